Context: an optimization exercise on an open-source flow, tuned for small area. The choices shown serve that exercise and are no tape-out recipe.
Where RTL was checked, it was by simulation tests only, not by an equivalence proof against the original.
Order is by start time. A run may have started before the one above it ended, and the first run may already hold edits.
Some runs may be left out. An edit can pass the tests and still lose a function that they never use.
Only the layout flow was run in runs 1 and 2; the RTL was not checked for function there.
Power is estimated from default activity; no workload was simulated.

### design/flow/design.v
module MUX2X32(A0, A1, S, Y);
	input [31:0] A0;
	input [31:0] A1;
	input S;
	output [31:0] Y;
	assign Y = S? A1 : A0; 
endmodule
module MUX2X5(A0, A1, S, Y);
	input [4:0] A0;
	input [4:0] A1;
	input S;
	output [4:0] Y;
	assign Y = S? A1 : A0; 
endmodule
module MUX4X32(A0 , A1, A2, A3, S, Y);
    input [31:0] A0, A1, A2, A3;
    input [1:0] S;
    output [31:0] Y;
    assign Y = (S == 2'b00)? A0 : (S == 2'b01)? A1 :
	             (S == 2'b10)? A2 : A3; 
endmodule
module addsub32(A, B, sub, Result);
	input [31:0] A, B;
	input sub;
	output[31:0] Result;
	cla32 as32(A , B^{32{sub}} , sub , Result); 
endmodule
module cla32(a, b, c, s);
	input [31:0] a, b;
	input c;
	output[31:0] s;
	assign s = a + b + c; 
endmodule
module SHIFTER_32(X,Sa,Arith,Right,Sh);
    input[31:0]X;
    input[4:0]Sa;
    input Arith,Right;
    output [31:0]Sh;
    wire [31:0]T4,S4,T3,S3,T2,S2,T1,S1,T0;
    wire a = X[31] & Arith;
    wire [15:0]e={16{a}};
    parameter z=16'b0;
    wire [31:0]L1u,L1d,L2u,L2d,L3u,L3d,L4u,L4d,L5u,L5d;
    assign L1u={X[15:0],z};
    assign L1d={e,X[31:16]};
    MUX2X32 M1l(L1u,L1d,Right,T4);
    MUX2X32 M1r(X,T4,Sa[4],S4);
    assign L2u={S4[23:0],z[7:0]};
    assign L2d={e[7:0],S4[31:8]};
    MUX2X32 M2l(L2u,L2d,Right,T3);
    MUX2X32 M2r(S4,T3,Sa[3],S3);
    assign L3u={S3[27:0],z[3:0]};
    assign L3d={e[3:0],S3[31:4]};
    MUX2X32 M3l(L3u,L3d,Right,T2);
    MUX2X32 M3r(S3,T2,Sa[2],S2);
    assign L4u={S2[29:0],z[1:0]};
    assign L4d={e[1:0],S2[31:2]};
    MUX2X32 M4l(L4u,L4d,Right,T1);
    MUX2X32 M4r(S2,T1,Sa[1],S1);
    assign L5u={S1[30:0],z[0]};
    assign L5d={e[0],S1[31:1]};
    MUX2X32 M5l(L5u,L5d,Right,T0);
    MUX2X32 M5r(S1,T0,Sa[0],Sh);
endmodule
module ALU(X, Y, Aluc, R, Z, V);
	input [31:0] X, Y;
	input [3:0] Aluc;
	output wire [31:0] R;
	output wire  Z, V;
	wire [31:0] d_and = X & Y;
	wire [31:0] d_or  = X | Y;
	wire [31:0] d_xor = X ^ Y;
	wire [31:0] d_lui = {Y[15:0],16'h0};
	wire [31:0] d_and_or = Aluc[2]? d_or:d_and;
	wire [31:0] d_xor_lui = Aluc[2]? d_lui:d_xor;
	wire [31:0] d_as, d_sh;
	addsub32 as32 (X, Y, Aluc[2], d_as);
	SHIFTER_32 shift_1 (Y, X[4:0], Aluc[2], Aluc[3], d_sh);
	MUX4X32 sel(d_as, d_and_or, d_xor_lui, d_sh, Aluc[1:0], R);
	assign Z = ~|R;
	assign V = ~Aluc[2] & ~X[31] & ~Y[31] &  R[31] & ~Aluc[1] & ~Aluc[0] |
	           ~Aluc[2] &  X[31] &  Y[31] & ~R[31] & ~Aluc[1] & ~Aluc[0] |
	           Aluc[2] & ~X[31] &  Y[31] &  R[31] & ~Aluc[1] & ~Aluc[0] |
	           Aluc[2] &  X[31] & ~Y[31] & ~R[31] & ~Aluc[1] & ~Aluc[0];
endmodule
module RegFile(Ra, Rb, D, Wr, We, Clk, Clrn, Qa, Qb);
	input [4:0] Ra, Rb, Wr;
	input [31:0] D;
	input Clk, Clrn, We;
	output [31:0] Qa, Qb;
    reg [31:0] Register[1:31];
	 assign Qa = (Ra == 0)? 0 : Register[Ra];
	 assign Qb = (Rb == 0)? 0 : Register[Rb];
	 integer i;
	 always @ (posedge Clk or negedge Clrn) begin
		if (Clrn == 0) begin				
			for (i=1 ; i <=31 ; i = i+1) Register[i] <= 0;
		end else  if (( We ) && ( Wr != 0)) 	
			Register[Wr] <= D;
	end
endmodule
module dffe32(D, Clock, Reset,We, Q);	 
	input Clock, Reset,We;
	input [31:0] D;
	output reg [31:0] Q;
	always @(posedge Clock or negedge Reset) 
		if (Reset == 0) begin
			Q <= 0;
		end else begin
			if (We) Q <= D;
		end
endmodule
module dff32(D, Clock, Reset, Q);	 
	input Clock, Reset;
	input [31:0] D;
	output reg [31:0] Q;
	always @(posedge Clock or negedge Reset) begin
		if(Reset == 0) Q <= 0;
		else     Q <= D;
	end
endmodule
module ControlUnit(Op, Func, Z,Op1,rd, Wmem, Wreg, Regrt, Reg2reg, Aluc, Shift, Aluqb, Pcsrc, jal, Se,
intr,inta,ov,sta,cause,exc,wsta,wcau,wepc,mtc0,mfc0,selpc);
	input [5:0] Op, Func;
	input [4:0] Op1, rd;
	input Z;
	output [3:0] Aluc;
	output [1:0] Pcsrc;
	output Wmem, Wreg, Regrt, Se, Shift, Aluqb, Reg2reg, jal;
	input intr, ov;
	input [31:0]sta;
	output inta, exc,wsta, wcau, wepc, mtc0;
	output [1:0]mfc0,selpc;
	output [31:0] cause;
        wire i_add = (Op == 6'b000000 & Func == 6'b100000)?1:0;
        wire i_sub = (Op == 6'b000000 & Func == 6'b100010)?1:0;
        wire i_and = (Op == 6'b000000 & Func == 6'b100100)?1:0;
        wire i_or  = (Op == 6'b000000 & Func == 6'b100101)?1:0;
        wire i_xor = (Op == 6'b000000 & Func == 6'b100110)?1:0;
        wire i_sll = (Op == 6'b000000 & Func == 6'b000000)?1:0;
        wire i_srl = (Op == 6'b000000 & Func == 6'b000010)?1:0;
        wire i_sra = (Op == 6'b000000 & Func == 6'b000011)?1:0;
        wire i_jr  = (Op == 6'b000000 & Func == 6'b001000)?1:0;
        wire i_addi = (Op == 6'b001000)?1:0;
        wire i_andi = (Op == 6'b001100)?1:0; 
        wire i_ori  = (Op == 6'b001101)?1:0;
        wire i_xori = (Op == 6'b001110)?1:0;
        wire i_lw   = (Op == 6'b100011)?1:0;
        wire i_sw   = (Op == 6'b101011)?1:0;
        wire i_beq  = (Op == 6'b000100)?1:0;
        wire i_bne  = (Op == 6'b000101)?1:0;
        wire i_lui  = (Op == 6'b001111)?1:0;
        wire i_j    = (Op == 6'b000010)?1:0;
        wire i_jal  = (Op == 6'b000011)?1:0; 
    wire r_type = ~|Op;
	wire i_syscall = (r_type &(Func == 6'b001100))?1:0;
	wire overflow = ov & (i_add | i_sub | i_addi);
	wire unimplemented_inst = ~(i_mfc0 | i_mtc0 | i_eret | i_syscall | i_add | i_sub | i_and | i_or| 
	i_xor| i_sll | i_srl | i_sra | i_jr | i_addi | i_andi | i_ori | i_xori | i_lw | i_sw | i_beq | i_bne |
	i_lui | i_j | i_jal);
	wire int_int = sta[0] & intr;
	assign inta = int_int;
	wire exc_sys = sta[1] & i_syscall;
	wire exc_uni = sta[2] & unimplemented_inst;
	wire exc_ovr = sta[3] & overflow;
	assign exc = int_int | exc_sys | exc_uni | exc_ovr;
	wire ExcCode0 = i_syscall | overflow;
	wire ExcCode1 = unimplemented_inst | overflow;
	assign cause = {28'h0,ExcCode1, ExcCode0,2'b00};
	wire c0_type = (Op == 6'b010000)?1:0;
	wire i_mfc0 = (c0_type &(Op1 == 5'b00000))?1:0;
	wire i_mtc0 = (c0_type &(Op1 == 5'b00100))?1:0; 
	wire i_eret = (c0_type &(Op1 == 5'b10000) & (Func == 6'b011000))?1:0;
	wire rd_is_status = (rd == 5'd12);
	wire rd_is_cause = (rd == 5'd13);
	wire rd_is_epc = (rd == 5'd14);
    assign mtc0 = i_mtc0;
    assign wsta = exc | mtc0 & rd_is_status | i_eret;
    assign wcau = exc | mtc0 & rd_is_cause;
    assign wepc = exc | mtc0 & rd_is_epc;
    assign mfc0[0] = i_mfc0 & rd_is_status | i_mfc0 & rd_is_epc;
    assign mfc0[1] = i_mfc0 & rd_is_cause | i_mfc0 & rd_is_epc;
    assign selpc[0] = i_eret;
    assign selpc[1] = exc;	
	assign Wreg  = i_add  | i_sub  | i_and | i_or | i_xor  | 
	i_sll | i_srl |i_sra |	i_addi | i_andi | 
	i_ori | i_or | i_xori | i_lw  | i_lui |i_jal | i_mfc0;
	assign Regrt  = i_addi | i_andi | i_ori | i_xori |i_lw |i_lui | i_mfc0; 
	assign jal = i_jal;
	assign Reg2reg  = i_lw;
	assign Shift  = i_sll | i_srl |i_sra;
	assign Aluqb = i_addi | i_andi | i_ori | i_xori | i_lw | i_lui |i_sw;
	assign Se = i_addi | i_lw | i_sw | i_beq | i_bne;
	assign Aluc[3] = i_sra;
	assign Aluc[2] = i_sub |i_or | i_srl | i_sra | i_ori |i_lui;
	assign Aluc[1] = i_xor | i_sll | i_srl | i_sra | i_xori |
	 i_beq | i_bne | i_lui;
	assign Aluc[0] = i_and | i_or | i_sll | i_srl |i_sra |
	 i_andi  | i_ori;
	assign Wmem  = i_sw;
	assign Pcsrc[1] = i_jr | i_j | i_jal;
	assign Pcsrc[0] = i_beq & Z | i_bne&~Z | i_j | i_jal;
endmodule
module CPU(Clk, Clrn, Inst, Dread, Iaddr, Wmem, DAddr, DWrite, intr, inta);
	input Clk, Clrn, intr;
	input [31:0] Inst, Dread;
	output [31:0] Iaddr, DWrite, DAddr;
	output Wmem, inta;
    parameter EXC_BASE = 32'h00000040;
    wire [31:0] p4, adr, npc, res, ra, alu_mem, alua, alub;
    wire [4:0] reg_dest, wn;
    wire [3:0] aluc;
    wire [1:0] Pcsrc;
    wire zero, wreg, regrt, reg2reg, shift, aluqb, jal, se, overflow;
	wire [31:0] sa = {27'b0 , Inst[10:6]};  
	wire e = se & Inst[15];
	wire [15:0] sign = {16{e}};
	wire [31:0] offset = {sign[13:0], Inst[15:0], 2'b00}; 
    wire [31:0] immdiate = {sign , Inst[15:0]}; 
    wire exc, wsta, wcau, wepc, mtc0;
    wire [31:0] sta, cau, epc, sta_in, cau_in, epc_in, sta_l1_a0, epc_l1_a0, cause, alu_mem_c0,next_pc;
    wire [1:0] mfc0, selpc;
    wire [31:0] jpc = {p4[31:28] , Inst[25:0],2'b00}; 
    dffe32 c0_Status (sta_in, Clk, Clrn, wsta, sta);
	dffe32 c0_Cause (cau_in, Clk, Clrn, wcau, cau);
	dffe32 c0_EPC (epc_in,Clk,Clrn, wepc, epc);
    ControlUnit CU (Inst[31:26], Inst[5:0], zero,Inst[25:21],Inst[15:11],  Wmem, wreg, regrt, reg2reg, aluc,shift, aluqb, Pcsrc, jal, se,
        intr,inta,overflow,sta,cause,exc,wsta,wcau,wepc,mtc0,mfc0,selpc);
	dff32 ip (next_pc , Clk , Clrn , Iaddr); 
	cla32 pcplus4(Iaddr , 32'h4 , 1'b0 , p4);
	cla32 br_adr(p4, offset, 1'b0, adr);
	assign wn = reg_dest | {5{jal}}; 
	RegFile rf (Inst[25:21], Inst[20:16], res, wn,
	                wreg, Clk, Clrn, ra, DWrite);               
	MUX2X32 alu_a (ra , sa , shift , alua);
	MUX2X32 alu_b (DWrite, immdiate, aluqb, alub);
	ALU alu(alua, alub, aluc, DAddr, zero, overflow);
	MUX2X5 reg_wn (Inst[15:11], Inst[20:16], regrt, reg_dest);
	MUX2X32 res_mem(DAddr, Dread, reg2reg , alu_mem);
	MUX4X32 nextpc( p4 , adr , ra , jpc , Pcsrc , npc);		
	MUX2X32 sta_l1 (sta_l1_a0, DWrite,mtc0,sta_in);
	MUX2X32 sta_l2 ({4'h0,sta[31:4]}, {sta[27:0],4'h0}, exc, sta_l1_a0);
	MUX2X32 cau_l1 (cause, DWrite, mtc0,cau_in);
	MUX2X32 epc_l1 (epc_l1_a0, DWrite, mtc0, epc_in);
	MUX2X32 epc_l2 (Iaddr, npc, inta, epc_l1_a0);
	MUX4X32 irq_pc (npc, epc,EXC_BASE, 32'h0, selpc, next_pc);
	MUX4X32 fromc0 (alu_mem, sta, cau, epc, mfc0,alu_mem_c0);
    MUX2X32 link(alu_mem_c0,  p4 , jal , res);
endmodule
### design/flow/run.sh
#!/bin/bash
# synth_recipe.tcl (not shown) runs the flow's synth.tcl, then flattens the netlist and writes it again
# the make line also repeats each setting of config.mk as NAME=value (left out here)
make -C /OpenROAD-flow-scripts/flow DESIGN_CONFIG=/design/flow/config.mk WORK_HOME=/design/flow/orfs CLKGATE_MAP_FILE= SYNTH_SCRIPT=/design/flow/synth_recipe.tcl finish
### design/flow/config.mk
export PLATFORM = sky130hd
export DESIGN_NAME = CPU
export DESIGN_NICKNAME = CPU
export VERILOG_FILES = /design/flow/design.v
export SDC_FILE = /design/flow/constraint.sdc
export NUM_CORES = 4
export LEC_CHECK = 0
export CAP_MARGIN = 20
export CORE_MARGIN = 2
export CORE_UTILIZATION = 30
export PLACE_DENSITY = 0.45
export SLEW_MARGIN = 20
### design/flow/constraint.sdc
create_clock -name core_clock -period 13.0 [get_ports {Clk}]
set_input_delay 2.6000 -clock core_clock [delete_from_list [all_inputs] [get_ports {Clk}]]
set_output_delay 2.6000 -clock core_clock [all_outputs]
set_load 0.01 [all_outputs]
==> results.toml, run 1 <==
[timing]
fmax_mhz = 77.8
rsz0062_at_grt = "no"
worstMarginPinSlew_ns = 1.35
tns_ns = 0
slew_violations = 0
setup_viol = 0
skew_ns = 0.0655
max-slew-margin-rel_pct = 9.58
setup_slack_ns = 0.153
timing.final.crit_period_ns = 12.85
min_period_over_period_pct = 98.8
hold-worst-slack_ns = 0.477
final_hold_viol_count = 0

[placed_design]
dpl.hpwl_um = 365000
gp_congestion = 1.03
dpl_worst_slack_ns = 0.146
numPortBuffers = 164
place_area_um2 = 79100

[detailed_routing]
avgRoutedWirePerCell_um = 43.7
drtIter0Drc = 12334
dr_total_vias = 78469
routed_wl_um = 517000
drtAntennaViolNets = 0
drcViolationCount = 0
dr.pass1.iters = 13
routed_via_density = 6.63

[setup_path]
path_common_cell = "buf_4"
critPathMaxFanout = 29
path_buf_inv = 7
worst_path_max_delay_cell = "o21ai_1"
crit_type = "in -> out"
required_ns = 10.40
cp_top_family = "compound AO/OA/AOI/OAI gates"
slowest_delay_ns = 0.74
critPathCaptureType = "output port"
crit_arrival_ns = 10.25
rrSetupSlack_ns = 3.51
cp-start-kind = "input port"

[yosys]
synthTopCellsByCount = "nand2_1, dfrtp_1, o21ai_0"
async_flop_share_pct = 100
synth_top_area_share_pct = 40.3
synth.cell_area_um2 = 69600
ys_types = 106
synth_edf_count = 0
synth-main-ff-cell = "dfrtp_1"
synth_seq_area_share_pct = 40.3
ys_ff_latch = 1120
synth_top_cell_by_area = "dfrtp_1"
synth.most_common_cell = "nand2_1"
syn_avg_cell_area_um2 = 8.25
syn_inst = 8429
ys_top_cells_by_area = "dfrtp_1, nand2_1, o21ai_0, a22oi_1, and3_1"
yosys_warnings = 4

[grt]
grt_pass1_wl_um = 688000
grt_pass1_vias = 73679
antenna_found_initial = 46
gr-total-overflow = 0
gr-usage-all-layers_pct = 42.6
grt_max_degree = 173

[floorplanning]
start_util_pct = 30.2
io_pins = 165
die_w_um = 486
dieHeight_um = 486
design.die.area_um2 = 236000
rows = 176
core_area_um2 = 230000

[clock_tree]
clock_sinks = 1120
cts_root_buf = "clkbuf_16"
cts_buffers = 136
clkSlewWorstSetupHoldPaths_ns = 0.06
cts_tree = "built"
htreeDepth = 4
cts_buffer_depth = 3
clk-insertion-delay-late_ns = 0.83
cts_setup_buffers = 0
cts_hold_buf = 0

[hold_path]
hold_class = "reg -> reg"

[pwr]
powerDensity_nw_per_um2 = 127
ir_drop_v = 0.000123
p_leak_nw = 37.9
power.total_mw = 10.7

[finish]
nNetsFinal = 8868
final_area_um2 = 84000
drive_gt1_share_pct = 15.3
final.fill_count = 23936
area_delta_synth_final_pct = 20.8

[status]
status = "timing/DRC/antenna clean"

[job]
cap_violations = 0
[state kept, by name, summed over array words and instances (netlist names)]
signal and cells:
c0_Cause.Q 32, ip.Q 32, rf.Register 992, c0_EPC.Q 32, c0_Status.Q 32
[metrics by stage]
stage               std cells  utilization, %
floorplan                8429               -
global placement        11559            34.3
detailed placement      11560            34.3
CTS                     11796            36.4
global route            11805            36.4
finish                  11840            36.5
[final timing paths]
check                                endpoint          startpoint  cells after the start
min in group asynchronous  rf.Register[6][18]                Clrn                      1
hold / removal                  c0_Cause.Q[2]       c0_Cause.Q[2]                      1
hold reg to reg                 c0_Cause.Q[2]       c0_Cause.Q[2]                      1
setup reg to reg                      ip.Q[8]  rf.Register[18][0]                     31
max in group asynchronous       c0_Cause.Q[7]                Clrn                      3
setup / recovery                    DAddr[30]            Inst[17]                     29
[where the power goes]
group	switching [mW]	internal [mW]
sequential	0.322	3.73
combinational	1.74	0.769
clock	1.74	2.38
total	3.80	6.88
[layout make-up]
cell class	instances	area [um^2]	share of cell area, %
inverter	123	462	0.550
tap	3026	3790	4.51
multi-input combinational	6412	39000	46.5
clock buffer	187	3950	4.70
timing repair buffer	881	7860	9.35
antenna	42	105	0.125
clock inverter	49	793	0.944
sequential	1120	28000	33.4
[per-layer routing]
metal / vias up / track usage [%] / part of all wire (%)
met2: 5888 / 62.6 / 42
met1: 39224 / 52.1 / 38
met5: - / 0 / 0.024
met4: 14 / 34.3 / 9.9
met3: 1848 / 12.0 / 11
li1: 31495 / - / -
[what timing repair did]
| item | in CTS | in global routing |
|---|---|---|
| hold endpoints to repair | 0 | 0 |
| gates resized for setup | 0 | 3 |
| setup endpoints to repair | 0 | 3 |
[cells by family after synthesis]
kind of cell	synth area share (%)
muxes	3.66
and+or+nand+nor	21.5
DFF	40.3
xor gates and xnor gates	1.28
buffers and inverters	5.10
AOI/OAI and AO/OA	25.8
adders and majority gates	2.31
[placed cells by master (no fill, tap or decap), types with 73 or more instances in the layout]
master | netlist | routed
xnor2_1 | 73 | 73
a211oi_1 | 100 | 99
nand3_1 | 237 | 234
a221oi_1 | 83 | 83
mux2i_1 | 106 | 105
nand2_1 | 1482 | 1461
nor2_1 | 371 | 316
a2111oi_0 | 120 | 120
clkdlybuf4s50_1 | 0 | 156
and3_1 | 461 | 460
mux2_2 | 118 | 118
o21ai_0 | 1103 | 1084
ha_1 | 125 | 125
inv_1 | 115 | 115
nand4_1 | 115 | 115
nor3_1 | 136 | 123
a22oi_1 | 462 | 462
buf_4 | 13 | 652
dfrtp_1 | 1120 | 1120
a21oi_1 | 355 | 330
clkbuf_16 | 0 | 138
==> inputs of run 2 (changes only) <==
==> design/flow/design.v (replaced) <==
module RegFile(Ra, Rb, D, Wr, We, Clk, Clrn, Qa, Qb);
	input [4:0] Ra, Rb, Wr;
	input [31:0] D;
	input Clk, Clrn, We;
	output [31:0] Qa, Qb;
	reg [31:1] valid;
	wire [31:1] wsel, wseln, sela, selb;
	wire [31:1] col [0:31];	 
	genvar i, b;
	generate
		for (i = 1; i < 32; i = i + 1) begin : r
			reg [31:0] q;
			wire [31:0] nx;
			assign wsel[i] = We & (Wr == i);
			assign wseln[i] = ~wsel[i];
			assign sela[i] = valid[i] & (Ra == i);
			assign selb[i] = valid[i] & (Rb == i);
			for (b = 0; b < 32; b = b + 1) begin : w
				rf_wmux m (wsel[i], wseln[i], D[b], q[b], nx[b]);
				assign col[b][i] = q[b];
			end
			always @(posedge Clk)
				q <= nx;
		end
		for (b = 0; b < 32; b = b + 1) begin : rd
			rf_read pa (sela, col[b], Qa[b]);
			rf_read pb (selb, col[b], Qb[b]);
		end
	endgenerate
	always @(posedge Clk or negedge Clrn)
		if (!Clrn) valid <= 31'b0;
		else valid <= valid | wsel;
endmodule
module rf_wmux(w, wn, d, q, y);
	input w, wn, d, q;
	output y;
	assign y = (w & d) | (wn & q);
endmodule
module rf_read(s, d, y);
	input [31:1] s, d;
	output y;
	wire [9:0] l;
	genvar k;
	generate
		for (k = 0; k < 10; k = k + 1) begin : g
			rf_aoi222 a (s[3*k+1], d[3*k+1], s[3*k+2], d[3*k+2], s[3*k+3], d[3*k+3], l[k]);
		end
	endgenerate
	assign y = ~(&l) | (s[31] & d[31]);
endmodule
module rf_aoi222(a1, a2, b1, b2, c1, c2, y);
	input a1, a2, b1, b2, c1, c2;
	output y;
	assign y = ~((a1 & a2) | (b1 & b2) | (c1 & c2));
endmodule
module CPU(Clk, Clrn, Inst, Dread, Iaddr, Wmem, DAddr, DWrite, intr, inta);
	input Clk, Clrn, intr;
	input [31:0] Inst, Dread;
	output [31:0] Iaddr, DWrite, DAddr;
	output Wmem, inta;
	wire [5:0] op = Inst[31:26];
	wire [5:0] fn = Inst[5:0];
	wire [4:0] rs = Inst[25:21];
	wire [4:0] rt = Inst[20:16];
	wire [4:0] rd = Inst[15:11];
	wire rtype  = op == 6'b000000;
	wire i_add  = rtype & (fn == 6'b100000);
	wire i_sub  = rtype & (fn == 6'b100010);
	wire i_and  = rtype & (fn == 6'b100100);
	wire i_or   = rtype & (fn == 6'b100101);
	wire i_xor  = rtype & (fn == 6'b100110);
	wire i_sll  = rtype & (fn == 6'b000000);
	wire i_srl  = rtype & (fn == 6'b000010);
	wire i_sra  = rtype & (fn == 6'b000011);
	wire i_jr   = rtype & (fn == 6'b001000);
	wire i_sys  = rtype & (fn == 6'b001100);
	wire i_addi = op == 6'b001000;
	wire i_andi = op == 6'b001100;
	wire i_ori  = op == 6'b001101;
	wire i_xori = op == 6'b001110;
	wire i_lw   = op == 6'b100011;
	wire i_sw   = op == 6'b101011;
	wire i_beq  = op == 6'b000100;
	wire i_bne  = op == 6'b000101;
	wire i_lui  = op == 6'b001111;
	wire i_j    = op == 6'b000010;
	wire i_jal  = op == 6'b000011;
	wire c0     = op == 6'b010000;
	wire i_mfc0 = c0 & (rs == 5'b00000);
	wire i_mtc0 = c0 & (rs == 5'b00100);
	wire i_eret = c0 & (rs == 5'b10000) & (fn == 6'b011000);
	wire unimpl = ~(i_add | i_sub | i_and | i_or | i_xor | i_sll | i_srl | i_sra | i_jr | i_sys |
		i_addi | i_andi | i_ori | i_xori | i_lw | i_sw | i_beq | i_bne | i_lui | i_j | i_jal |
		i_mfc0 | i_mtc0 | i_eret);
	wire rd12 = rd == 5'd12;
	wire rd13 = rd == 5'd13;
	wire rd14 = rd == 5'd14;
	reg [31:0] pc, sta, cau, epc;
	assign Iaddr = pc;
	wire [31:0] ra, rb;
	wire [31:0] res;
	wire wreg = i_add | i_sub | i_and | i_or | i_xor | i_sll | i_srl | i_sra | i_addi | i_andi |
		i_ori | i_xori | i_lw | i_lui | i_jal | i_mfc0;
	wire regrt = i_addi | i_andi | i_ori | i_xori | i_lw | i_lui | i_mfc0;
	wire [4:0] wn = i_jal ? 5'd31 : (regrt ? rt : rd);
	RegFile rf (rs, rt, res, wn, wreg, Clk, Clrn, ra, rb);
	assign DWrite = rb;
	assign Wmem = i_sw;
	wire se = i_addi | i_lw | i_sw;
	wire aluqb = i_addi | i_andi | i_ori | i_xori | i_lw | i_sw;
	wire [31:0] imm = {{16{se & Inst[15]}}, Inst[15:0]};
	wire [31:0] b = aluqb ? imm : rb;
	wire [31:0] bx = b ^ {32{i_sub}};
	wire [31:0] sum = ra + bx + {31'b0, i_sub};
	wire [31:0] x_and = ra & b;
	wire [31:0] x_or  = ra | b;
	wire [31:0] x_xor = ra ^ b;
	wire [4:0] sh = Inst[10:6];
	wire [31:0] x_shl = rb << sh;
	wire [31:0] x_sra = $signed(rb) >>> sh;
	wire [31:0] x_lui = {Inst[15:0], 16'b0};
	wire s_and = i_and | i_andi;
	wire s_or  = i_or | i_ori;
	wire s_xor = i_xor | i_xori;
	wire s_shl = i_sll | i_srl;
	wire s_sra = i_sra;
	wire s_lui = i_lui;
	wire s_add = ~(s_and | s_or | s_xor | s_shl | s_sra | s_lui);
	wire [31:0] alu = ({32{s_add}} & sum) | ({32{s_and}} & x_and) | ({32{s_or}} & x_or) |
		({32{s_xor}} & x_xor) | ({32{s_shl}} & x_shl) | ({32{s_sra}} & x_sra) | ({32{s_lui}} & x_lui);
	assign DAddr = alu;
	wire zero = ~|x_xor;
	wire ov = (ra[31] == bx[31]) & (sum[31] != ra[31]);
	wire overflow = ov & (i_add | i_sub | i_addi);
	wire [31:0] p4 = {pc[31:2] + 30'd1, pc[1:0]};
	wire [31:0] adr = {pc[31:2] + {{14{Inst[15]}}, Inst[15:0]} + 30'd1, pc[1:0]};
	wire [31:0] jpc = {p4[31:28], Inst[25:0], 2'b00};
	wire taken = i_beq & zero | i_bne & ~zero;
	wire [31:0] npc = i_jr ? ra : (i_j | i_jal) ? jpc : taken ? adr : p4;
	assign inta = sta[0] & intr;
	wire exc = inta | sta[1] & i_sys | sta[2] & unimpl | sta[3] & overflow;
	wire [31:0] cause = {28'b0, unimpl | overflow, i_sys | overflow, 2'b00};
	wire wsta = exc | i_mtc0 & rd12 | i_eret;
	wire wcau = exc | i_mtc0 & rd13;
	wire wepc = exc | i_mtc0 & rd14;
	wire [31:0] sta_in = i_mtc0 ? rb : exc ? {sta[27:0], 4'b0} : {4'b0, sta[31:4]};
	wire [31:0] cau_in = i_mtc0 ? rb : cause;
	wire [31:0] epc_in = i_mtc0 ? rb : inta ? npc : pc;
	wire [31:0] next_pc = exc ? (i_eret ? 32'h0 : 32'h40) : i_eret ? epc : npc;
	always @(posedge Clk or negedge Clrn)
		if (!Clrn) begin
			pc <= 32'b0; sta <= 32'b0; cau <= 32'b0; epc <= 32'b0;
		end else begin
			pc <= next_pc;
			if (wsta) sta <= sta_in;
			if (wcau) cau <= cau_in;
			if (wepc) epc <= epc_in;
		end
	wire [31:0] c0r = ({32{rd12}} & sta) | ({32{rd13}} & cau) | ({32{rd14}} & epc);
	wire mf = i_mfc0 & (rd12 | rd13 | rd14);
	assign res = i_jal ? p4 : mf ? c0r : i_lw ? Dread : alu;
endmodule
--- a/design/flow/config.mk
+++ b/design/flow/config.mk
@@ -7,6 +7,7 @@
 export LEC_CHECK = 0
 export CAP_MARGIN = 20
 export CORE_MARGIN = 2
-export CORE_UTILIZATION = 30
-export PLACE_DENSITY = 0.45
+export CORE_UTILIZATION = 55
+export PLACE_DENSITY = 0.65
 export SLEW_MARGIN = 20
+export SYNTH_HIERARCHICAL = 1
==> results.toml, run 2 <==
[status]
status = "timing/DRC/antenna clean"

[setup_path]
crit_type = "in -> out"
critPathMaxFanout = 20
critPathCaptureType = "output port"
crit_arrival_ns = 10.09
required_ns = 10.40
rrSetupSlack_ns = 5.23
r2r_cells = 19
r2r_end = "sta[15]"
cp-start-kind = "input port"
reg2reg_from = "rf.valid[13]"

[clock_tree]
clock_sinks = 1151
clk-insertion-delay-late_ns = 0.74
cts_tree = "built"
cts_setup_buffers = 0
cts_hold_buf = 0
cts.repair.resized = 0
clkSlewWorstSetupHoldPaths_ns = 0.06
cts_buffer_depth = 3
cts_root_buf = "clkbuf_16"
htreeDepth = 3
cts_buffers = 112

[finish]
final_cell_mix = "a22o_1, dfxtp_1, a222oi_1"
largest_reg_flops = 992
drive_gt1_share_pct = 10.7
area_delta_synth_final_pct = 15.4
final_area_um2 = 66500
nNetsFinal = 6121
top_register = "rf.r.q"
final_common_cell = "a22o_1"

[timing]
setup_viol = 0
timing.final.crit_period_ns = 12.69
tns_ns = 0
final_hold_viol_count = 0
skew_ns = 0.0631
rsz0062_at_grt = "no"
max-slew-margin-rel_pct = 12.5
fmax_mhz = 78.8
hold-worst-slack_ns = 0.475
min_period_over_period_pct = 97.6
slew_violations = 0
worstMarginPinSlew_ns = 1.31

[floorplanning]
die_w_um = 328
dieHeight_um = 328
io_pins = 165
start_util_pct = 55.5
rows = 118
core_area_um2 = 104000
design.die.area_um2 = 107000

[yosys]
synth_top_area_share_pct = 34.5
async_flop_share_pct = 13.8
synth_edf_count = 0
ys_ff_latch = 1151
synth.most_common_cell = "a22o_1"
synthTopCellsByCount = "a22o_1, dfxtp_1, a222oi_1"
synth.cell_area_um2 = 57600
ys_top_cells_by_area = "dfxtp_1, a22o_1, a222oi_1, dfrtp_1, ha_1"
syn_inst = 5648
syn_avg_cell_area_um2 = 10.2
synth_seq_area_share_pct = 41.4
synth_top_cell_by_area = "dfxtp_1"
synth-main-ff-cell = "dfxtp_1"
ys_types = 90
yosys_warnings = 8

[placed_design]
gp_congestion = 1.10
place_area_um2 = 62400
dpl.hpwl_um = 195000
numPortBuffers = 164

[detailed_routing]
dr.pass1.iters = 20
drtIter0Drc = 15575
drcViolationCount = 0
avgRoutedWirePerCell_um = 40.2
drtAntennaViolNets = 0
dr_total_vias = 61884
routed_wl_um = 298000
routed_via_density = 8.34

[hold_path]
hold_path_depth = 1
hold_end = "rf.valid[7]"
hold_path.startpoint = "rf.valid[7]"
hold_class = "reg -> reg"

[grt]
antenna_found_initial = 24
grt_pass1_wl_um = 417000
grt_max_degree = 73
gr-usage-all-layers_pct = 53.1
grt_pass1_vias = 56657
gr-total-overflow = 0

[job]
cap_violations = 0

[pwr]
powerDensity_nw_per_um2 = 128
ir_drop_v = 0.000144
p_leak_nw = 26.3
-- run 2: cell count changes after synthesis, sizes merged, moves of 112 or more --
| cell | delta |
|---|---|
| nand2 | -1145 |
| dfxtp | +992 |
| a22o | +973 |
| dfrtp | -961 |
| o21ai | -925 |
| a222oi | +609 |
| clkbuf | -469 |
| a22oi | -444 |
| and3 | -378 |
| nand3 | -176 |
| a21oi | -163 |
| a2111oi | -114 |
| mux2 | -112 |
-- run 2: per-layer routing --
metal / global-route usage (%) / wire [um] / vias up
li1: - / - / 24554
met1: 63.8 / 99600 / 29540
met4: 43.5 / 31500 / 16
met2: 74.0 / 117000 / 6222
met5: 0.399 / 131 / -
met3: 21.7 / 49600 / 1552
-- run 2: cell families after synthesis --
logic type / count (synthesis) / synth area share (%)
XOR/XNOR: 94 / 1.43
AND/OR/NAND/NOR: 1209 / 10.1
AO/OA/AOI/OAI: 2521 / 36.9
multiplexers: 219 / 5.15
flip-flops: 1151 / 41.4
buffers and inverters: 328 / 2.25
adder cells (fa/ha/maj): 126 / 2.76
-- run 2: metrics by stage --
stage                     utilization, %  power, mW  worst slack [ns]  cells
after global placement              60.1       5.02             0.950   7186
after detailed placement            60.2       5.04             0.830   7189
final                               64.1       8.50             0.314   7418
after global routing                64.1       8.70             0.342   7408
after floorplan                        -       4.62              2.21   5648
after CTS                           64.0       8.41             0.819   7398
-- run 2: worst max-delay path by stage --
stage	startpoint	to	cells after the start
2_1_floorplan	Inst[22]	DAddr[27]	16
3_3_place_gp	Inst[19]	DAddr[27]	21
3_5_place_dp	Inst[20]	DAddr[27]	21
4_1_cts	Inst[20]	DAddr[27]	21
5_1_grt	Inst[20]	DAddr[27]	21
6_report	Inst[19]	DAddr[27]	21
-- run 2: modules after synthesis (local to each module, per instance) --
module     flops+latches  cell area [um^2]  cells inside
CPU                  128             18700          2503
rf_aoi222              0              10.0             1
rf_read                0              27.5             4
RegFile             1023             22000          1257
rf_wmux                0              8.76             1
-- run 2: report_power, final --
| part | internal [mW] | switching, mW | leakage [nW] | total, mW |
|---|---|---|---|---|
| clock | 1.97 | 1.50 | 1.93 | 3.47 |
| combinational | 0.396 | 0.715 | 14.3 | 1.11 |
| sequential | 3.71 | 0.206 | 10.0 | 3.92 |
| total | 6.08 | 2.42 | 26.3 | 8.50 |
-- run 2: layout make-up --
type / count / area (um^2)
Sequential cell: 1151 / 23800
Antenna cell: 15 / 37.5
Clock inverter: 46 / 533
Multi-Input combinational cell: 4169 / 33000
Fill cell: 8598 / 37200
Tap cell: 1380 / 1730
Clock buffer: 163 / 3350
Timing Repair Buffer: 394 / 3550
Inverter: 100 / 375
-- run 2: worst max-delay path: stages --
cell and delay [ns]:
clkdlybuf4s50_1 0.85, and3b_1 0.27, and3_1 0.58, buf_4 0.39, a222oi_1 0.40, nand4_1 0.56, a2111o_1 0.67, a21oi_1 0.33
xor2_1 0.13, ha_1 0.24, a21oi_1 0.23, o21bai_1 0.10, a21oi_1 0.29, o21ai_0 0.15, a21oi_1 0.33, nand2_1 0.20
a21oi_1 0.36, o21ai_0 0.26, mux2_2 0.33, or2_2 0.28, clkdlybuf4s50_1 0.49
==> inputs of run 3 (changes only) <==
==> design/flow/design.v (replaced) <==
module RegFile(Ra, Rb, D, Wr, We, Clk, Clrn, Qa, Qb);
	input [4:0] Ra, Rb, Wr;
	input [31:0] D;
	input Clk, Clrn, We;
	output [31:0] Qa, Qb;
	reg ph;
	reg [31:1] valid;
	wire [31:1] wsel, wseln, sela, selb;
	wire [31:1] col [0:31];	 
	wire [31:0] dx = D ^ {32{ph}};
	wire [31:0] ra, rb;
	wire [31:0] vx = {valid, 1'b0};
	wire pha = ph & vx[Ra];
	wire phb = ph & vx[Rb];
	genvar i, b;
	generate
		for (i = 1; i < 32; i = i + 1) begin : r
			reg [31:0] q;
			wire [31:0] nx;
			assign wsel[i] = We & (Wr == i);
			assign wseln[i] = ~wsel[i];
			assign sela[i] = valid[i] & (Ra == i);
			assign selb[i] = valid[i] & (Rb == i);
			for (b = 0; b < 32; b = b + 1) begin : w
				c_oai22 m (wsel[i], q[b], wseln[i], dx[b], nx[b]);
				assign col[b][i] = q[b];
			end
			always @(posedge Clk)
				q <= nx;
		end
		for (b = 0; b < 32; b = b + 1) begin : rd
			rf_read pa (sela, col[b], ra[b]);
			rf_read pb (selb, col[b], rb[b]);
			c_xor2 xa (ra[b], pha, Qa[b]);
			c_xor2 xb (rb[b], phb, Qb[b]);
		end
	endgenerate
	always @(posedge Clk or negedge Clrn)
		if (!Clrn) begin
			valid <= 31'b0;
			ph <= 1'b0;
		end else begin
			valid <= valid | wsel;
			ph <= ~ph;
		end
endmodule
module rf_read(s, d, y);
	input [31:1] s, d;
	output y;
	wire [9:0] l;
	genvar k;
	generate
		for (k = 0; k < 10; k = k + 1) begin : g
			c_aoi222 a (s[3*k+1], d[3*k+1], s[3*k+2], d[3*k+2], s[3*k+3], d[3*k+3], l[k]);
		end
	endgenerate
	assign y = ~(&l) | (s[31] & d[31]);
endmodule
module CPU(Clk, Clrn, Inst, Dread, Iaddr, Wmem, DAddr, DWrite, intr, inta);
	input Clk, Clrn, intr;
	input [31:0] Inst, Dread;
	output [31:0] Iaddr, DWrite, DAddr;
	output Wmem, inta;
	wire [5:0] op = Inst[31:26];
	wire [5:0] fn = Inst[5:0];
	wire [4:0] rs = Inst[25:21];
	wire [4:0] rt = Inst[20:16];
	wire [4:0] rd = Inst[15:11];
	wire rtype  = op == 6'b000000;
	wire i_add  = rtype & (fn == 6'b100000);
	wire i_sub  = rtype & (fn == 6'b100010);
	wire i_and  = rtype & (fn == 6'b100100);
	wire i_or   = rtype & (fn == 6'b100101);
	wire i_xor  = rtype & (fn == 6'b100110);
	wire i_sll  = rtype & (fn == 6'b000000);
	wire i_srl  = rtype & (fn == 6'b000010);
	wire i_sra  = rtype & (fn == 6'b000011);
	wire i_jr   = rtype & (fn == 6'b001000);
	wire i_sys  = rtype & (fn == 6'b001100);
	wire i_addi = op == 6'b001000;
	wire i_andi = op == 6'b001100;
	wire i_ori  = op == 6'b001101;
	wire i_xori = op == 6'b001110;
	wire i_lw   = op == 6'b100011;
	wire i_sw   = op == 6'b101011;
	wire i_beq  = op == 6'b000100;
	wire i_bne  = op == 6'b000101;
	wire i_lui  = op == 6'b001111;
	wire i_j    = op == 6'b000010;
	wire i_jal  = op == 6'b000011;
	wire c0     = op == 6'b010000;
	wire i_mfc0 = c0 & (rs == 5'b00000);
	wire i_mtc0 = c0 & (rs == 5'b00100);
	wire i_eret = c0 & (rs == 5'b10000) & (fn == 6'b011000);
	wire unimpl = ~(i_add | i_sub | i_and | i_or | i_xor | i_sll | i_srl | i_sra | i_jr | i_sys |
		i_addi | i_andi | i_ori | i_xori | i_lw | i_sw | i_beq | i_bne | i_lui | i_j | i_jal |
		i_mfc0 | i_mtc0 | i_eret);
	wire rd12 = rd == 5'd12;
	wire rd13 = rd == 5'd13;
	wire rd14 = rd == 5'd14;
	reg [31:0] pc, sta, cau, epc;
	wire [31:0] pc_d, sta_d, cau_d, epc_d;
	always @(posedge Clk or negedge Clrn)
		if (!Clrn) begin
			pc <= 32'b0; sta <= 32'b0; cau <= 32'b0; epc <= 32'b0;
		end else begin
			pc <= pc_d; sta <= sta_d; cau <= cau_d; epc <= epc_d;
		end
	assign Iaddr = pc;
	wire [31:0] ra, rb, res;
	wire wreg = i_add | i_sub | i_and | i_or | i_xor | i_sll | i_srl | i_sra | i_addi | i_andi |
		i_ori | i_xori | i_lw | i_lui | i_jal | i_mfc0;
	wire regrt = i_addi | i_andi | i_ori | i_xori | i_lw | i_lui | i_mfc0;
	wire [4:0] wn = i_jal ? 5'd31 : (regrt ? rt : rd);
	RegFile rf (rs, rt, res, wn, wreg, Clk, Clrn, ra, rb);
	assign DWrite = rb;
	assign Wmem = i_sw;
	wire se = i_addi | i_lw | i_sw;
	wire aluqb = i_addi | i_andi | i_ori | i_xori | i_lw | i_sw;
	wire [31:0] imm = {{16{se & Inst[15]}}, Inst[15:0]};
	wire [31:0] bx = (aluqb ? imm : rb) ^ {32{i_sub}};
	wire [31:0] sum, p, g;
	wire c31, c32;
	alu_add add (ra, bx, i_sub, sum, p, g, c31, c32);
	wire [31:0] ysh;
	alu_shift shf (rb, Inst[10:6], i_sra, ysh);
	wire s_and = i_and | i_andi;
	wire s_or  = i_or | i_ori;
	wire s_xor = i_xor | i_xori;
	wire s_shl = i_sll | i_srl;
	wire s_add = ~(s_and | s_or | s_xor | s_shl | i_sra | i_lui);
	alu_out aout (s_add, s_and | s_or, s_or | s_xor, s_shl, i_sra, i_lui, sum, p, g, ysh,
		Inst[15:0], DAddr);
	wire zero = ~|p;	 
	wire overflow = (c31 ^ c32) & (i_add | i_sub | i_addi);
	assign inta = sta[0] & intr;
	wire exc = inta | sta[1] & i_sys | sta[2] & unimpl | sta[3] & overflow;
	wire [31:2] p4h, adrh;
	pc_inc pinc (pc[31:2], Inst[15:0], p4h, adrh);
	wire [31:0] p4 = {p4h, pc[1:0]};
	wire [31:0] adr = {adrh, pc[1:0]};
	wire [31:0] jpc = {p4[31:28], Inst[25:0], 2'b00};
	wire taken = i_beq & zero | i_bne & ~zero;
	wire jj = i_j | i_jal;
	wire [31:0] u;
	sel3 su (i_jr, ra, jj, jpc, taken, adr, ~(i_jr | jj | taken), p4, u);
	wire pc_u = ~exc & ~i_eret;
	wire pc_e = ~exc & i_eret;
	genvar i;
	generate
		for (i = 0; i < 32; i = i + 1) begin : np
			if (i == 6) begin : b6
				assign pc_d[i] = pc_u & u[i] | pc_e & epc[i] | exc & ~i_eret;
			end else begin : bx_
				c_ao22 m (pc_u, u[i], pc_e, epc[i], pc_d[i]);
			end
		end
	endgenerate
	wire wsta = exc | i_mtc0 & rd12 | i_eret;
	wire wcau = exc | i_mtc0 & rd13;
	wire wepc = exc | i_mtc0 & rd14;
	sel3 se_ (wepc & i_mtc0, rb, wepc & ~i_mtc0 & inta, u, wepc & ~i_mtc0 & ~inta, pc, ~wepc, epc, epc_d);
	sel3 ss_ (wsta & i_mtc0, rb, wsta & ~i_mtc0 & exc, {sta[27:0], 4'b0}, wsta & ~i_mtc0 & ~exc,
		{4'b0, sta[31:4]}, ~wsta, sta, sta_d);
	wire [31:0] cause = {28'b0, unimpl | overflow, i_sys | overflow, 2'b00};
	generate
		for (i = 0; i < 32; i = i + 1) begin : cs
			if (i == 2 || i == 3) begin : code
				assign cau_d[i] = wcau ? (i_mtc0 ? rb[i] : cause[i]) : cau[i];
			end else begin : other
				c_ao22 m (wcau & i_mtc0, rb[i], ~wcau, cau[i], cau_d[i]);
			end
		end
	endgenerate
	wire mf12 = i_mfc0 & rd12;
	wire mf13 = i_mfc0 & rd13;
	wire mf14 = i_mfc0 & rd14;
	wire mf = mf12 | mf13 | mf14;
	sel6 sw_ (i_jal, p4, mf12, sta, mf13, cau, mf14, epc, i_lw, Dread, ~(i_jal | mf | i_lw), DAddr, res);
endmodule
module sel3(s0, d0, s1, d1, s2, d2, s3, d3, y);
	input s0, s1, s2, s3;
	input [31:0] d0, d1, d2, d3;
	output [31:0] y;
	wire [31:0] l0, l1;
	genvar i;
	generate
		for (i = 0; i < 32; i = i + 1) begin : b_
			c_aoi222 a (s0, d0[i], s1, d1[i], s2, d2[i], l0[i]);
			c_nand2 b (s3, d3[i], l1[i]);
			c_nand2 o (l0[i], l1[i], y[i]);
		end
	endgenerate
endmodule
module sel6(s0, d0, s1, d1, s2, d2, s3, d3, s4, d4, s5, d5, y);
	input s0, s1, s2, s3, s4, s5;
	input [31:0] d0, d1, d2, d3, d4, d5;
	output [31:0] y;
	wire [31:0] l0, l1;
	genvar i;
	generate
		for (i = 0; i < 32; i = i + 1) begin : b_
			c_aoi222 a (s0, d0[i], s1, d1[i], s2, d2[i], l0[i]);
			c_aoi222 b (s3, d3[i], s4, d4[i], s5, d5[i], l1[i]);
			c_nand2 o (l0[i], l1[i], y[i]);
		end
	endgenerate
endmodule
module alu_add(a, b, ci, s, p, g, c31, co);
	input [31:0] a, b;
	input ci;
	output [31:0] s, p, g;
	output c31, co;
	wire [32:0] c;	 
	assign c[0] = ci;
	genvar k;
	generate
		for (k = 0; k < 32; k = k + 2) begin : q
			if (k % 4 == 0) begin : pos
				wire g0, t0, g1, t1, G, T;
				c_and2 ug0 (a[k], b[k], g0);
				c_or2 ut0 (a[k], b[k], t0);
				c_and2 ug1 (a[k+1], b[k+1], g1);
				c_or2 ut1 (a[k+1], b[k+1], t1);
				c_xor2 up0 (a[k], b[k], p[k]);
				c_xor2 up1 (a[k+1], b[k+1], p[k+1]);
				c_a21o uG (t1, g0, g1, G);
				c_a21o uT (t1, t0, g1, T);
				c_oai21 cy (G, c[k], T, c[k+2]);
				c_oai21 cm (g0, c[k], t0, c[k+1]);
				c_xor2 us0 (p[k], c[k], s[k]);
				c_xnor2 us1 (p[k+1], c[k+1], s[k+1]);
				assign g[k] = g0;
				assign g[k+1] = g1;
			end else begin : neg
				wire ng0, nt0, ng1, nt1, nG, nT;
				c_nand2 ug0 (a[k], b[k], ng0);
				c_nor2 ut0 (a[k], b[k], nt0);
				c_nand2 ug1 (a[k+1], b[k+1], ng1);
				c_nor2 ut1 (a[k+1], b[k+1], nt1);
				c_xor2 up0 (a[k], b[k], p[k]);
				c_xor2 up1 (a[k+1], b[k+1], p[k+1]);
				c_o21a uG (nt1, ng0, ng1, nG);
				c_o21a uT (nt1, nt0, ng1, nT);
				c_oai21 cy (nT, c[k], nG, c[k+2]);
				c_oai21 cm (nt0, c[k], ng0, c[k+1]);
				c_xnor2 us0 (p[k], c[k], s[k]);
				c_xor2 us1 (p[k+1], c[k+1], s[k+1]);
				c_inv ig0 (ng0, g[k]);
				c_inv ig1 (ng1, g[k+1]);
			end
		end
	endgenerate
	assign c31 = c[31];
	assign co = c[32];
endmodule
module alu_shift(x, sh, right, y);
	input [31:0] x;
	input [4:0] sh;
	input right;
	output [31:0] y;
	wire f = right & x[31];
	wire [31:0] t0, t1, t2, t3, t4;
	genvar i;
	generate
		for (i = 0; i < 32; i = i + 1) begin : rv
			c_oai22 m (~right, x[31-i], right, x[i], t0[i]);	 
		end
	endgenerate
	alu_shst #(1)  s0 (t0, sh[0], ~f, t1);
	alu_shst #(2)  s1 (t1, sh[1], f, t2);
	alu_shst #(4)  s2 (t2, sh[2], ~f, t3);
	alu_shst #(8)  s3 (t3, sh[3], f, t4);
	alu_shst #(16) s4 (t4, sh[4], ~f, y);
endmodule
module alu_shst(x, s, f, y);
	parameter N = 1;
	input [31:0] x;
	input s, f;
	output [31:0] y;
	wire [31:0] xs = {x[31-N:0], {N{f}}};
	genvar i;
	generate
		for (i = 0; i < 32; i = i + 1) begin : b_
			c_oai22 m (~s, xs[i], s, x[i], y[i]);
		end
	endgenerate
endmodule
module alu_out(s_add, kg, kp, s_shl, s_sra, s_lui, sum, p, g, ysh, imm, r);
	input s_add, kg, kp, s_shl, s_sra, s_lui;
	input [31:0] sum, p, g, ysh;
	input [15:0] imm;
	output [31:0] r;
	wire [31:0] l0, l1;
	genvar i;
	generate
		for (i = 0; i < 32; i = i + 1) begin : b_
			c_aoi222 a (s_add, sum[i], kg, g[i], kp, p[i], l0[i]);
			if (i >= 16) begin : h
				c_aoi222 b (s_shl, ysh[i], s_sra, ysh[31-i], s_lui, imm[i-16], l1[i]);
			end else begin : l
				c_aoi222 b (s_shl, ysh[i], s_sra, ysh[31-i], 1'b0, 1'b0, l1[i]);
			end
			c_nand2 o (l0[i], l1[i], r[i]);
		end
	endgenerate
endmodule
module pc_inc(pc, off, p4, adr);
	input [31:2] pc;
	input [15:0] off;
	output [31:2] p4, adr;
	wire [32:2] ci;
	assign ci[2] = 1'b1;
	genvar k;
	generate
		for (k = 2; k < 32; k = k + 1) begin : i_
			assign ci[k+1] = ci[k] & pc[k];
			assign p4[k] = pc[k] ^ ci[k];
		end
	endgenerate
	wire [18:2] c;
	assign c[2] = 1'b1;
	generate
		for (k = 2; k < 18; k = k + 1) begin : l_
			fa1 a (pc[k], off[k-2], c[k], adr[k], c[k+1]);
		end
	endgenerate
	wire up = c[18] & ~off[15];
	wire dn = ~c[18] & off[15];
	wire [32:18] hi, lo;	 
	assign hi[18] = 1'b1;
	assign lo[18] = 1'b1;
	generate
		for (k = 18; k < 32; k = k + 1) begin : h_
			assign hi[k+1] = hi[k] & pc[k];
			assign lo[k+1] = lo[k] & ~pc[k];
			assign adr[k] = pc[k] ^ (up & hi[k] | dn & lo[k]);
		end
	endgenerate
endmodule
module fa1(a, b, ci, s, co);
	input a, b, ci;
	output s, co;
	assign s = a ^ b ^ ci;
	assign co = a & b | a & ci | b & ci;
endmodule
module c_inv(a, y);
	input a;
	output y;
	assign y = ~a;
endmodule
module c_nand2(a, b, y);
	input a, b;
	output y;
	assign y = ~(a & b);
endmodule
module c_nor2(a, b, y);
	input a, b;
	output y;
	assign y = ~(a | b);
endmodule
module c_and2(a, b, y);
	input a, b;
	output y;
	assign y = a & b;
endmodule
module c_or2(a, b, y);
	input a, b;
	output y;
	assign y = a | b;
endmodule
module c_and2b(a_n, b, y);
	input a_n, b;
	output y;
	assign y = ~a_n & b;
endmodule
module c_nor2b(a, b_n, y);
	input a, b_n;
	output y;
	assign y = ~a & b_n;
endmodule
module c_xor2(a, b, y);
	input a, b;
	output y;
	assign y = a ^ b;
endmodule
module c_xnor2(a, b, y);
	input a, b;
	output y;
	assign y = ~(a ^ b);
endmodule
module c_a21o(a1, a2, b1, y);
	input a1, a2, b1;
	output y;
	assign y = (a1 & a2) | b1;
endmodule
module c_o21a(a1, a2, b1, y);
	input a1, a2, b1;
	output y;
	assign y = (a1 | a2) & b1;
endmodule
module c_oai21(a1, a2, b1, y);
	input a1, a2, b1;
	output y;
	assign y = ~((a1 | a2) & b1);
endmodule
module c_oai22(a1, a2, b1, b2, y);
	input a1, a2, b1, b2;
	output y;
	assign y = ~((a1 | a2) & (b1 | b2));
endmodule
module c_ao22(a1, a2, b1, b2, y);
	input a1, a2, b1, b2;
	output y;
	assign y = (a1 & a2) | (b1 & b2);
endmodule
module c_aoi222(a1, a2, b1, b2, c1, c2, y);
	input a1, a2, b1, b2, c1, c2;
	output y;
	assign y = ~((a1 & a2) | (b1 & b2) | (c1 & c2));
endmodule
==> design/flow/flow/run.sh (new file) <==
#!/bin/bash
# Layout flow: the standard flow (standard.sh), with two changes to how the layout is made:
# every port still gets a buffer, but a plain buf_1 instead of the default choice, and the
# clock tree is built from clkbuf_4/clkbuf_8 without dummy loads.
set -euo pipefail
export BUFFER_PORTS_ARGS="-buffer_cell sky130_fd_sc_hd__buf_1"
export CTS_ARGS="-sink_clustering_enable -repair_clock_nets -dont_use_dummy_load -buf_list {sky130_fd_sc_hd__clkbuf_4 sky130_fd_sc_hd__clkbuf_8}"
bash standard.sh synth > synth.log 2>&1
bash standard.sh finish > layout.log 2>&1
==> design/flow/standard.sh (new file) <==
#!/bin/bash
# synth_recipe.tcl (not shown) runs the flow's synth.tcl, then flattens the netlist and writes it again
# the make line also repeats each setting of config.mk as NAME=value (left out here)
make -C /OpenROAD-flow-scripts/flow DESIGN_CONFIG=/design/flow/config.mk WORK_HOME=/design/flow/orfs CLKGATE_MAP_FILE= SYNTH_SCRIPT=/design/flow/synth_recipe.tcl "${@:-finish}"
--- a/design/flow/config.mk
+++ b/design/flow/config.mk
@@ -7,7 +7,7 @@
 export LEC_CHECK = 0
 export CAP_MARGIN = 20
 export CORE_MARGIN = 2
-export CORE_UTILIZATION = 55
-export PLACE_DENSITY = 0.65
+export CORE_UTILIZATION = 50
+export PLACE_DENSITY = 0.6
 export SLEW_MARGIN = 20
 export SYNTH_HIERARCHICAL = 1
removed: design/flow/run.sh
==> results.toml, run 3 <==
[floorplanning]
rows = 115
start_util_pct = 50.6
core_area_um2 = 98700
die_w_um = 320
design.die.area_um2 = 102000
io_pins = 165
dieHeight_um = 320

[clock_tree]
htreeDepth = 4
cts_root_buf = "clkbuf_8"
cts_setup_buffers = 0
cts_buffers = 189
cts_buffer_depth = 3
clk-insertion-delay-late_ns = 0.92
clkSlewWorstSetupHoldPaths_ns = 0.06
clock_sinks = 1152
cts_tree = "built"

[pwr]
powerDensity_nw_per_um2 = 197
p_leak_nw = 22.7
power.total_mw = 11.4
ir_drop_v = 0.000188

[setup_path]
crit_arrival_ns = 10.17
worst_path_max_delay_cell = "a2111o_1"
r2r_cells = 26
r2r_end = "epc[25]"
setup.worst_path.end = "DAddr[31]"
crit_type = "in -> out"
cp-start-kind = "input port"
critPathCaptureType = "output port"
rrSetupSlack_ns = 3.20
path_common_cell = "o21ai_1"
slowest_delay_ns = 0.68
required_ns = 10.40
worstSetupStartpoint = "Inst[23]"
critPathMaxFanout = 19
reg2reg_from = "pc[2]"

[status]
status = "timing/DRC/antenna clean"

[placed_design]
gp_congestion = 1.05
numPortBuffers = 164
dp.cells = 6413
dpl_worst_slack_ns = 0.265
place_area_um2 = 54800
dpl.hpwl_um = 175000

[detailed_routing]
drtIter0Drc = 14150
avgRoutedWirePerCell_um = 40.1
dr.pass1.iters = 17
routed_wl_um = 265000
dr_total_vias = 55789
drtAntennaViolNets = 0
drcViolationCount = 0
routed_via_density = 8.43

[finish]
top_register = "rf.r.q"
final_cell_mix = "o22ai_1, dfxtp_1, a222oi_1"
final.fill_count = 8632
final_common_cell = "o22ai_1"
drive_gt1_share_pct = 11.4
stdcell_count = 6618
largest_reg_flops = 992
nNetsFinal = 5437
area_delta_synth_final_pct = 15.3
final_area_um2 = 57600

[yosys]
synth_edf_count = 0
synth_seq_area_share_pct = 47.8
synth-main-ff-cell = "dfxtp_1"
synthTopCellsByCount = "o22ai_1, dfxtp_1, a222oi_1"
ys_ff_latch = 1152
async_flop_share_pct = 13.9
synth.cell_area_um2 = 49900
synth_top_cell_by_area = "dfxtp_1"
synth_top_area_share_pct = 39.8
syn_avg_cell_area_um2 = 10.6
synth.most_common_cell = "o22ai_1"
ys_top_cells_by_area = "dfxtp_1, a222oi_1, o22ai_1, dfrtp_1, nand2_1"
ys_types = 79
syn_inst = 4703
yosys_warnings = 8

[timing]
final_hold_viol_count = 0
slew_violations = 0
setup_slack_ns = 0.227
max-slew-margin-rel_pct = 15.0
rsz0062_at_grt = "no"
tns_ns = 0
setup_viol = 0
timing.final.crit_period_ns = 12.77
skew_ns = 0.119
fmax_mhz = 78.3
worstMarginPinSlew_ns = 1.27
min_period_over_period_pct = 98.3

[job]
cap_violations = 0

[grt]
grt_pass1_wl_um = 370000
antenna_found_initial = 16
gr-usage-all-layers_pct = 49.3
grt_pass1_vias = 50525
gr-total-overflow = 0
grt_max_degree = 69

[hold_path]
hold_class = "reg -> reg"
-- run 3: changes by cell type after synthesis, sizes merged, moves of 52 or more --
cell    change
xor2       +86
a21oi     -195
nor3       -52
a22o      -935
o21ai     -148
nand2      +54
a222oi    +223
ha         -94
o22ai    +1160
clkbuf    -165
a211oi     -57
mux2i     -110
nor2      -297
-- run 3: timing repair --
action / CTS / global route
endpoints found under the setup margin: 0 / 3
gates resized for setup: 0 / 12
hold buffers: 0 / 0
-- run 3: how the worst min path moves through the flow --
stage | start | to | slack, ns | cells past startpoint
global route | rf.r[23].q[28] | rf.r[23].q[28] | 0.49 | 1
finish | rf.r[5].q[22] | rf.r[5].q[22] | 0.48 | 1
CTS | rf.r[23].q[9] | rf.r[23].q[9] | 0.48 | 1
detailed placement | rf.r[25].q[19] | rf.r[25].q[19] | 0.47 | 1
floorplan | rf.r[10].q[0] | rf.r[10].q[0] | 0.45 | 1
global placement | rf.r[16].q[25] | rf.r[16].q[25] | 0.46 | 1
-- run 3: critical path: cells and delay by family --
kind / cells / cell delay (ns)
AOI/OAI and AO/OA: 16 / 4.13
and+or+nand+nor: 6 / 1.96
buffers and inverters: 3 / 0.94
xor gates and xnor gates: 2 / 0.49
-- run 3: cells by family after synthesis --
family	synth area share (%)
AOI/OAI and AO/OA	36.2
DFF	47.8
and+or+nand+nor	8.33
xor gates and xnor gates	3.68
buffers and inverters	1.22
adders and majority gates	1.41
muxes	1.31
other	0.0226
-- run 3: cell type report --
cell class                 count  area, um^2  area share, %
antenna                        9        22.5         0.0391
clock buffer                 189        2600           4.52
inverter                      68         255          0.443
multi-input combinational   3471       26300           45.7
sequential                  1152       23900           41.5
tap                         1287        1610           2.80
timing repair buffer         442        2870           4.99
-- run 3: per-stage QoR --
step | util [%] | hold slack (ns)
after floorplan | - | 0.455
after CTS | 58.1 | 0.480
after detailed placement | 55.5 | 0.470
after global routing | 58.3 | 0.493
after global placement | 55.4 | 0.462
final | 58.3 | 0.481
-- run 3: metal layers --
| layer | track usage [%] | wire, um | up-vias |
|---|---|---|---|
| met5 | 0.142 | 120 | - |
| met4 | 35.6 | 23600 | 18 |
| li1 | - | - | 22227 |
| met3 | 19.3 | 43100 | 1175 |
| met1 | 61.4 | 92800 | 26962 |
| met2 | 69.1 | 105000 | 5407 |
-- run 3: report_power, final --
part	internal, mW	switching (mW)	leakage [nW]	total [mW]
sequential	4.23	0.673	11.0	4.90
combinational	1.29	2.55	10.3	3.84
clock	1.27	1.36	1.36	2.63
-- run 3: per-module statistics from Yosys (local to each module, per instance), a selection --
module / cell area [um^2] / flip-flops and latches / times used / cells inside
CPU: 4800 / 128 / 1 / 362
alu_out: 3.75 / 0 / 1 / 1
alu_shift: 13.8 / 0 / 1 / 3
c_a21o: 7.51 / 0 / 16 / 1
c_and2: 6.26 / 0 / 16 / 1
c_ao22: 8.76 / 0 / 61 / 1
c_aoi222: 10.0 / 0 / 864 / 1
c_inv: 3.75 / 0 / 16 / 1
c_nand2: 3.75 / 0 / 272 / 1
c_nor2: 3.75 / 0 / 16 / 1
c_oai21: 5.00 / 0 / 32 / 1
c_oai22: 6.26 / 0 / 1184 / 1
c_xnor2: 8.76 / 0 / 16 / 1
pc_inc: 795 / 0 / 1 / 85
rf_read: 27.5 / 0 / 64 / 4
==> inputs of run 4 (changes only) <==
--- a/design/flow/design.v
+++ b/design/flow/design.v
@@ -54,7 +54,12 @@
 			c_aoi222 a (s[3*k+1], d[3*k+1], s[3*k+2], d[3*k+2], s[3*k+3], d[3*k+3], l[k]);
 		end
 	endgenerate
-	assign y = ~(&l) | (s[31] & d[31]);
+	wire n0, n1, n2, m;
+	c_nand2 u0 (s[31], d[31], m);
+	c_nand4 u1 (l[0], l[1], l[2], l[3], n0);
+	c_nand4 u2 (l[4], l[5], l[6], l[7], n1);
+	c_nand3 u3 (l[8], l[9], m, n2);
+	c_or3 u4 (n0, n1, n2, y);
 endmodule
 module CPU(Clk, Clrn, Inst, Dread, Iaddr, Wmem, DAddr, DWrite, intr, inta);
 	input Clk, Clrn, intr;
@@ -215,40 +220,39 @@
 	assign c[0] = ci;
 	genvar k;
 	generate
-		for (k = 0; k < 32; k = k + 2) begin : q
-			if (k % 4 == 0) begin : pos
-				wire g0, t0, g1, t1, G, T;
-				c_and2 ug0 (a[k], b[k], g0);
-				c_or2 ut0 (a[k], b[k], t0);
-				c_and2 ug1 (a[k+1], b[k+1], g1);
-				c_or2 ut1 (a[k+1], b[k+1], t1);
-				c_xor2 up0 (a[k], b[k], p[k]);
-				c_xor2 up1 (a[k+1], b[k+1], p[k+1]);
-				c_a21o uG (t1, g0, g1, G);
-				c_a21o uT (t1, t0, g1, T);
-				c_oai21 cy (G, c[k], T, c[k+2]);
-				c_oai21 cm (g0, c[k], t0, c[k+1]);
-				c_xor2 us0 (p[k], c[k], s[k]);
-				c_xnor2 us1 (p[k+1], c[k+1], s[k+1]);
-				assign g[k] = g0;
-				assign g[k+1] = g1;
-			end else begin : neg
-				wire ng0, nt0, ng1, nt1, nG, nT;
-				c_nand2 ug0 (a[k], b[k], ng0);
-				c_nor2 ut0 (a[k], b[k], nt0);
-				c_nand2 ug1 (a[k+1], b[k+1], ng1);
-				c_nor2 ut1 (a[k+1], b[k+1], nt1);
-				c_xor2 up0 (a[k], b[k], p[k]);
-				c_xor2 up1 (a[k+1], b[k+1], p[k+1]);
-				c_o21a uG (nt1, ng0, ng1, nG);
-				c_o21a uT (nt1, nt0, ng1, nT);
-				c_oai21 cy (nT, c[k], nG, c[k+2]);
-				c_oai21 cm (nt0, c[k], ng0, c[k+1]);
-				c_xnor2 us0 (p[k], c[k], s[k]);
-				c_xor2 us1 (p[k+1], c[k+1], s[k+1]);
-				c_inv ig0 (ng0, g[k]);
-				c_inv ig1 (ng1, g[k+1]);
-			end
+		for (k = 0; k < 32; k = k + 4) begin : q
+			wire g0, t0, g1, t1, GA, TA;
+			c_and2 ug0 (a[k], b[k], g0);
+			c_or2 ut0 (a[k], b[k], t0);
+			c_and2 ug1 (a[k+1], b[k+1], g1);
+			c_or2 ut1 (a[k+1], b[k+1], t1);
+			c_xor2 up0 (a[k], b[k], p[k]);
+			c_xor2 up1 (a[k+1], b[k+1], p[k+1]);
+			c_a21o uG (t1, g0, g1, GA);
+			c_a21o uT (t1, t0, g1, TA);
+			c_oai21 cm (g0, c[k], t0, c[k+1]);
+			c_oai21 cy (GA, c[k], TA, c[k+2]);
+			c_xor2 us0 (p[k], c[k], s[k]);
+			c_xnor2 us1 (p[k+1], c[k+1], s[k+1]);
+			assign g[k] = g0;
+			assign g[k+1] = g1;
+			wire ng2, nt2, ng3, nt3, nGB, nTB;
+			c_nand2 ug2 (a[k+2], b[k+2], ng2);
+			c_nor2 ut2 (a[k+2], b[k+2], nt2);
+			c_nand2 ug3 (a[k+3], b[k+3], ng3);
+			c_nor2 ut3 (a[k+3], b[k+3], nt3);
+			c_xor2 up2 (a[k+2], b[k+2], p[k+2]);
+			c_xor2 up3 (a[k+3], b[k+3], p[k+3]);
+			c_o21a uGB (nt3, ng2, ng3, nGB);
+			c_o21a uTB (nt3, nt2, ng3, nTB);
+			c_oai21 cm2 (nt2, c[k+2], ng2, c[k+3]);
+			c_xnor2 us2 (p[k+2], c[k+2], s[k+2]);
+			c_xor2 us3 (p[k+3], c[k+3], s[k+3]);
+			c_inv ig2 (ng2, g[k+2]);
+			c_inv ig3 (ng3, g[k+3]);
+			wire G4 = ~nGB | ~nTB & GA;
+			wire T4 = ~nGB | ~nTB & TA;
+			c_a21o cg (T4, c[k], G4, c[k+4]);
 		end
 	endgenerate
 	assign c31 = c[31];
@@ -399,6 +403,21 @@
 	output y;
 	assign y = (a1 | a2) & b1;
 endmodule
+module c_nand3(a, b, c, y);
+	input a, b, c;
+	output y;
+	assign y = ~(a & b & c);
+endmodule
+module c_nand4(a, b, c, d, y);
+	input a, b, c, d;
+	output y;
+	assign y = ~(a & b & c & d);
+endmodule
+module c_or3(a, b, c, y);
+	input a, b, c;
+	output y;
+	assign y = a | b | c;
+endmodule
 module c_oai21(a1, a2, b1, y);
 	input a1, a2, b1;
 	output y;
==> design/flow/flow/run.sh (replaced) <==
#!/bin/bash
# Layout flow: the standard flow (standard.sh), with two changes to how the layout is made:
# every port still gets a buffer, but a plain buf_1 instead of the default choice, and the
# clock tree is built from clkbuf_8/clkbuf_16 in larger sink clusters, without dummy loads.
set -euo pipefail
export BUFFER_PORTS_ARGS="-buffer_cell sky130_fd_sc_hd__buf_1"
export CTS_ARGS="-sink_clustering_enable -repair_clock_nets -dont_use_dummy_load -sink_clustering_size 24 -sink_clustering_max_diameter 100 -buf_list {sky130_fd_sc_hd__clkbuf_8 sky130_fd_sc_hd__clkbuf_16}"
bash standard.sh synth > synth.log 2>&1
bash standard.sh finish > layout.log 2>&1
==> design/flow/config.mk (replaced) <==
export PLATFORM = sky130hd
export DESIGN_NAME = CPU
export DESIGN_NICKNAME = CPU
export VERILOG_FILES = /design/flow/design.v
export SDC_FILE = /design/flow/constraint.sdc
export NUM_CORES = 4
export LEC_CHECK = 0
export CAP_MARGIN = 5
export CORE_MARGIN = 2
export CORE_UTILIZATION = 55
export PLACE_DENSITY = 0.65
export SLEW_MARGIN = 5
export SYNTH_HIERARCHICAL = 1
==> results.toml, run 4 <==
[status]
status = "timing/DRC/antenna clean"

[timing]
tns_ns = 0
skew_ns = 0.129
final_hold_viol_count = 0
fmax_mhz = 79.7
rsz0062_at_grt = "no"
setup_viol = 0
timing.final.crit_period_ns = 12.55
min_period_over_period_pct = 96.6
hold-worst-slack_ns = 0.484
slew_violations = 0
worstMarginPinSlew_ns = 1.36
max-slew-margin-rel_pct = 9.11

[floorplanning]
start_util_pct = 55.6
io_pins = 165
die_w_um = 306
dieHeight_um = 306
core_area_um2 = 90100
rows = 110
design.die.area_um2 = 93500

[yosys]
synth-main-ff-cell = "dfxtp_1"
ys_top_cells_by_area = "dfxtp_1, a222oi_1, o22ai_1, dfrtp_1, nand2_1"
syn_avg_cell_area_um2 = 10.4
synth_seq_area_share_pct = 47.6
synthTopCellsByCount = "o22ai_1, dfxtp_1, a222oi_1"
synth.most_common_cell = "o22ai_1"
synth_top_cell_by_area = "dfxtp_1"
async_flop_share_pct = 13.9
synth_top_area_share_pct = 39.6
ys_ff_latch = 1152
ys_types = 78
yosys_warnings = 8
syn_inst = 4804
synth.cell_area_um2 = 50100
synth_edf_count = 0

[placed_design]
dpl.hpwl_um = 172000
gp_congestion = 1.11
place_area_um2 = 54600
numPortBuffers = 164

[pwr]
ir_drop_v = 0.000174
p_leak_nw = 21.5
power.total_mw = 10.9
powerDensity_nw_per_um2 = 194

[grt]
grt_max_degree = 67
grt_pass1_wl_um = 368000
gr-total-overflow = 0
met2_usage_pct = 73.8
grt_pass1_vias = 50072
grt_util_met3_pct = 23.5
met1_usage_pct = 65.7
antenna_found_initial = 39
gr-usage-all-layers_pct = 53.5
gr-max-usage-layer = "met2"

[detailed_routing]
drcViolationCount = 0
dr.pass1.iters = 19
routed_via_density = 8.73
drtAntennaViolNets = 0
avgRoutedWirePerCell_um = 40.8
drtIter0Drc = 16772
routed_wl_um = 263000
dr_total_vias = 56243

[setup_path]
crit_type = "in -> out"
worst_path_max_delay_cell = "a222oi_1"
r2r_end = "epc[29]"
rrSetupSlack_ns = 3.34
setup.worst_path.end = "DAddr[31]"
crit_arrival_ns = 9.95
worstSetupStartpoint = "Inst[18]"
path_buf_inv = 3
r2r_cells = 26
required_ns = 10.40
critPathCaptureType = "output port"
crit_cells = 26
slowest_delay_ns = 0.74
cp_top_family = "compound AO/OA/AOI/OAI gates"
reg2reg_from = "pc[2]"
path_common_cell = "a21o_1"
cp-start-kind = "input port"
critPathMaxFanout = 16

[finish]
final.fill_count = 7640
nNetsFinal = 5363
final_area_um2 = 56000
largest_reg_flops = 992
drive_gt1_share_pct = 7.98
area_delta_synth_final_pct = 11.8
post-route-util_pct = 62.1
top_register = "rf.r.q"
final_common_cell = "o22ai_1"
final_cell_mix = "o22ai_1, dfxtp_1, a222oi_1"

[job]
cap_violations = 0

[clock_tree]
htreeDepth = 2
cts_hold_buf = 0
cts_root_buf = "clkbuf_16"
clkSlewWorstSetupHoldPaths_ns = 0.09
cts_tree = "built"
cts_buffer_depth = 3
clock_sinks = 1152
clk-insertion-delay-late_ns = 0.74
cts.repair.resized = 0
cts_setup_buffers = 0
cts_buffers = 55

[hold_path]
hold_class = "reg -> reg"
==> run 4: worst register-to-register path: cells and delay by family (launching register included) <==
family	cells	cell delay [ns]
xor gates and xnor gates	1	0.18
DFF	1	0.46
and+or+nand+nor	4	1.23
buffers and inverters	1	0.08
adders and majority gates	17	6.76
AOI/OAI and AO/OA	3	0.79
==> run 4: worst min-delay path by stage <==
stage                                 to            from  cells past startpoint
after global placement    rf.r[25].q[19]  rf.r[25].q[19]                      1
after detailed placement    rf.r[7].q[4]    rf.r[7].q[4]                      1
after CTS                 rf.r[14].q[15]  rf.r[14].q[15]                      1
final                     rf.r[14].q[15]  rf.r[14].q[15]                      1
after global routing       rf.r[29].q[1]   rf.r[29].q[1]                      1
after floorplan            rf.r[10].q[0]   rf.r[10].q[0]                      1
==> run 4: Yosys stat by module (local to each module, per instance), excerpt <==
module	area [um^2]	times used	flip-flops and latches
c_nand4	6.26	128	0
c_ao22	8.76	61	0
c_oai21	5.00	24	0
c_nand3	5.00	64	0
c_nor2	3.75	16	0
fa1	20.0	16	0
c_oai22	6.26	1184	0
alu_shift	13.8	1	0
==> run 4: logic make-up after synthesis <==
family          share of synthesized area [%]
compound gates                           35.0
simple gates                             9.69
fa+ha+maj                                1.41
mux                                      1.28
xor+xnor                                 3.67
buf+inv                                  1.33
other cells                            0.0225
flops                                    47.6
==> run 4: area by class of cell <==
| cell class | count | area (um^2) | area share (%) |
|---|---|---|---|
| antenna | 21 | 52.6 | 0.0938 |
| sequential | 1152 | 23900 | 42.6 |
| inverter | 86 | 323 | 0.576 |
| timing repair buffer | 402 | 2420 | 4.32 |
| clock buffer | 55 | 1380 | 2.46 |
| multi-input combinational | 3553 | 26500 | 47.3 |
| tap | 1176 | 1470 | 2.63 |
==> run 4: per-layer routing <==
metal / part of all wire [%] / up-vias
met2: 39 / 5846
met1: 33 / 26814
met4: 9.6 / 38
met5: 0.11 / -
met3: 18 / 1377
li1: - / 22168
==> run 4: through the flow <==
| step | setup WS [ns] | instances |
|---|---|---|
| after global placement | 1.09 | 6369 |
| after floorplan | 1.25 | 4844 |
| after global routing | 0.435 | 6431 |
| final | 0.447 | 6445 |
| after CTS | 0.867 | 6424 |
| after detailed placement | 0.913 | 6369 |
==> run 4: report_power, final <==
part	switching [mW]	leakage (nW)	internal, mW
Combinational	2.81	9.87	1.27
Sequential	0.637	11.0	4.22
Clock	1.17	0.678	0.753
==> inputs of run 5 (changes only) <==
--- a/design/flow/design.v
+++ b/design/flow/design.v
@@ -104,13 +104,18 @@
 	wire rd13 = rd == 5'd13;
 	wire rd14 = rd == 5'd14;
 	reg [31:0] pc, sta, cau, epc;
+	reg cv, ev;
 	wire [31:0] pc_d, sta_d, cau_d, epc_d;
+	wire wcau, wepc;
 	always @(posedge Clk or negedge Clrn)
 		if (!Clrn) begin
-			pc <= 32'b0; sta <= 32'b0; cau <= 32'b0; epc <= 32'b0;
+			pc <= 32'b0; sta <= 32'b0; cv <= 1'b0; ev <= 1'b0;
 		end else begin
-			pc <= pc_d; sta <= sta_d; cau <= cau_d; epc <= epc_d;
+			pc <= pc_d; sta <= sta_d; cv <= cv | wcau; ev <= ev | wepc;
 		end
+	always @(posedge Clk) begin
+		cau <= cau_d; epc <= epc_d;
+	end
 	assign Iaddr = pc;
 	wire [31:0] ra, rb, res;
 	wire wreg = i_add | i_sub | i_and | i_or | i_xor | i_sll | i_srl | i_sra | i_addi | i_andi |
@@ -150,7 +155,7 @@
 	wire [31:0] u;
 	sel3 su (i_jr, ra, jj, jpc, taken, adr, ~(i_jr | jj | taken), p4, u);
 	wire pc_u = ~exc & ~i_eret;
-	wire pc_e = ~exc & i_eret;
+	wire pc_e = ~exc & i_eret & ev;
 	genvar i;
 	generate
 		for (i = 0; i < 32; i = i + 1) begin : np
@@ -162,8 +167,8 @@
 		end
 	endgenerate
 	wire wsta = exc | i_mtc0 & rd12 | i_eret;
-	wire wcau = exc | i_mtc0 & rd13;
-	wire wepc = exc | i_mtc0 & rd14;
+	assign wcau = exc | i_mtc0 & rd13;
+	assign wepc = exc | i_mtc0 & rd14;
 	sel3 se_ (wepc & i_mtc0, rb, wepc & ~i_mtc0 & inta, u, wepc & ~i_mtc0 & ~inta, pc, ~wepc, epc, epc_d);
 	sel3 ss_ (wsta & i_mtc0, rb, wsta & ~i_mtc0 & exc, {sta[27:0], 4'b0}, wsta & ~i_mtc0 & ~exc,
 		{4'b0, sta[31:4]}, ~wsta, sta, sta_d);
@@ -181,7 +186,9 @@
 	wire mf13 = i_mfc0 & rd13;
 	wire mf14 = i_mfc0 & rd14;
 	wire mf = mf12 | mf13 | mf14;
-	sel6 sw_ (i_jal, p4, mf12, sta, mf13, cau, mf14, epc, i_lw, Dread, ~(i_jal | mf | i_lw), DAddr, res);
+	wire mf13v = mf13 & cv;
+	wire mf14v = mf14 & ev;
+	sel6 sw_ (i_jal, p4, mf12, sta, mf13v, cau, mf14v, epc, i_lw, Dread, ~(i_jal | mf | i_lw), DAddr, res);
 endmodule
 module sel3(s0, d0, s1, d1, s2, d2, s3, d3, y);
 	input s0, s1, s2, s3;
==> results.toml, run 5 <==
[placed_design]
numPortBuffers = 164
dpl.hpwl_um = 177000
gp_congestion = 1.09
place_area_um2 = 54500

[pwr]
ir_drop_v = 0.000143
sw_frac_of_total_pct = 42.8
internal-power_mw = 6.24
p_leak_nw = 21.4
powerDensity_nw_per_um2 = 195
pwr-share-seq_pct = 44.2
p_clk_share_pct = 17.6
switchingPower_mw = 4.68
combPwrFrac_pct = 38.2

[timing]
slew_violations = 0
skew_ns = 0.105
fmax_mhz = 78.3
final_hold_viol_count = 0
rsz0062_at_grt = "no"
min_period_over_period_pct = 98.2
worstMarginPinSlew_ns = 1.32
setup_viol = 0
timing.final.crit_period_ns = 12.76
tns_ns = 0
max-slew-margin-rel_pct = 11.7

[setup_path]
crit_type = "in -> out"
r2r_end = "epc[21]"
r2r_cells = 25
cp-start-kind = "input port"
critPathMaxFanout = 17
required_ns = 10.40
crit_arrival_ns = 10.16
reg2reg_from = "pc[2]"
critPathCaptureType = "output port"
rrSetupSlack_ns = 3.01
worstSetupStartpoint = "Inst[16]"

[clock_tree]
cts_tree = "built"
htreeDepth = 2
clk-insertion-delay-late_ns = 0.73
cts_buffers = 55
cts_root_buf = "clkbuf_16"
cts_setup_buffers = 0
cts_buffer_depth = 3
clock_sinks = 1154
clkSlewWorstSetupHoldPaths_ns = 0.08

[detailed_routing]
drcViolationCount = 0
drtAntennaViolNets = 0
met2_length_um = 104000
routed_via_density = 8.71
m1WireLength_um = 88400
wl_met3_um = 48000
drtIter0Drc = 16640
routed_wl_um = 267000
dr.pass1.iters = 14
avgRoutedWirePerCell_um = 41.2
dr_total_vias = 56502
top_layer_used = "met5"

[grt]
grt_pass1_vias = 50503
antenna_found_initial = 34
gr-usage-all-layers_pct = 54.7
grt_max_degree = 67
grt_pass1_wl_um = 374000
gr-total-overflow = 0

[floorplanning]
io_pins = 165
die_w_um = 305
core_area_um2 = 89900
design.die.area_um2 = 92900
dieHeight_um = 305
rows = 110
start_util_pct = 55.4

[hold_path]
hold_end = "epc[7]"
hold_path.startpoint = "epc[7]"
hold_path_depth = 2
hold_class = "reg -> reg"

[yosys]
synth_seq_area_share_pct = 47.4
ys_types = 69
yosys_warnings = 8
synth_top_area_share_pct = 42.4
synth_edf_count = 2
synth.cell_area_um2 = 49800
synth_top_cell_by_area = "dfxtp_1"
async_flop_share_pct = 8.49
syn_inst = 4813
synth.most_common_cell = "o22ai_1"
synth-main-ff-cell = "dfxtp_1"
ys_ff_latch = 1154
syn_avg_cell_area_um2 = 10.3
ys_top_cells_by_area = "dfxtp_1, a222oi_1, o22ai_1, dfrtp_1, xor2_1"
synthTopCellsByCount = "o22ai_1, dfxtp_1, a222oi_1"

[finish]
final_cell_mix = "o22ai_1, dfxtp_1, a222oi_1"
final_area_um2 = 56000
largest_reg_flops = 992
register_area_um2 = 23600
multi_input_comb_area_um2 = 26400
drive_gt1_share_pct = 8.42
final.fill_count = 7712
final_common_cell = "o22ai_1"
nNetsFinal = 5399
top_register = "rf.r.q"
area_delta_synth_final_pct = 12.5

[status]
status = "timing/DRC/antenna clean"

[job]
cap_violations = 0
run 5: cell types whose count changed after synthesis, moves of 4 or more:
cell      delta
a21o_1       +5
a21oi_1      +4
buf_4        -5
clkbuf_1    +13
dfrtp_1     -62
dfxtp_1     +62
or3_1        +4
xnor2_1     -31
xor2_1      +32
run 5: kinds of logic after synthesis:
kind of cell | Yosys count | synth area share [%]
and+or+nand+nor | 957 | 9.62
other | 3 | 0.0226
muxes | 44 | 1.24
buffers and inverters | 142 | 1.28
adders and majority gates | 47 | 1.42
xor gates and xnor gates | 211 | 3.71
DFF | 1154 | 47.4
AOI/OAI and AO/OA | 2255 | 35.3
run 5: through the flow:
step	hold slack [ns]	std cells	total power, mW	util [%]	setup WS (ns)
finish	0.463	6485	10.9	62.3	0.235
global route	0.483	6466	11.1	62.2	0.00856
CTS	0.463	6459	10.6	62.2	0.570
detailed placement	0.448	6404	8.74	60.7	0.575
global placement	0.441	6404	8.68	60.7	0.648
floorplan	0.430	4853	6.82	-	0.0160
run 5: metal layers:
metal | global-route usage (%) | vias to the layer above
li1 | - | 22243
met1 | 67.4 | 26956
met2 | 75.4 | 5882
met3 | 23.4 | 1395
met4 | 40.9 | 26
met5 | 0 | -
run 5: worst max-delay path by stage:
stage | to | slack [ns]
after floorplan | DAddr[31] | 0.02
after global placement | DAddr[31] | 0.65
after detailed placement | DAddr[31] | 0.57
after CTS | DAddr[31] | 0.57
after global routing | DAddr[31] | 0.009
final | DAddr[31] | 0.24
run 5: cell type report:
type	instances	area share, %
inverter	84	0.563
clock buffer	55	2.46
multi-input combinational	3557	47.2
sequential	1154	42.2
tap	1176	2.63
antenna	25	0.112
timing repair buffer	434	4.80
run 5: power groups by stage:
| stage | logic [mW] | clock network [mW] | registers [mW] |
|---|---|---|---|
| 2_1_floorplan | 2.15 | 0 | 4.67 |
| 3_3_place_gp | 3.85 | 0 | 4.83 |
| 3_5_place_dp | 3.88 | 0 | 4.85 |
| 4_1_cts | 3.89 | 1.89 | 4.77 |
| 5_1_grt | 4.20 | 2.00 | 4.88 |
| 6_report | 4.17 | 1.92 | 4.83 |
run 5: modules after synthesis, one instance, submodules excluded, a selection:
module	flops+latches	cell area, um^2	times used	cells
RegFile	1024	22600	1	1322
c_and2	0	6.26	16	1
c_ao22	0	8.76	61	1
c_inv	0	3.75	16	1
c_oai21	0	5.00	24	1
c_or2	0	6.26	16	1
c_or3	0	6.26	64	1
c_xor2	0	8.76	112	1
fa1	0	20.0	16	1
run 5: critical path, stage by stage:
cell and delay (ns):
buf_1 0.66, nor2_1 0.43, and3_1 0.69, a222oi_1 0.60, nand4_1 0.59, or3_1 0.65, xor2_1 0.18, buf_4 0.27
mux2i_1 0.12, xor2_1 0.20, nor2_1 0.17, o21a_1 0.16, o21ai_1 0.08, a21o_1 0.23, a21o_1 0.22, a21o_1 0.22
a21o_1 0.22, a21o_1 0.22, a21o_1 0.23, o21ai_1 0.23, o21ai_1 0.15, xor2_1 0.18, a222oi_1 0.39, nand2_1 0.22
buf_1 0.19
run 5: repair_timing:
| action | 4_1_cts | 5_1_grt |
|---|---|---|
| setup endpoints to repair | 0 | 1 |
| gates resized for setup | 0 | 2 |
| hold buffers | 0 | 0 |
==> inputs of run 6 (changes only) <==
--- a/design/flow/design.v
+++ b/design/flow/design.v
@@ -7,7 +7,7 @@
 	reg [31:1] valid;
 	wire [31:1] wsel, wseln, sela, selb;
 	wire [31:1] col [0:31];	 
-	wire [31:0] dx = D ^ {32{ph}};
+	wire [31:0] dx, dxn;
 	wire [31:0] ra, rb;
 	wire [31:0] vx = {valid, 1'b0};
 	wire pha = ph & vx[Ra];
@@ -28,6 +28,10 @@
 			always @(posedge Clk)
 				q <= nx;
 		end
+		for (b = 0; b < 32; b = b + 1) begin : wd
+			c_xnor2 x (D[b], ph, dxn[b]);
+			c_inv n (dxn[b], dx[b]);
+		end
 		for (b = 0; b < 32; b = b + 1) begin : rd
 			rf_read pa (sela, col[b], ra[b]);
 			rf_read pb (selb, col[b], rb[b]);
--- a/design/flow/config.mk
+++ b/design/flow/config.mk
@@ -7,7 +7,7 @@
 export LEC_CHECK = 0
 export CAP_MARGIN = 5
 export CORE_MARGIN = 2
-export CORE_UTILIZATION = 55
-export PLACE_DENSITY = 0.65
+export CORE_UTILIZATION = 50
+export PLACE_DENSITY = 0.6
 export SLEW_MARGIN = 5
 export SYNTH_HIERARCHICAL = 1
==> results.toml, run 6 <==
[detailed_routing]
routed_via_density = 8.36
dr_total_vias = 55238
drtIter0Drc = 14468
avgRoutedWirePerCell_um = 39.1
routed_wl_um = 258000
drcViolationCount = 0
dr.pass1.iters = 14
drtAntennaViolNets = 0

[yosys]
synth_top_area_share_pct = 42.3
yosys.area_share.simple_pct = 9.62
synth.most_common_cell = "o22ai_1"
syn_inst = 4839
ys_top_cells_by_area = "dfxtp_1, a222oi_1, o22ai_1, dfrtp_1, nand2_1"
synth_seq_area_share_pct = 47.4
yosys_warnings = 8
ys_types = 67
synth-main-ff-cell = "dfxtp_1"
synth_xor_area_share_pct = 3.71
synthTopCellsByCount = "o22ai_1, dfxtp_1, a222oi_1"
synth_top_cell_by_area = "dfxtp_1"
syn_avg_cell_area_um2 = 10.3
synthMuxAreaShare_pct = 1.16
async_flop_share_pct = 8.49
synth_compound_area_share_pct = 35.2
synth.cell_area_um2 = 49800
synth_top_family_by_area = "compound AO/OA/AOI/OAI gates"
ys_ff_latch = 1154
synth_edf_count = 2
synthAdderAreaFrac_pct = 1.42

[pwr]
p_leak_nw = 21.4
power.total_mw = 10.3
ir_drop_v = 0.000145
powerDensity_nw_per_um2 = 186

[floorplanning]
dieHeight_um = 320
rows = 115
core_area_um2 = 98600
design.die.area_um2 = 102000
io_pins = 165
die_w_um = 320
start_util_pct = 50.6

[finish]
area_delta_synth_final_pct = 11.3
register_area_um2 = 23600
drive_gt1_share_pct = 7.64
top_register = "rf.r.q"
final_cell_mix = "o22ai_1, dfxtp_1, a222oi_1"
nNetsFinal = 5418
multi_input_comb_area_um2 = 25800
final_common_cell = "o22ai_1"
final.fill_count = 8839
largest_reg_flops = 992

[grt]
grt_pass1_wl_um = 364000
antenna_found_initial = 22
grt_max_degree = 67
gr-total-overflow = 0
gr-usage-all-layers_pct = 48.1
grt_pass1_vias = 49992

[timing]
hold-worst-slack_ns = 0.459
tns_ns = 0
fmax_mhz = 78.3
setup_viol = 0
rsz0062_at_grt = "no"
final_hold_viol_count = 0
timing.final.crit_period_ns = 12.77
slew_violations = 0
max-slew-margin-rel_pct = 15.1
skew_ns = 0.103
min_period_over_period_pct = 98.3
worstMarginPinSlew_ns = 1.27

[job]
cap_violations = 0

[clock_tree]
htreeDepth = 2
clk-insertion-delay-late_ns = 0.75
cts_buffers = 56
cts_tree = "built"
clock_sinks = 1154
cts_setup_buffers = 0
cts_buffer_depth = 3
clkSlewWorstSetupHoldPaths_ns = 0.06
cts_hold_buf = 0
cts.repair.resized = 0
cts_root_buf = "clkbuf_16"

[placed_design]
numPortBuffers = 164
gp_congestion = 1.08
dpl.hpwl_um = 171000

[setup_path]
crit_type = "in -> out"
critPathMaxFanout = 16
critPathCaptureType = "output port"
cp-start-kind = "input port"
worst_path_max_delay_cell = "and3_1"
crit_arrival_ns = 10.17
path_common_cell = "a21o_1"
slowest_delay_ns = 1.07
required_ns = 10.40

[status]
status = "timing/DRC/antenna clean"

[hold_path]
hold_class = "reg -> reg"
-- run 6: per-module statistics from Yosys, one instance, submodules excluded, excerpt --
module     cells inside  cell area [um^2]  times used
c_xor2                1              8.76         112
alu_shift             3              13.8           1
c_aoi222              1              10.0         864
c_oai22               1              6.26        1184
c_xnor2               1              8.76          48
RegFile            1286             22300           1
c_and2                1              6.26          16
c_nand3               1              5.00          64
c_inv                 1              3.75          48
-- run 6: final timing paths --
kind | startpoint | endpoint | slack [ns] | cells after the start
worst max-delay path | Inst[18] | DAddr[31] | 0.23 | 28
worst min-delay path | epc[15] | epc[15] | 0.46 | 2
worst max register to register | pc[2] | epc[30] | 3.15 | 26
worst min register to register | epc[15] | epc[15] | 0.46 | 2
max in group asynchronous | Clrn | rf.ph | 9.58 | 2
min in group asynchronous | Clrn | sta[2] | 2.01 | 1
-- run 6: area by class of cell --
| cell class | instances | area share [%] |
|---|---|---|
| Multi-Input combinational cell | 3557 | 46.6 |
| Sequential cell | 1154 | 42.6 |
| Timing Repair Buffer | 420 | 4.58 |
| Tap cell | 1287 | 2.90 |
| Clock buffer | 56 | 2.53 |
| Inverter | 116 | 0.785 |
| Antenna cell | 16 | 0.0722 |
-- run 6: cell families (layout without fill, tap and decap cells) --
group / Yosys count / after routing
simple gates: 955 / 955
fa+ha+maj: 47 / 47
compound gates: 2258 / 2258
other cells: 3 / 59
xor+xnor: 211 / 211
buf+inv: 168 / 592
flops: 1154 / 1154
mux: 43 / 43
-- run 6: through the flow --
stage / area (um^2) / utilization, % / worst slack, ns / instances
3_3_place_gp: 54000 / 54.8 / 0.764 / 6533
5_1_grt: 55500 / 56.3 / 0.105 / 6594
3_5_place_dp: 54000 / 54.8 / 0.646 / 6533
6_report: 55500 / 56.3 / 0.226 / 6606
4_1_cts: 55400 / 56.2 / 0.625 / 6589
2_1_floorplan: 50000 / - / 0.0160 / 4879
-- run 6: power by group --
| part | switching, mW | internal (mW) | leakage [nW] |
|---|---|---|---|
| registers | 0.627 | 4.21 | 10.7 |
| clock network | 1.17 | 0.767 | 0.690 |
| logic | 2.38 | 1.14 | 10.0 |
-- run 6: metal layers --
layer	up-vias	global-route usage, %	wire length, um
li1	22258	-	-
met1	26529	60.4	89800
met2	5327	69.5	104000
met3	1112	15.0	39600
met4	12	35.6	24500
met5	-	0	86
-- run 6: worst max-delay path: cells and delay by family --
family	cells	cell delay, ns
AO/OA/AOI/OAI	14	3.28
XOR/XNOR	2	0.38
buffers and inverters	4	1.20
AND/OR/NAND/NOR	8	2.66
==> inputs of run 7 (changes only) <==
--- a/design/flow/config.mk
+++ b/design/flow/config.mk
@@ -9,5 +9,6 @@
 export CORE_MARGIN = 2
 export CORE_UTILIZATION = 50
 export PLACE_DENSITY = 0.6
+export SETUP_SLACK_MARGIN = 0.15
 export SLEW_MARGIN = 5
 export SYNTH_HIERARCHICAL = 1
==> results.toml, run 7 <==
[status]
status = "timing/DRC/antenna clean"

[clock_tree]
cts_buffers = 55
cts.repair.resized = 0
cts_hold_buf = 0
clkSlewWorstSetupHoldPaths_ns = 0.07
cts_setup_buffers = 0
cts_root_buf = "clkbuf_16"
clk-insertion-delay-late_ns = 0.74
cts_buffer_depth = 3
cts_tree = "built"
htreeDepth = 2
clock_sinks = 1154

[floorplanning]
dieHeight_um = 320
design.die.area_um2 = 102000
die_w_um = 320
start_util_pct = 50.6
rows = 115
io_pins = 165
core_area_um2 = 98600

[placed_design]
gp_congestion = 1.05
place_area_um2 = 54300
dpl.hpwl_um = 172000
numPortBuffers = 164

[grt]
gr-usage-all-layers_pct = 48.8
gr-total-overflow = 0
grt_pass1_wl_um = 368000
antenna_found_initial = 18
grt_pass1_vias = 50385
grt_max_degree = 67

[yosys]
synth_edf_count = 2
synth_top_area_share_pct = 42.3
synth_seq_area_share_pct = 47.4
synthMuxAreaShare_pct = 1.16
synth-main-ff-cell = "dfxtp_1"
syn_inst = 4839
yosys_warnings = 8
synthAdderAreaFrac_pct = 1.42
async_flop_share_pct = 8.49
synthTopCellsByCount = "o22ai_1, dfxtp_1, a222oi_1"
synth_compound_area_share_pct = 35.2
syn_avg_cell_area_um2 = 10.3
synth_xor_area_share_pct = 3.71
synth_top_family_by_area = "compound AO/OA/AOI/OAI gates"
ys_top_cells_by_area = "dfxtp_1, a222oi_1, o22ai_1, dfrtp_1, nand2_1"
synth.most_common_cell = "o22ai_1"
ys_types = 67
yosys.area_share.simple_pct = 9.62
synth.cell_area_um2 = 49800
ys_ff_latch = 1154
synth_top_cell_by_area = "dfxtp_1"

[detailed_routing]
routed_wl_um = 262000
dr.pass1.iters = 22
drtAntennaViolNets = 0
routed_via_density = 8.39
avgRoutedWirePerCell_um = 39.4
dr_total_vias = 55698
drtIter0Drc = 15237
drcViolationCount = 0

[hold_path]
hold_path.startpoint = "epc[9]"
hold_class = "reg -> reg"

[pwr]
ir_drop_v = 0.000140
power.total_mw = 10.3
p_leak_nw = 21.6
powerDensity_nw_per_um2 = 185
combPwrFrac_pct = 34.3
switchingPower_mw = 4.19
internal-power_mw = 6.10
pwr-share-seq_pct = 47.1
p_clk_share_pct = 18.7
sw_frac_of_total_pct = 40.7

[setup_path]
worstSetupStartpoint = "Inst[21]"
reg2reg_from = "pc[2]"
critPathCaptureType = "output port"
required_ns = 10.40
cp-start-kind = "input port"
crit_arrival_ns = 9.80
critPathMaxFanout = 14
crit_type = "in -> out"

[timing]
worstMarginPinSlew_ns = 1.38
setup_viol = 0
tns_ns = 0
fmax_mhz = 80.7
timing.final.crit_period_ns = 12.40
min_period_over_period_pct = 95.4
slew_violations = 0
rsz0062_at_grt = "no"
max-slew-margin-rel_pct = 8.08
final_hold_viol_count = 0
skew_ns = 0.0780

[finish]
final_common_cell = "o22ai_1"
area_delta_synth_final_pct = 11.7
final.fill_count = 8966
final_area_um2 = 55700
largest_reg_flops = 992
drive_gt1_share_pct = 7.64
top_register = "rf.r.q"
nNetsFinal = 5455
final_cell_mix = "o22ai_1, dfxtp_1, a222oi_1"

[job]
cap_violations = 0
run 7: cell types whose count changed in the layout (fill, tap and decap cells not counted), sizes merged:
| cell | change |
|---|---|
| buf | +38 |
| clkbuf | -1 |
| clkinv | -2 |
| diode | -1 |
| inv | +2 |
run 7: worst max-delay path, stage by stage:
cell and delay (ns):
buf_1 0.40, nor2b_1 0.83, nor2b_1 0.42, and3_1 0.92
buf_4 0.36, a222oi_1 0.14, nand4_1 0.14, or3_1 0.26
xor2_1 0.40, and2_1 0.25, a21o_1 0.12, inv_1 0.05
o21ai_2 0.12, a21o_1 0.20, a21o_1 0.24, a21o_1 0.21
a21o_1 0.25, a21o_1 0.27, a21o_1 0.25, a21o_1 0.25
o21ai_1 0.13, o21ai_1 0.26, xor2_1 0.11, a222oi_1 0.32
nand2_1 0.13, buf_1 0.15
run 7: area by class of cell:
| type | count | area, um^2 | share of cell area (%) |
|---|---|---|---|
| Timing Repair Buffer | 458 | 2830 | 5.08 |
| Clock buffer | 55 | 1380 | 2.47 |
| Sequential cell | 1154 | 23600 | 42.4 |
| Antenna cell | 15 | 37.5 | 0.0674 |
| Tap cell | 1287 | 1610 | 2.89 |
| Multi-Input combinational cell | 3557 | 25800 | 46.3 |
| Inverter | 116 | 435 | 0.782 |
run 7: per-module statistics from Yosys, one instance, submodules excluded, excerpt:
| module | cell area [um^2] | cells inside | flip-flops and latches |
|---|---|---|---|
| RegFile | 22300 | 1286 | 1024 |
| CPU | 4460 | 371 | 130 |
| pc_inc | 771 | 88 | 0 |
| alu_add | 290 | 48 | 0 |
| alu_shift | 13.8 | 3 | 0 |
| c_aoi222 | 10.0 | 1 | 0 |
| c_xor2 | 8.76 | 1 | 0 |
| c_o21a | 7.51 | 1 | 0 |
| c_a21o | 7.51 | 1 | 0 |
| c_or3 | 6.26 | 1 | 0 |
| c_oai22 | 6.26 | 1 | 0 |
| c_or2 | 6.26 | 1 | 0 |
| c_oai21 | 5.00 | 1 | 0 |
| c_inv | 3.75 | 1 | 0 |
| alu_out | 3.75 | 1 | 0 |
| c_nor2 | 3.75 | 1 | 0 |
run 7: logic make-up (layout without fill, tap and decap cells):
kind of cell    Yosys count  count (layout)
flops                  1154            1154
mux                      43              43
fa+ha+maj                47              47
compound gates         2258            2258
buf+inv                 168             629
simple gates            955             955
other cells               3              58
xor+xnor                211             211
run 7: power by group through the flow:
stage	Combinational, mW	Clock, mW	Sequential [mW]
global route	3.62	2.03	4.90
global placement	3.32	0	4.86
finish	3.53	1.92	4.84
CTS	3.35	1.92	4.79
floorplan	2.00	0	4.67
detailed placement	3.34	0	4.87
run 7: metrics by stage:
stage	instances	hold slack [ns]	setup slack, ns	utilization, %
floorplan	4879	0.430	2.10	-
global placement	6572	0.443	0.974	55.1
detailed placement	6572	0.447	0.890	55.1
CTS	6627	0.456	0.916	56.5
global route	6632	0.476	0.539	56.5
finish	6642	0.461	0.601	56.5
run 7: path summary, 6_finish.rpt:
path,to,slack (ns),cells after the start
max,DAddr[31],0.60,26
min,epc[9],0.46,2
max reg2reg,epc[24],2.98,26
min reg2reg,epc[9],0.46,2
max in group asynchronous,rf.valid[19],9.67,2
min in group asynchronous,cv,2.04,1
run 7: per-layer routing:
metal  global-route usage (%)  wire length (um)
met4                     37.0             25000
met3                     15.0             39100
met2                     70.9            107000
met1                     60.7             90600
met5                   0.0946                 8

-- re-timing with driven ports --
How much do the figures lean on ideal ports? The routed layouts below were timed once more, with nothing changed but the port constraints.
Step 1 sets driving cells, clkbuf_16 on the clock port and buf_2 on the other inputs (assumed; they add their load-dependent delay and slew).
Step 2, shift: input delay + t, output delay - t, t = (earliest + latest rising clock arrival at the registers) / 2. This alone moves slack from input paths to output paths.
Slacks: ideal ports / drivers / drivers and shift; pairs: ideal ports / drivers.
run	shift t [ns]	slack for setup (ns)	slew at the worst register clock pin (ns)	worst slew at a driven data input, ns	pins driven straight from the clock port
run 1	0.892	0.153 / 0.131 / 0.131	0.07 / 0.07	0.11	1
run 2	0.791	0.314 / 0.276 / 0.276	0.07 / 0.07	0.20	1
run 3	0.936	0.227 / 0.194 / 0.194	0.07 / 0.07	0.10	1
run 4	0.752	0.447 / 0.314 / 0.314	0.11 / 0.11	0.19	1
run 5	0.756	0.235 / 0.207 / 0.207	0.12 / 0.12	0.13	1
run 6	0.778	0.226 / 0.195 / 0.195	0.11 / 0.11	0.14	1
run 7	0.769	0.601 / 0.574 / 0.562	0.11 / 0.11	0.17	1
After both steps every run listed still meets setup and hold. For run 4, which loses most, drivers alone change the setup slack by -0.133 ns; drivers and shift together by -0.133 ns.
